Background: an optimization exercise with open tools, aiming at small area. Do not read the settings as production practice.
The RTL was checked by simulation tests, not by an equivalence proof against the original design.
Order is by start time. A run may have started before the one above it ended, and the first run may already hold edits.
Some runs may be left out. An edit can pass the tests and still lose a function that they never use.
Power figures rest on the tool's default switching activity, not on a simulated workload.

==> design/flow/design.v <==
module register_file #(parameter DATA_WIDTH=32, LOG2_NUM_REGS=4, NUM_REGS=16)
	  		(
			clk, 
			reset_n,
			read_en, 
			write_en, 
			raddr_0,
			raddr_1, 
			waddr,
			wdata,
			rdata_0,
			rdata_1
			);
input clk;				 
input reset_n;				 
input [1:0] read_en;			 
input [LOG2_NUM_REGS-1:0] raddr_0;	 
input [LOG2_NUM_REGS-1:0] raddr_1;	 
input write_en;				 
input [LOG2_NUM_REGS-1:0] waddr;	 
input [DATA_WIDTH-1:0]    wdata;	 
output [DATA_WIDTH-1:0]    rdata_0;	 
output [DATA_WIDTH-1:0]    rdata_1;	 
reg   [DATA_WIDTH-1:0]    RF[0:NUM_REGS-1];  
wire read_port_0;
wire read_port_1;
wire read_port_2;
assign read_port_0 = read_en[0]; 
assign read_port_1 = read_en[1];    
assign rdata_0 = read_port_0 ? RF[raddr_0]: 32'h0;
assign rdata_1 = read_port_1 ? RF[raddr_1]: 32'h0;
always @(posedge clk)
begin
	if(~reset_n)
	begin
		RF[0] 	<= 32'h0;
		RF[1] 	<= 32'h0;
		RF[2] 	<= 32'h0;
		RF[3] 	<= 32'h0;
		RF[4] 	<= 32'h0;
		RF[5] 	<= 32'h0;
		RF[6] 	<= 32'h0;
		RF[7] 	<= 32'h0;
		RF[8] 	<= 32'h0;
		RF[9] 	<= 32'h0;
		RF[10]	<= 32'h0;
		RF[11] 	<= 32'h0;
		RF[12] 	<= 32'h0;
		RF[13] 	<= 32'h0;
		RF[14] 	<= 32'h0;
		RF[15] 	<= 32'h0;
	end
	else
	begin
	if(write_en)
		RF[waddr] <= wdata;
	end
end
endmodule
module register_bank  #(parameter NUM_LANES=8, DATA_WIDTH=32, NUM_REGS=16, LOG2_NUM_REGS=4)
			(
			clk, 
			rst_n,
			read_en_0,
			read_en_1, 
			raddr_0,
			raddr_1, 
			write_en, 
			wdata_0,	 
			wdata_1,	 
			wdata_2,	 
			wdata_3,	 
			wdata_4,	 
			wdata_5,	 
			wdata_6,	 
			wdata_7,	 
			rdata_0_0,	 
			rdata_1_0,	 
			rdata_0_1,	 
			rdata_1_1,	 
			rdata_0_2,	 
			rdata_1_2,	 
			rdata_0_3,	 
			rdata_1_3,	 
			rdata_0_4,	 
			rdata_1_4,	 
			rdata_0_5,	 
			rdata_1_5,	 
			rdata_0_6,	 
			rdata_1_6,	 
			rdata_0_7,	 
			rdata_1_7,	 
			waddr
			);
input clk;				 
input rst_n;				 
input [NUM_LANES-1:0] read_en_0; 	 
input [NUM_LANES-1:0] read_en_1;
input [NUM_LANES-1:0] write_en;
input [LOG2_NUM_REGS-1:0] raddr_0;
input [LOG2_NUM_REGS-1:0] raddr_1;
input [LOG2_NUM_REGS-1:0] waddr;
input [DATA_WIDTH-1:0]    wdata_0;	 
input [DATA_WIDTH-1:0]    wdata_1;	 
input [DATA_WIDTH-1:0]    wdata_2;	 
input [DATA_WIDTH-1:0]    wdata_3;	 
input [DATA_WIDTH-1:0]    wdata_4;	 
input [DATA_WIDTH-1:0]    wdata_5;	 
input [DATA_WIDTH-1:0]    wdata_6;	 
input [DATA_WIDTH-1:0]    wdata_7;	 
output [DATA_WIDTH-1:0]    rdata_0_0;	 
output [DATA_WIDTH-1:0]    rdata_1_0;	 
output [DATA_WIDTH-1:0]    rdata_0_1;	 
output [DATA_WIDTH-1:0]    rdata_1_1;	 
output [DATA_WIDTH-1:0]    rdata_0_2;	 
output [DATA_WIDTH-1:0]    rdata_1_2;	 
output [DATA_WIDTH-1:0]    rdata_0_3;	 
output [DATA_WIDTH-1:0]    rdata_1_3;	 
output [DATA_WIDTH-1:0]    rdata_0_4;	 
output [DATA_WIDTH-1:0]    rdata_1_4;	 
output [DATA_WIDTH-1:0]    rdata_0_5;	 
output [DATA_WIDTH-1:0]    rdata_1_5;	 
output [DATA_WIDTH-1:0]    rdata_0_6;	 
output [DATA_WIDTH-1:0]    rdata_1_6;	 
output [DATA_WIDTH-1:0]    rdata_0_7;	 
output [DATA_WIDTH-1:0]    rdata_1_7;	 
register_file 		#(.DATA_WIDTH(32), 
                          .NUM_REGS(16),
                          .LOG2_NUM_REGS(4))
		RF_LANE_0(
			.clk(clk),
			.reset_n(rst_n),
			.read_en({read_en_1[0], read_en_0[0]}),
			.write_en(write_en[0]),
			.raddr_0(raddr_0),
			.raddr_1(raddr_1),
			.waddr(waddr),
			.wdata(wdata_0),
			.rdata_0(rdata_0_0),
			.rdata_1(rdata_1_0)
			);
register_file 		#(.DATA_WIDTH(32), 
			  .NUM_REGS(16),
			  .LOG2_NUM_REGS(4))
		RF_LANE_1(
			.clk(clk),
			.reset_n(rst_n),
			.read_en({read_en_1[1], read_en_0[1]}),
			.write_en(write_en[1]),
			.raddr_0(raddr_0),
			.raddr_1(raddr_1),
			.waddr(waddr),
			.wdata(wdata_1),
			.rdata_0(rdata_0_1),
			.rdata_1(rdata_1_1)
			);
register_file 		#(.DATA_WIDTH(32), 
                          .NUM_REGS(16),
                          .LOG2_NUM_REGS(4))
		RF_LANE_2(
			.clk(clk),
			.reset_n(rst_n),
			.read_en({read_en_1[2], read_en_0[2]}),
			.write_en(write_en[2]),
			.raddr_0(raddr_0),
			.raddr_1(raddr_1),
			.waddr(waddr),
			.wdata(wdata_2),
			.rdata_0(rdata_0_2),
			.rdata_1(rdata_1_2)
			);
register_file 		#(.DATA_WIDTH(32), 
                          .NUM_REGS(16),
                          .LOG2_NUM_REGS(4))
		RF_LANE_3(
			.clk(clk),
			.reset_n(rst_n),
			.read_en({read_en_1[3], read_en_0[3]}),
			.write_en(write_en[3]),
			.raddr_0(raddr_0),
			.raddr_1(raddr_1),
			.waddr(waddr),
			.wdata(wdata_3),
			.rdata_0(rdata_0_3),
			.rdata_1(rdata_1_3)
			);
register_file 		#(.DATA_WIDTH(32), 
                          .NUM_REGS(16),
                          .LOG2_NUM_REGS(4))
		RF_LANE_4(
			.clk(clk),
			.reset_n(rst_n),
			.read_en({read_en_1[4], read_en_0[4]}),
			.write_en(write_en[4]),
			.raddr_0(raddr_0),
			.raddr_1(raddr_1),
			.waddr(waddr),
			.wdata(wdata_4),
			.rdata_0(rdata_0_4),
			.rdata_1(rdata_1_4)
			);
register_file 		#(.DATA_WIDTH(32), 
                          .NUM_REGS(16),
                          .LOG2_NUM_REGS(4))
		RF_LANE_5 (
			.clk(clk),
			.reset_n(rst_n),
			.read_en({read_en_1[5], read_en_0[5]}),
			.write_en(write_en[5]),
			.raddr_0(raddr_0),
			.raddr_1(raddr_1),
			.waddr(waddr),
			.wdata(wdata_5),
			.rdata_0(rdata_0_5),
			.rdata_1(rdata_1_5)
			);
register_file 		#(.DATA_WIDTH(32), 
                          .NUM_REGS(16),
                          .LOG2_NUM_REGS(4))
		RF_LANE_6(
			.clk(clk),
			.reset_n(rst_n),
			.read_en({read_en_1[6], read_en_0[6]}),
			.write_en(write_en[6]),
			.raddr_0(raddr_0),
			.raddr_1(raddr_1),
			.waddr(waddr),
			.wdata(wdata_6),
			.rdata_0(rdata_0_6),
			.rdata_1(rdata_1_6)
			);
register_file 		#(.DATA_WIDTH(32), 
                          .NUM_REGS(16),
                          .LOG2_NUM_REGS(4))
		RF_LANE_7(
			.clk(clk),
			.reset_n(rst_n),
			.read_en({read_en_1[7], read_en_0[7]}),
			.write_en(write_en[7]),
			.raddr_0(raddr_0),
			.raddr_1(raddr_1),
			.waddr(waddr),
			.wdata(wdata_7),
			.rdata_0(rdata_0_7),
			.rdata_1(rdata_1_7)
			);
endmodule			
==> design/flow/run.sh <==
#!/bin/bash
# synth_recipe.tcl (not shown) runs the flow's synth.tcl, then flattens the netlist and writes it again
# the make line also repeats each setting of config.mk as NAME=value (left out here)
make -C /OpenROAD-flow-scripts/flow DESIGN_CONFIG=/design/flow/config.mk WORK_HOME=/design/flow/orfs CLKGATE_MAP_FILE= SYNTH_SCRIPT=/design/flow/synth_recipe.tcl finish
==> design/flow/config.mk <==
export PLATFORM = sky130hd
export DESIGN_NAME = register_bank
export DESIGN_NICKNAME = register_bank
export VERILOG_FILES = /design/flow/design.v
export SDC_FILE = /design/flow/constraint.sdc
export NUM_CORES = 4
export LEC_CHECK = 0
export CAP_MARGIN = 20
export CORE_MARGIN = 2
export CORE_UTILIZATION = 40
export SLEW_MARGIN = 20
==> design/flow/constraint.sdc <==
create_clock -name core_clock -period 8.0 [get_ports {clk}]
set_input_delay 1.6000 -clock core_clock [delete_from_list [all_inputs] [get_ports {clk}]]
set_output_delay 1.6000 -clock core_clock [all_outputs]
set_load 0.01 [all_outputs]
==> results of run 1 <==
-- area by class of cell --
class	instances	area [um2]	share of cell area (%)
Tap cell	7261	9085	3.571
Antenna cell	98	245.2	0.09638
Sequential cell	4096	123000	48.34
Multi-Input combinational cell	11692	92490	36.35
Inverter	2	20.02	0.007868
Timing Repair Buffer	1467	14950	5.875
Clock buffer	547	11750	4.619
Clock inverter	284	2893	1.137
-- worst max-delay path, delay by kind of cell --
kind            cells  cell delay (ns)
compound gates      2             1.42
buf+inv             3             1.80
mux                 1             0.40
-- metal layers --
metal	up-vias	global-route usage, %	routed length, um
met1	79268	38.50	330900
met3	1979	6.803	88930
met2	8744	47.52	394600
li1	65656	-	-
met4	102	12.96	41160
met5	-	0	645
-- cells in the mapped netlist (all sizes together) --
cell / instances / area, um2
nor2: 132 / 495.5
a22oi: 1638 / 12300
and2: 4098 / 25640
edfxtp: 4096 / 123000
nand3: 6 / 30.03
mux2i: 3686 / 36900
nand2b: 16 / 100.1
nor2b: 4 / 25.02
buf: 536 / 2959
inv: 2 / 7.510
and2b: 4 / 30.03
o22ai: 307 / 1921
clkbuf: 1146 / 4320
o21ai: 538 / 2693
nand2: 852 / 3198
a221oi: 205 / 1795
nand4: 1 / 6.260
mux4: 205 / 4617
-- stage by stage --
stage / area [um2] / util [%] / total power (uW)
3_5_place_dp: 239400 / 43.67 / 32980
3_3_place_gp: 238900 / 43.58 / 32860
5_1_grt: 254300 / 46.37 / 55090
6_report: 254400 / 46.41 / 53730
4_1_cts: 254100 / 46.34 / 53730
2_1_floorplan: 220000 / - / 29610
-- layout by cell type, fill, tap and decap left out, types with 248 or more instances in the layout --
cell             netlist  layout
a22oi_1             1638    1638
buf_4                142     537
edfxtp_1            4096    4096
clkdlybuf4s50_1        0     783
and2_1              4098    4096
clkbuf_16              0     456
o22ai_1              307     304
mux2i_1             3686    3686
nand2_1              852     819
o21ai_0              377     248
-- power groups by stage --
stage / logic, uW / clock network (uW) / registers [uW]
after floorplan: 3800 / 0 / 25800
after global placement: 7030 / 0 / 25800
after detailed placement: 7070 / 0 / 25900
after CTS: 7100 / 21200 / 25500
after global routing: 7480 / 22000 / 25600
final: 7210 / 21000 / 25500
-- cells by family (layout without fill, tap and decap cells) --
group / after synthesis / count (layout) / synth area share [%]
flip-flops: 4096 / 4096 / 55.90
AO/OA/AOI/OAI: 2688 / 2688 / 8.502
buffers and inverters: 1684 / 2300 / 3.312
AND/OR/NAND/NOR: 5113 / 5113 / 13.42
other: 0 / 98 / 0
multiplexers: 3891 / 3891 / 18.87
-- registers in the layout, summed over array words and instances, names as in the netlist --
signal	flops
RF_LANE_0.RF	512
RF_LANE_1.RF	512
RF_LANE_2.RF	512
RF_LANE_3.RF	512
RF_LANE_4.RF	512
RF_LANE_5.RF	512
RF_LANE_6.RF	512
RF_LANE_7.RF	512
-- final timing paths --
check	startpoint	endpoint	slack, ns	cells past startpoint
max	raddr_0[2]	rdata_0_4[31]	0.94	6
min	rst_n	RF_LANE_7.RF[9][28]	1.34	2
==> summary.txt, run 1 <==
Status: no timing/DRC/antenna violations
Port Buffers: 805
NetSw: 14390 uW
Root buf cell: clkbuf_16
Worst setup EP type: output pin
Crit path cell chain: buf_8 > buf_4 > mux4_2 > o21ai_0 > o21ai_0 > clkdlybuf4s50_1
Vias in the first global route: 154279
Placed cells: 24514
1st-iter DRT viols: 19789
Reg clk slew, reported paths: 0.06 ns
PD cells: 211.2 mW/mm2
Crit-path max FO: 31
Slew Viols, Final: 0
Die width: 745.7 um
Most Frequent Cell on Critical Path: o21ai_0
Max_slew headroom: 19.21%
Cell area after synthesis: 0.2200 mm2
DR DRC count: 0
Fillers: 48494
Final setup violation count: 0
Synth Net Count: 17766
Crit path kind: primary input to output pin
Grt total ovfl: 0
Routed len/inst: 33.65 um
Int Power: 39350 uW
Dpl ws: 1.092 ns
Initial core utilization: 40.13%
Post-synthesis sequential area ratio: 55.90%
Avg Cell Area, Syn: 12.59 um2
Final-stage net count: 18005
Type of origin of the critical path: primary input
Synthesis-stage register bit count: 4096
Pre-Repair DR Iteration Count: 5
CP max stage cell: o21ai_0
DRT Wirelength: 856300 um
Io pins: 806
Worst hold path type: primary input to register
WP data required: 6.40 ns
ANT nets after route: 0
Syn Inst Count: 17472
Die area: 0.5560 mm2
Post-DP HPWL: 486600 um
H-tree depth: 5
CTS tree: built
Vias: 155749
Global placer's final weighted congestion: 0.8268
Layout cell share with drive strength beyond 1: 10.16%
RSZ-0062 raised after global routing: no
Crit path DAT: 5.46 ns
Net Sw Frac: 26.77%
Cts hold-fix bufs: 0
First-pass GRT wire length: 1185000 um
Final Non-Filler Cells: 25447
Fin Hold WS: 1.344 ns
Number of vias per cell: 6.121
Final worst slack: 0.9429 ns
Largest net degree at the start of global routing: 117
Clock tree buffer depth: 4
Clock share of power: 39.2%
Post-CTS Setup Inserts: 0
# Max-Cap Violations: 0
Number of distinct library cells after synthesis: 23
Hold Fails Final Rpt: 0
CORE AREA: 0.5483 mm2
Sequential share of power: 47.4%
Peak VDD IR: 0.2116 mV
Area delta synth->final: 15.64%
Number of buffers created by CTS: 452
Comb power frac: 13.4%
Yosys warns: 1
Die H: 745.7 um
Leakage: 0.09722 uW
Fmax: 141.7 MHz
FP Rows: 272
Antenna violations before repair: 164
Post-CTS sizing: 0
Post-route minimum period: 7.057 ns
Setup Total Neg Slack: 0 ns
CP peak stage delay: 0.87 ns
Final period util: 88.21%
# clock sinks: 4096
GRT Overall Usage: 29.65%
Worst-margin pin slew: 1.199 ns
==> run 2, diff against run 1 <==
--- a/design/flow/design.v
+++ b/design/flow/design.v
@@ -1,61 +1,46 @@
 module register_file #(parameter DATA_WIDTH=32, LOG2_NUM_REGS=4, NUM_REGS=16)
-	  		(
-			clk, 
-			reset_n,
-			read_en, 
-			write_en, 
-			raddr_0,
-			raddr_1, 
-			waddr,
-			wdata,
-			rdata_0,
-			rdata_1
-			);
-input clk;				 
-input reset_n;				 
-input [1:0] read_en;			 
-input [LOG2_NUM_REGS-1:0] raddr_0;	 
-input [LOG2_NUM_REGS-1:0] raddr_1;	 
-input write_en;				 
-input [LOG2_NUM_REGS-1:0] waddr;	 
-input [DATA_WIDTH-1:0]    wdata;	 
-output [DATA_WIDTH-1:0]    rdata_0;	 
-output [DATA_WIDTH-1:0]    rdata_1;	 
-reg   [DATA_WIDTH-1:0]    RF[0:NUM_REGS-1];  
-wire read_port_0;
-wire read_port_1;
-wire read_port_2;
-assign read_port_0 = read_en[0]; 
-assign read_port_1 = read_en[1];    
-assign rdata_0 = read_port_0 ? RF[raddr_0]: 32'h0;
-assign rdata_1 = read_port_1 ? RF[raddr_1]: 32'h0;
+	(
+	input                      clk,
+	input                      reset_n,
+	input  [1:0]               read_en,
+	input                      write_en,
+	input  [LOG2_NUM_REGS-1:0] raddr_0,
+	input  [LOG2_NUM_REGS-1:0] raddr_1,
+	input  [LOG2_NUM_REGS-1:0] waddr,
+	input  [DATA_WIDTH-1:0]    wdata,
+	output [DATA_WIDTH-1:0]    rdata_0,
+	output [DATA_WIDTH-1:0]    rdata_1
+	);
+wire [DATA_WIDTH-1:0] wd = wdata & {DATA_WIDTH{reset_n}};
+reg [DATA_WIDTH-1:0] RF [0:NUM_REGS-1];
+wire [NUM_REGS-1:0] sel_0, sel_1;
+genvar r;
+generate
+for (r = 0; r < NUM_REGS; r = r + 1) begin : g_dec
+	assign sel_0[r] = read_en[0] & (raddr_0 == r);
+	assign sel_1[r] = read_en[1] & (raddr_1 == r);
+end
+endgenerate
+integer w;
 always @(posedge clk)
-begin
-	if(~reset_n)
-	begin
-		RF[0] 	<= 32'h0;
-		RF[1] 	<= 32'h0;
-		RF[2] 	<= 32'h0;
-		RF[3] 	<= 32'h0;
-		RF[4] 	<= 32'h0;
-		RF[5] 	<= 32'h0;
-		RF[6] 	<= 32'h0;
-		RF[7] 	<= 32'h0;
-		RF[8] 	<= 32'h0;
-		RF[9] 	<= 32'h0;
-		RF[10]	<= 32'h0;
-		RF[11] 	<= 32'h0;
-		RF[12] 	<= 32'h0;
-		RF[13] 	<= 32'h0;
-		RF[14] 	<= 32'h0;
-		RF[15] 	<= 32'h0;
+	if (~reset_n) begin
+		for (w = 0; w < NUM_REGS; w = w + 1)
+			RF[w] <= wd;
 	end
-	else
-	begin
-	if(write_en)
-		RF[waddr] <= wdata;
+	else if (write_en)
+		RF[waddr] <= wd;
+reg [DATA_WIDTH-1:0] rd0, rd1;
+integer i;
+always @* begin
+	rd0 = {DATA_WIDTH{1'b0}};
+	rd1 = {DATA_WIDTH{1'b0}};
+	for (i = 0; i < NUM_REGS; i = i + 1) begin
+		rd0 = rd0 | (RF[i] & {DATA_WIDTH{sel_0[i]}});
+		rd1 = rd1 | (RF[i] & {DATA_WIDTH{sel_1[i]}});
 	end
 end
+assign rdata_0 = rd0;
+assign rdata_1 = rd1;
 endmodule
 module register_bank  #(parameter NUM_LANES=8, DATA_WIDTH=32, NUM_REGS=16, LOG2_NUM_REGS=4)
 			(
==> summary.txt, run 2 <==
Status: no timing/DRC/antenna violations
Ys flop type: edfxtp_1
Root buf cell: clkbuf_16
Commonest non-fill, non-tap cell in the layout: edfxtp_1
Int Power: 38460 uW (-2.2%)
Vias: 136508 (-12%)
Die area: 0.4446 mm2 (-20%)
Most frequent cell after synthesis: edfxtp_1
FP Rows: 243 (-11%)
Post-CTS Setup Inserts: 0 (unchanged)
Final period util: 93.49% (+5.3 points)
Type of origin of the critical path: primary input
Global placer's final weighted congestion: 0.9083 (+9.9%)
Initial core utilization: 40.14% (about the same)
Final setup violation count: 0 (unchanged)
WP data required: 6.40 ns (about the same)
PD cells: 250.5 mW/mm2 (+19%)
# Max-Cap Violations: 0 (unchanged)
Synthesis-stage register bit count: 4096 (unchanged)
Fillers: 38030 (-22%)
Net Sw Frac: 25.49% (-1.3 points)
Pre-Repair DR Iteration Count: 9 (+4)
Crit path from: raddr_1[2]
Die H: 666.8 um (-11%)
First-pass GRT wire length: 1043000 um (-12%)
Hold Fails Final Rpt: 0 (unchanged)
Leakage: 0.07042 uW (-28%)
Port Buffers: 805 (unchanged)
Syn Inst Count: 12572 (-28%)
Number of distinct library cells after synthesis: 57 (+150%)
1st-iter DRT viols: 23161 (+17%)
Number of buffers created by CTS: 430 (-4.9%)
GRT Overall Usage: 33.52% (+3.9 points)
DRT Wirelength: 776300 um (-9.3%)
Yosys warns: 1 (unchanged)
Final worst slack: 0.5205 ns (-0.4224 ns)
DR DRC count: 0 (unchanged)
Area delta synth->final: 17.26%
Synth Net Count: 12866 (-28%)
Final-stage net count: 13458 (-25%)
Synth area leader: edfxtp_1
Crit path DAT: 5.88 ns (+0.42 ns)
H-tree depth: 5 (unchanged)
Die width: 666.8 um (-11%)
Slew Viols, Final: 0 (unchanged)
Most frequent cells in the layout: edfxtp_1 (4096), a22oi_1 (2474), nand2_1 (1091)
Routed len/inst: 40.12 um (+19%)
Dominant cells by area after synthesis: edfxtp_1 (70%), a22oi_1 (11%), nand2_1 (2.6%)
Grt total ovfl: 0 (unchanged)
Post-route minimum period: 7.480 ns (+0.4224 ns)
Post-synth EDFFs: 4096 (unchanged)
ANT nets after route: 0 (unchanged)
Worst hold path type: primary input to register
Share of the synthesized area in the top cell type: 69.99% (+14 points)
Synth top cells by count: edfxtp_1 (4096), a22oi_1 (2474), nand2_1 (1222)
Worst-margin pin slew: 1.253 ns (+0.05353 ns)
Clock tree buffer depth: 4 (unchanged)
Crit path kind: primary input to output pin
CORE AREA: 0.4378 mm2 (-20%)
Ys async rst share: 0% (unchanged)
Cell area after synthesis: 0.1757 mm2 (-20%)
Crit-path max FO: 21 (-32%)
Post-CTS sizing: 0 (unchanged)
Post-synthesis sequential area ratio: 69.99% (+14 points)
Worst setup EP type: output pin
Antenna violations before repair: 74 (-55%)
Cts hold-fix bufs: 0 (unchanged)
Fmax: 133.7 MHz (-5.6%)
NetSw: 13160 uW (-8.5%)
Sequential share of power: 52.0% (+4.6 points)
Vias in the first global route: 130074 (-16%)
Max_slew headroom: 16.48% (-2.7 points)
# clock sinks: 4096 (unchanged)
Io pins: 806 (unchanged)
CTS tree: built
Worst Min Path Start: rst_n
Clock share of power: 38.9% (-0.3 points)
Setup Total Neg Slack: 0 ns (unchanged)
Reg clk slew, reported paths: 0.06 ns (about the same)
Largest net degree at the start of global routing: 96 (-18%)
Peak VDD IR: 0.2199 mV (+3.9%)
Number of vias per cell: 7.055 (+15%)
RSZ-0062 raised after global routing: no
Avg Cell Area, Syn: 13.98 um2 (+11%)
Post-DP HPWL: 435800 um (-10%)
Layout cell share with drive strength beyond 1: 11.97% (+1.8 points)
Comb power frac: 9.1% (-4.3 points)
Dpl ws: 0.7951 ns (-0.2969 ns)
==> run 2: cell types whose count changed after synthesis, sizes merged, moves of 300 or more <==
cell,change
mux2i,-3664
o21ai,-517
o22ai,-300
and2,-3802
nand3,+774
buf,-312
nand2,+370
a22oi,+836
a22o,+501
nand4,+475
==> run 2: worst paths after layout <==
kind | to | slack [ns] | cells past startpoint
worst max-delay path | rdata_1_2[7] | 0.52 | 9
worst min-delay path | RF_LANE_6.RF[6][30] | 1.26 | 2
==> run 2: routing by layer <==
layer  up-vias  global-route usage (%)  routed length (um)
met4        16                   22.40               59620
met5         -                 0.05426                 138
met2     12407                   49.36              334400
met1     68137                   43.52              277500
met3      2662                   8.880              104700
li1      53286                       -                   -
==> run 2: layout make-up <==
cell class,instances,area (um2),share of cell area [%]
flip-flops and latches,4096,123000,59.69
diodes,62,155.1,0.07530
inverters,2,7.507,0.003643
multi-input cells,7307,49540,24.04
repair buffers,1327,12260,5.951
clock buffers,511,11090,5.380
well taps,5757,7203,3.496
clock inverters,287,2800,1.359
==> run 2: stage by stage <==
step                power, uW  utilization [%]  hold WS (ns)  cell area (um2)  std cells
global route            52740            47.05         1.219           206000      19329
detailed placement      31770            43.83         2.219           191900      18484
CTS                     51490            47.00         1.158           205800      19282
finish                  51620            47.06         1.262           206100      19349
global placement        31740            43.81         2.218           191800      18481
floorplan               28710                -         2.046           175700      12572
==> run 2: worst max-delay path: stages <==
cell	delay, ns
buf_4	0.48
nor2b_4	0.81
buf_4	0.38
and3_2	0.78
buf_4	0.39
a22o_1	0.16
a221oi_1	0.05
nand4_1	0.43
clkdlybuf4s50_1	0.66
==> run 2: power by group through the flow <==
stage | clock network (uW) | registers (uW) | logic [uW]
floorplan | 0 | 26900 | 1840
global placement | 0 | 27200 | 4550
detailed placement | 0 | 27200 | 4560
CTS | 20100 | 26800 | 4580
global route | 20900 | 27000 | 4780
finish | 20100 | 26800 | 4710
==> run 2: cell families after synthesis <==
family                 synth area share [%]
flip-flops                            69.99
AO/OA/AOI/OAI                         16.89
AND/OR/NAND/NOR                       10.06
buffers and inverters                 2.615
multiplexers                         0.4329
==> run 3, diff against run 2 <==
--- a/design/flow/design.v
+++ b/design/flow/design.v
@@ -13,14 +13,6 @@
 	);
 wire [DATA_WIDTH-1:0] wd = wdata & {DATA_WIDTH{reset_n}};
 reg [DATA_WIDTH-1:0] RF [0:NUM_REGS-1];
-wire [NUM_REGS-1:0] sel_0, sel_1;
-genvar r;
-generate
-for (r = 0; r < NUM_REGS; r = r + 1) begin : g_dec
-	assign sel_0[r] = read_en[0] & (raddr_0 == r);
-	assign sel_1[r] = read_en[1] & (raddr_1 == r);
-end
-endgenerate
 integer w;
 always @(posedge clk)
 	if (~reset_n) begin
@@ -29,18 +21,48 @@
 	end
 	else if (write_en)
 		RF[waddr] <= wd;
-reg [DATA_WIDTH-1:0] rd0, rd1;
-integer i;
-always @* begin
-	rd0 = {DATA_WIDTH{1'b0}};
-	rd1 = {DATA_WIDTH{1'b0}};
-	for (i = 0; i < NUM_REGS; i = i + 1) begin
-		rd0 = rd0 | (RF[i] & {DATA_WIDTH{sel_0[i]}});
-		rd1 = rd1 | (RF[i] & {DATA_WIDTH{sel_1[i]}});
-	end
+wire [15:0] sel_0, sel_1;
+wire [DATA_WIDTH-1:0] q [0:15];
+genvar r, b;
+generate
+for (r = 0; r < 16; r = r + 1) begin : g_reg
+	assign sel_0[r] = read_en[0] & (raddr_0 == r);
+	assign sel_1[r] = read_en[1] & (raddr_1 == r);
+	assign q[r] = RF[r];
 end
-assign rdata_0 = rd0;
-assign rdata_1 = rd1;
+for (b = 0; b < DATA_WIDTH; b = b + 1) begin : g_bit
+	wire [15:0] col = {q[15][b], q[14][b], q[13][b], q[12][b],
+	                   q[11][b], q[10][b], q[9][b],  q[8][b],
+	                   q[7][b],  q[6][b],  q[5][b],  q[4][b],
+	                   q[3][b],  q[2][b],  q[1][b],  q[0][b]};
+	rb_mux16 u_rd0 (.s(sel_0), .d(col), .y(rdata_0[b]));
+	rb_mux16 u_rd1 (.s(sel_1), .d(col), .y(rdata_1[b]));
+end
+endgenerate
+endmodule
+module rb_mux16 (input [15:0] s, input [15:0] d, output y);
+wire [5:0] n;
+wire       a;
+rb_aoi222 u0 (.a1(s[0]),  .a2(d[0]),  .b1(s[1]),  .b2(d[1]),  .c1(s[2]),  .c2(d[2]),  .y(n[0]));
+rb_aoi222 u1 (.a1(s[3]),  .a2(d[3]),  .b1(s[4]),  .b2(d[4]),  .c1(s[5]),  .c2(d[5]),  .y(n[1]));
+rb_aoi222 u2 (.a1(s[6]),  .a2(d[6]),  .b1(s[7]),  .b2(d[7]),  .c1(s[8]),  .c2(d[8]),  .y(n[2]));
+rb_aoi222 u3 (.a1(s[9]),  .a2(d[9]),  .b1(s[10]), .b2(d[10]), .c1(s[11]), .c2(d[11]), .y(n[3]));
+rb_aoi222 u4 (.a1(s[12]), .a2(d[12]), .b1(s[13]), .b2(d[13]), .c1(s[14]), .c2(d[14]), .y(n[4]));
+rb_nand2  u5 (.a(s[15]), .b(d[15]), .y(n[5]));
+rb_and3   u6 (.a(n[0]), .b(n[1]), .c(n[2]), .y(a));
+rb_nand4  u7 (.a(a), .b(n[3]), .c(n[4]), .d(n[5]), .y(y));
+endmodule
+module rb_aoi222 (input a1, a2, b1, b2, c1, c2, output y);
+assign y = ~((a1 & a2) | (b1 & b2) | (c1 & c2));
+endmodule
+module rb_nand2 (input a, b, output y);
+assign y = ~(a & b);
+endmodule
+module rb_and3 (input a, b, c, output y);
+assign y = a & b & c;
+endmodule
+module rb_nand4 (input a, b, c, d, output y);
+assign y = ~(a & b & c & d);
 endmodule
 module register_bank  #(parameter NUM_LANES=8, DATA_WIDTH=32, NUM_REGS=16, LOG2_NUM_REGS=4)
 			(
==> design/flow/flow/run.sh (new file) <==
#!/bin/bash
# Standard ORFS layout with two changes: ports are buffered with the
# smallest buffer, and the clock tree uses small clock buffers in clusters
# of about 8 registers, without dummy loads (the design has no
# register-to-register paths, so the tree needs no balancing).
set -e
cp standard.sh standard_sh.log
export BUFFER_PORTS_ARGS="-buffer_cell sky130_fd_sc_hd__buf_1"
export CTS_ARGS="-sink_clustering_enable -repair_clock_nets -dont_use_dummy_load -buf_list sky130_fd_sc_hd__clkbuf_4 -root_buf sky130_fd_sc_hd__clkbuf_8 -sink_clustering_size 8 -sink_clustering_max_diameter 50"
bash standard.sh > standard.log 2>&1
==> design/flow/standard.sh (new file) <==
#!/bin/bash
# synth_recipe.tcl (not shown) runs the flow's synth.tcl, then flattens the netlist and writes it again
# the make line also repeats each setting of config.mk as NAME=value (left out here)
make -C /OpenROAD-flow-scripts/flow DESIGN_CONFIG=/design/flow/config.mk WORK_HOME=/design/flow/orfs CLKGATE_MAP_FILE= SYNTH_SCRIPT=/design/flow/synth_recipe.tcl "${@:-finish}"
==> design/flow/config.mk (replaced) <==
export PLATFORM = sky130hd
export DESIGN_NAME = register_bank
export DESIGN_NICKNAME = register_bank
export VERILOG_FILES = /design/flow/design.v
export SDC_FILE = /design/flow/constraint.sdc
export NUM_CORES = 4
export LEC_CHECK = 0
export CAP_MARGIN = 5
export CORE_MARGIN = 2
export CORE_UTILIZATION = 45
export SLEW_MARGIN = 5
export SYNTH_HIERARCHICAL = 1
removed: design/flow/run.sh
==> summary.txt, run 3 <==
Final worst slack: 1.084 ns (+0.5635 ns)
Fmax: 144.6 MHz (+8.1%)
Crit path kind: primary input to output pin
Vias: 120089 (-12%)
Max_slew headroom: 11.71% (-4.8 points)
Synth top cells by count: edfxtp_1 (4096), a222oi_1 (2560), nand2_1 (536)
Dpl ws: 1.148 ns (+0.3534 ns)
Number of buffers created by CTS: 597 (+39%)
Cell area after synthesis: 0.1616 mm2 (-8.0%)
Worst Min Path Start: wdata_3[6]
FP Rows: 220 (-9.5%)
Share of the synthesized area in the top cell type: 76.10% (+6.1 points)
Top Usage Layer GRT: met2
Met2 usage: 49.53% (+0.17 points)
# Max-Cap Violations: 0 (unchanged)
Clock share of power: 25.4% (-14 points)
Met1 Track Usage GR: 40.35% (-3.2 points)
Worst hold path type: primary input to register
Synth Net Count: 9342 (-27%)
Post-DP HPWL: 351100 um (-19%)
Post-CTS Setup Inserts: 0 (unchanged)
Crit-path max FO: 32 (+52%)
1st-iter DRT viols: 28178 (+22%)
Pre-Repair DR Iteration Count: 14 (+5)
H-tree depth: 6 (+1)
Type of origin of the critical path: primary input
Area delta synth->final: 12.25%
Final period util: 86.45% (-7.0 points)
Ys async rst share: 0% (unchanged)
Leakage: 0.05474 uW (-22%)
Port Buffers: 805 (unchanged)
Crit path DAT: 5.32 ns (-0.56 ns)
Worst hold endpoint: RF_LANE_3.RF[9][6]
Final-stage net count: 11139 (-17%)
Slew Viols, Final: 0 (unchanged)
Int Power: 30060 uW (-22%)
First-pass GRT wire length: 845600 um (-19%)
Synthesis-stage register bit count: 4096 (unchanged)
Number of distinct library cells after synthesis: 19 (-67%)
Net Sw Frac: 26.04% (+0.55 points)
Initial core utilization: 45.10% (+5.0 points)
Crit path cell chain: buf_2 > nand3b_1 > nor2_2 > buf_4 > a222oi_1 > and3_1 > nand4_1 > buf_1
Vias in the first global route: 117516 (-9.7%)
CORE AREA: 0.3584 mm2 (-18%)
ANT nets after route: 0 (unchanged)
Layout cell share with drive strength beyond 1: 13.31% (+1.3 points)
Commonest non-fill, non-tap cell in the layout: edfxtp_1
Sequential share of power: 65.6% (+14 points)
# clock sinks: 4096 (unchanged)
Post-route minimum period: 6.916 ns (-0.5635 ns)
Routed len/inst: 39.19 um (-2.3%)
PD cells: 224.0 mW/mm2 (-11%)
Synth area leader: edfxtp_1
Global placer's final weighted congestion: 0.8569 (-5.7%)
Cts hold-fix bufs: 0 (unchanged)
Hold Crit Depth: 2 (unchanged)
Peak VDD IR: 0.1449 mV (-34%)
Die width: 603.3 um (-9.5%)
CTS tree: built
Final Non-Filler Cells: 15674 (-19%)
Dominant cells by area after synthesis: edfxtp_1 (76%), a222oi_1 (16%), and3_1 (2.0%)
Root buf cell: clkbuf_8
Status: no timing/DRC/antenna violations
Comb power frac: 9.0% (about the same)
Post-CTS sizing: 0 (unchanged)
Yosys warns: 7 (+6)
Ys flop type: edfxtp_1
GRT Overall Usage: 32.26% (-1.3 points)
WP data required: 6.40 ns (about the same)
Number of vias per cell: 7.662 (+8.6%)
Largest net degree at the start of global routing: 112 (+17%)
CP max stage cell: nor2_2
Clock tree buffer depth: 4 (unchanged)
Io pins: 806 (unchanged)
Hold Fails Final Rpt: 0 (unchanged)
Most frequent cell after synthesis: edfxtp_1
NetSw: 10580 uW (-20%)
Post-synth EDFFs: 4096 (unchanged)
Final setup violation count: 0 (unchanged)
Most frequent cells in the layout: edfxtp_1 (4096), a222oi_1 (2560), buf_1 (792)
GR Util met3: 8.322% (-0.56 points)
Reg clk slew, reported paths: 0.09 ns (+0.03 ns)
Avg Cell Area, Syn: 17.86 um2 (+28%)
Grt total ovfl: 0 (unchanged)
RSZ-0062 raised after global routing: no
Setup Total Neg Slack: 0 ns (unchanged)
DRT Wirelength: 614300 um (-21%)
Post-synthesis sequential area ratio: 76.10% (+6.1 points)
Antenna violations before repair: 80 (+8.1%)
Die area: 0.3640 mm2 (-18%)
Syn Inst Count: 9048 (-28%)
Worst setup EP type: output pin
Final standard cell utilization of the core: 50.62% (+3.6 points)
CP peak stage delay: 1.06 ns (+0.25 ns)
Placed cells: 15019 (-19%)
Worst-margin pin slew: 1.323 ns (+0.07015 ns)
Die H: 603.3 um (-9.5%)
DR DRC count: 0 (unchanged)
-- run 3: cell count changes after synthesis, moves of 501 or more --
cell / previous run / this run
nand3_1: 780 / 24
clkbuf_1: 943 / 32
a222oi_1: 12 / 2560
a22o_1: 501 / 0
nand2_1: 1222 / 536
a22oi_1: 2474 / 0
-- run 3: layout make-up --
| class | count | area [um2] |
|---|---|---|
| well taps | 4773 | 5972 |
| flip-flops and latches | 4096 | 123000 |
| clock buffers | 597 | 4488 |
| fillers | 29567 | 177000 |
| multi-input cells | 4912 | 41440 |
| diodes | 58 | 145.1 |
| repair buffers | 1238 | 6389 |
-- run 3: kinds of logic (layout without fill, tap and decap cells) --
| group | count (synthesis) | after routing | synth area share (%) |
|---|---|---|---|
| buffers and inverters | 40 | 1835 | 0.09909 |
| AO/OA/AOI/OAI | 2688 | 2688 | 16.25 |
| flip-flops | 4096 | 4096 | 76.10 |
| AND/OR/NAND/NOR | 2224 | 2224 | 7.549 |
| other | 0 | 58 | 0 |
-- run 3: modules after synthesis, one instance, submodules excluded, a selection --
module     cells  flops+latches
rb_and3        1              0
rb_aoi222      1              0
rb_nand2       1              0
rb_nand4       1              0
-- run 3: critical path, delay by kind of cell --
kind	cells	cell delay (ns)
simple gates	4	2.13
compound gates	1	0.08
buf+inv	3	1.44
-- run 3: layer usage --
metal | vias up | wire length, um
li1 | 47360 | -
met3 | 2175 | 88440
met1 | 59515 | 204300
met4 | 22 | 45170
met2 | 11017 | 276000
met5 | - | 379
-- run 3: through the flow --
stage	hold slack [ns]	power (uW)	area [um2]
finish	0.6724	40640	181400
global route	0.6565	41830	181400
CTS	0.5787	40610	181300
detailed placement	2.186	30700	176800
global placement	2.169	30490	176800
floorplan	2.028	28530	161600
-- run 3: worst max path at each step --
| stage | endpoint | from | slack (ns) | cells after the start |
|---|---|---|---|---|
| detailed placement | rdata_0_0[29] | raddr_0[2] | 1.15 | 8 |
| finish | rdata_1_0[6] | raddr_1[2] | 1.08 | 8 |
| global route | rdata_0_0[17] | raddr_0[2] | 1.07 | 8 |
| CTS | rdata_0_0[29] | raddr_0[2] | 1.15 | 8 |
| global placement | rdata_0_0[29] | raddr_0[2] | 1.18 | 8 |
| floorplan | rdata_0_0[0] | raddr_0[2] | 2.34 | 5 |
-- run 3: power by group through the flow --
| stage | Clock (uW) | Sequential (uW) | Combinational (uW) |
|---|---|---|---|
| 2_1_floorplan | 0 | 26900 | 1630 |
| 3_3_place_gp | 0 | 26900 | 3540 |
| 3_5_place_dp | 0 | 27100 | 3590 |
| 4_1_cts | 10400 | 26600 | 3600 |
| 5_1_grt | 11200 | 26900 | 3760 |
| 6_report | 10300 | 26700 | 3670 |
==> run 4, diff against run 3 <==
==> design/flow/run.sh (new file) <==
#!/bin/bash
# synth_recipe.tcl (not shown) runs the flow's synth.tcl, then flattens the netlist and writes it again
# the make line also repeats each setting of config.mk as NAME=value (left out here)
make -C /OpenROAD-flow-scripts/flow DESIGN_CONFIG=/design/flow/config.mk WORK_HOME=/design/flow/orfs CLKGATE_MAP_FILE= SYNTH_SCRIPT=/design/flow/synth_recipe.tcl finish
--- a/design/flow/config.mk
+++ b/design/flow/config.mk
@@ -8,5 +8,8 @@
 export CAP_MARGIN = 5
 export CORE_MARGIN = 2
 export CORE_UTILIZATION = 45
+export CTS_BUF_LIST = sky130_fd_sc_hd__clkbuf_4 sky130_fd_sc_hd__clkbuf_8
+export CTS_CLUSTER_DIAMETER = 50
+export CTS_CLUSTER_SIZE = 8
 export SLEW_MARGIN = 5
 export SYNTH_HIERARCHICAL = 1
removed: design/flow/flow/run.sh
removed: design/flow/standard.sh
==> summary.txt, run 4 <==
Status: no timing/DRC/antenna violations
Final Non-Filler Cells: 15781 (+0.68%)
Most frequent cells in the layout: edfxtp_1 (4096), a222oi_1 (2560), clkdlybuf4s50_1 (792)
Cts hold-fix bufs: 0 (unchanged)
GRT Overall Usage: 32.27% (about the same)
Synth top cells by count: edfxtp_1 (4096), a222oi_1 (2560), nand2_1 (536)
Worst hold path type: primary input to register
Worst setup EP type: output pin
Post-DP HPWL: 346700 um (-1.3%)
Fmax: 139.4 MHz (-3.6%)
Dpl ws: 0.9660 ns (-0.1825 ns)
Hold Crit Depth: 2 (unchanged)
Commonest non-fill, non-tap cell in the layout: edfxtp_1
Routed len/inst: 38.92 um (-0.68%)
Worst-margin pin slew: 1.369 ns (+0.04577 ns)
Number of distinct library cells after synthesis: 19 (unchanged)
Die H: 603.3 um (unchanged)
Dominant cells by area after synthesis: edfxtp_1 (76%), a222oi_1 (16%), and3_1 (2.0%)
Placed cells: 15023 (+0.027%)
XOR/XNOR share of the synthesized area: 0% (unchanged)
Final setup violation count: 0 (unchanged)
Cell area after synthesis: 0.1616 mm2 (unchanged)
Multiplexer area fraction after synthesis: 0% (unchanged)
Die width: 603.3 um (unchanged)
First-pass GRT wire length: 847100 um (+0.18%)
Post-CTS Setup Inserts: 0 (unchanged)
1st-iter DRT viols: 27217 (-3.4%)
Largest net degree at the start of global routing: 97 (-13%)
# Max-Cap Violations: 0 (unchanged)
Number of vias per cell: 7.586 (-0.99%)
Vias in the first global route: 117818 (+0.26%)
Yosys warns: 7 (unchanged)
ANT nets after route: 0 (unchanged)
RSZ-0062 raised after global routing: no
Leakage: 0.05886 uW (+7.5%)
Global placer's final weighted congestion: 0.8682 (+1.3%)
Root buf cell: clkbuf_8
Area delta synth->final: 18.20%
Syn Inst Count: 9048 (unchanged)
Synthesis-stage register bit count: 4096 (unchanged)
Clock tree buffer depth: 4 (unchanged)
Share of the synthesized area in the top cell type: 76.10% (unchanged)
Post-route minimum period: 7.175 ns (+0.2594 ns)
Synth area leader: edfxtp_1
DR DRC count: 0 (unchanged)
CTS tree: built
Slew Viols, Final: 0 (unchanged)
Port Buffers: 805 (unchanged)
Ys async rst share: 0% (unchanged)
Type of origin of the critical path: primary input
Ys flop type: edfxtp_1
Max_slew headroom: 8.257% (-3.5 points)
CORE AREA: 0.3584 mm2 (unchanged)
Peak VDD IR: 0.1809 mV (+25%)
Post-synthesis sequential area ratio: 76.10% (unchanged)
Die area: 0.3640 mm2 (unchanged)
Io pins: 806 (unchanged)
Crit path DAT: 5.58 ns (+0.26 ns)
Layout cell share with drive strength beyond 1: 14.11% (+0.80 points)
Setup Total Neg Slack: 0 ns (unchanged)
Synth Area in Simple Gates: 7.549% (unchanged)
Sequential Area: 0.1230 mm2 (unchanged)
Synth Area in Compound Gates: 16.25% (unchanged)
Final-stage net count: 11144 (+0.045%)
PD cells: 240.5 mW/mm2 (+7.4%)
Reg clk slew, reported paths: 0.06 ns (-0.03 ns)
FP Rows: 220 (unchanged)
Synth Net Count: 9342 (unchanged)
Largest family of logic cells by synthesized area: compound AO/OA/AOI/OAI gates
Final standard cell utilization of the core: 53.30% (+2.7 points)
Hold Fails Final Rpt: 0 (unchanged)
DRT Wirelength: 614300 um (about the same)
Vias: 119715 (-0.31%)
Crit-path max FO: 23 (-28%)
Most frequent cell after synthesis: edfxtp_1
Post-Synth Adder-Cell Area: 0% (unchanged)
Post-synth EDFFs: 4096 (unchanged)
Number of buffers created by CTS: 598 (+0.17%)
Final period util: 89.69% (+3.2 points)
Initial core utilization: 45.10% (unchanged)
WP data required: 6.40 ns (about the same)
# clock sinks: 4096 (unchanged)
Grt total ovfl: 0 (unchanged)
Antenna violations before repair: 72 (-10%)
Avg Cell Area, Syn: 17.86 um2 (unchanged)
Post-CTS sizing: 0 (unchanged)
Fillers: 28605 (-3.3%)
Multi-input gate area: 0.04114 mm2 (-0.72%)
Final worst slack: 0.8246 ns (-0.2594 ns)
Pre-Repair DR Iteration Count: 14 (unchanged)
H-tree depth: 6 (unchanged)
Crit path kind: primary input to output pin
-- run 4: power by group --
group / total, uW / internal (uW) / switching, uW
Clock: 15100 / 7210 / 7850
Sequential: 26700 / 25800 / 935
Combinational: 4170 / 1410 / 2760
-- run 4: path summary, 6_finish.rpt --
path	from	to	slack, ns
min	wdata_3[20]	RF_LANE_3.RF[11][20]	1.30
max	raddr_0[2]	rdata_0_0[26]	0.82
-- run 4: cell families (layout without fill, tap and decap cells) --
kind of cell	Yosys count	after routing
simple gates	2224	2224
flops	4096	4096
other cells	0	48
buf+inv	40	1952
compound gates	2688	2688
-- run 4: critical path, stage by stage --
cell and delay [ns]:
buf_2 0.60, buf_4 0.44, nand3b_1 0.28, nor3_2 1.09
buf_12 0.29, a222oi_1 0.10, and3_1 0.22, nand4_1 0.13
clkdlybuf4s50_1 0.78
-- run 4: area by class of cell --
class | count | share of cell area (%)
clock inverter | 81 | 0.4414
tap | 4773 | 3.126
clock buffer | 629 | 4.469
sequential | 4096 | 64.38
antenna | 48 | 0.06287
multi-input combinational | 4912 | 21.53
timing repair buffer | 1242 | 5.984
-- run 4: modules after synthesis (local to each module, per instance), a selection --
module / cells / area [um2] / flip-flops and latches / times used
rb_nand2: 1 / 3.754 / 0 / 512
rb_nand4: 1 / 6.256 / 0 / 512
rb_aoi222: 1 / 10.01 / 0 / 2560
rb_and3: 1 / 6.256 / 0 / 512
-- run 4: routing by layer --
metal  GRT usage [%]  vias to the layer above  wire [um]
met5               0                        -        134
met4           21.35                       22      44410
met3           8.482                     2063      84820
met2           50.14                    10637     279700
met1           39.94                    59781     205100
li1                -                    47212          -
-- run 4: metrics by stage --
stage	power (uW)	hold slack [ns]	cell area (um2)
6_report	45950	1.303	191000
5_1_grt	47160	1.284	191000
4_1_cts	45950	1.208	190900
3_5_place_dp	31210	2.540	181500
3_3_place_gp	30990	2.504	181500
2_1_floorplan	28530	2.028	161600
==> run 5, diff against run 4 <==
==> design/flow/flow/run.sh (new file) <==
#!/bin/bash
# Standard ORFS layout with three changes:
#  - ports are buffered with the smallest buffer;
#  - after placement, flow/downsize.tcl makes over-sized gates and buffers
#    smaller where slew, capacitance and setup slack keep a margin;
#  - the clock tree uses small clock buffers in clusters of about 8
#    registers, without dummy loads (the design has no register-to-register
#    paths, so the tree needs no balancing).
set -e
cp standard.sh standard_sh.log
export BUFFER_PORTS_ARGS="-buffer_cell sky130_fd_sc_hd__buf_1"
export CTS_ARGS="-sink_clustering_enable -repair_clock_nets -dont_use_dummy_load -buf_list sky130_fd_sc_hd__clkbuf_4 -root_buf sky130_fd_sc_hd__clkbuf_8 -sink_clustering_size 8 -sink_clustering_max_diameter 50"
bash standard.sh place > standard_place.log 2>&1
openroad -no_init -exit flow/place_downsize.tcl > downsize.log 2>&1
bash standard.sh > standard.log 2>&1
==> design/flow/flow/downsize.tcl (new file) <==
# Area recovery after placement (run on 3_place.odb, before clock tree
# synthesis). Two kinds of cell are made smaller, keeping function and pins:
#  1. a gate or buffer that drives a single input pin is set to the
#     smallest drive strength of its family;
set db [ord::get_db]
set block [ord::get_db_block]
estimate_parasitics -placement

proc family_sizes {db m} {
  if {![regexp {^(sky130_fd_sc_hd__[a-z0-9]+)_([0-9]+)$} $m -> fam sz]} { return {} }
  if {[regexp {clkbuf|clkinv|dfxtp|dfrtp|edfxtp|tap|fill|decap|diode|conb|dly|lpflow} $fam]} { return {} }
  set out {}
  for {set s 0} {$s < $sz} {incr s} {
    set nm [$db findMaster ${fam}_$s]
    if {$nm != "NULL" && $nm != ""} { lappend out $nm }
  }
  return $out
}

proc out_net {inst} {
  foreach it [$inst getITerms] {
    if {[$it isOutputSignal]} { return [$it getNet] }
  }
  return "NULL"
}

proc is_clock_inst {inst} {
  foreach it [$inst getITerms] {
    set net [$it getNet]
    if {$net != "NULL" && [$net getSigType] == "CLOCK"} { return 1 }
  }
  return 0
}

proc sink_count {net} {
  set n [llength [$net getBTerms]]
  foreach l [$net getITerms] { if {[$l isInputSignal]} { incr n } }
  return $n
}

proc area_um2 {block} {
  set a 0.0
  foreach inst [$block getInsts] {
    set mm [$inst getMaster]
    if {[$mm getType] eq "CORE"} { set a [expr {$a + double([$mm getWidth])*[$mm getHeight]}] }
  }
  set dbu [$block getDbUnitsPerMicron]
  return [expr {$a/$dbu/$dbu}]
}

set a0 [area_um2 $block]
set wns0 [sta::worst_slack_cmd max]
puts "downsize: area $a0 wns $wns0 slew viol [sta::max_slew_violation_count] cap viol [sta::max_capacitance_violation_count]"

# 1. single-sink drivers
set single {}
foreach inst [$block getInsts] {
  set sizes [family_sizes $db [[$inst getMaster] getName]]
  if {[llength $sizes] == 0} continue
  if {[is_clock_inst $inst]} continue
  set net [out_net $inst]
  if {$net == "NULL"} continue
  if {[sink_count $net] != 1} continue
  set om [$inst getMaster]
  if {[$inst swapMaster [lindex $sizes 0]]} { lappend single [list $inst $om] }
}
estimate_parasitics -placement
puts "downsize: single-sink drivers made smaller: [llength $single]; area [area_um2 $block] wns [sta::worst_slack_cmd max]"

set bufs {}
for {set pass 0} {$pass < 1} {incr pass} {
# 2. multi-sink cells, one size down, with margin
set cur {}
foreach inst [$block getInsts] {
  set m [[$inst getMaster] getName]
  set sizes [family_sizes $db $m]
  if {[llength $sizes] == 0} continue
  if {[is_clock_inst $inst]} continue
  set net [out_net $inst]
  if {$net == "NULL" || [sink_count $net] < 2} continue
  set om [$inst getMaster]
  if {[$inst swapMaster [lindex $sizes end]]} { lappend cur [list $inst $om $net] }
}
estimate_parasitics -placement
set nrev 0
foreach b $cur {
  lassign $b inst om net
  set ok 1
  foreach it [$net getITerms] {
    set pin [sta::find_pin [[$it getInst] getName]/[[$it getMTerm] getName]]
    foreach e {rise fall} { if {[get_property $pin slew_max_$e] > 1.1} { set ok 0 } }
  }
  if {!$ok} { $inst swapMaster $om; incr nrev }
}
estimate_parasitics -placement
set bufs [concat $bufs $cur]
puts "downsize: multi-sink cells tried [llength $cur], undone $nrev; area [area_um2 $block] wns [sta::worst_slack_cmd max]"

}
# capacitance margin: undo any buffer whose driver pin is within 25% of max cap
set nrev2 0
sta::redirect_string_begin
report_check_types -max_capacitance -max_count 100000
set rep [sta::redirect_string_end]
set tight [dict create]
foreach line [split $rep "\n"] {
  if {[regexp {^(\S+)/[A-Z]+\s+([0-9.]+)\s+([0-9.]+)\s+(-?[0-9.]+)} $line -> iname lim cap sl]} {
    if {$cap > 0.75 * $lim} { dict set tight $iname 1 }
  }
}
foreach b [lreverse $bufs] {
  lassign $b inst om net
  if {[$inst getMaster] ne $om && [dict exists $tight [$inst getName]]} { $inst swapMaster $om; incr nrev2 }
}
estimate_parasitics -placement
puts "downsize: undone for capacitance margin $nrev2"

if {[sta::worst_slack_cmd max] < 0.3e-9} {
  puts "downsize: slack too small, undoing buffer changes"
  foreach b [lreverse $bufs] { lassign $b inst om net; $inst swapMaster $om }
  estimate_parasitics -placement
}
if {[sta::worst_slack_cmd max] < 0.3e-9} {
  puts "downsize: slack too small, undoing single-sink changes"
  foreach b $single { lassign $b inst om; $inst swapMaster $om }
  estimate_parasitics -placement
}
puts "downsize: final area [area_um2 $block] wns [sta::worst_slack_cmd max] slew viol [sta::max_slew_violation_count] cap viol [sta::max_capacitance_violation_count]"
report_check_types -max_slew -max_capacitance -max_count 3
==> design/flow/flow/place_downsize.tcl (new file) <==
# Runs flow/downsize.tcl on the placed design and writes it back, so that
# the rest of the standard flow (clock tree, routing) continues from it.
set res orfs/results/sky130hd/register_bank/base
read_liberty $::env(FLOW_HOME)/platforms/sky130hd/lib/sky130_fd_sc_hd__tt_025C_1v80.lib
read_db $res/3_place.odb
read_sdc $res/3_place.sdc
source $::env(FLOW_HOME)/platforms/sky130hd/setRC.tcl
source flow/downsize.tcl
write_db $res/3_place.odb
==> design/flow/standard.sh (new file) <==
#!/bin/bash
# synth_recipe.tcl (not shown) runs the flow's synth.tcl, then flattens the netlist and writes it again
# the make line also repeats each setting of config.mk as NAME=value (left out here)
make -C /OpenROAD-flow-scripts/flow DESIGN_CONFIG=/design/flow/config.mk WORK_HOME=/design/flow/orfs CLKGATE_MAP_FILE= SYNTH_SCRIPT=/design/flow/synth_recipe.tcl "${@:-finish}"
--- a/design/flow/config.mk
+++ b/design/flow/config.mk
@@ -8,8 +8,5 @@
 export CAP_MARGIN = 5
 export CORE_MARGIN = 2
 export CORE_UTILIZATION = 45
-export CTS_BUF_LIST = sky130_fd_sc_hd__clkbuf_4 sky130_fd_sc_hd__clkbuf_8
-export CTS_CLUSTER_DIAMETER = 50
-export CTS_CLUSTER_SIZE = 8
 export SLEW_MARGIN = 5
 export SYNTH_HIERARCHICAL = 1
removed: design/flow/run.sh
==> summary.txt, run 5 <==
Post-route minimum period: 7.229 ns (+0.05339 ns)
Clock tree buffer depth: 4 (unchanged)
Peak VDD IR: 0.1462 mV (-19%)
Routed len/inst: 39.23 um (+0.77%)
Largest net degree at the start of global routing: 112 (+15%)
Post-synth EDFFs: 4096 (unchanged)
Ys async rst share: 0% (unchanged)
Crit path kind: primary input to output pin
CTS tree: built
Synth top cells by count: edfxtp_1 (4096), a222oi_1 (2560), nand2_1 (536)
Die H: 603.3 um (unchanged)
ANT nets after route: 0 (unchanged)
Global placer's final weighted congestion: 0.8569 (-1.3%)
Leakage: 0.05418 uW (-7.9%)
Fin Hold WS: 0.7708 ns (-0.5326 ns)
Most frequent cells in the layout: edfxtp_1 (4096), a222oi_1 (2560), buf_1 (794)
Commonest non-fill, non-tap cell in the layout: edfxtp_1
FP Rows: 220 (unchanged)
CORE AREA: 0.3584 mm2 (unchanged)
Number of distinct library cells after synthesis: 19 (unchanged)
Number of buffers created by CTS: 597 (-0.17%)
Share of the synthesized area in the top cell type: 76.10% (unchanged)
Final standard cell utilization of the core: 49.87% (-3.4 points)
Worst-margin pin slew: 1.332 ns (-0.03624 ns)
RSZ-0062 raised after global routing: no
Antenna violations before repair: 77 (+6.9%)
Max_slew headroom: 10.96% (+2.7 points)
Crit path DAT: 5.63 ns (+0.05 ns)
Worst setup EP type: output pin
CP Capture Point: rdata_1_5[30]
Post-CTS sizing: 0 (unchanged)
Post-synthesis sequential area ratio: 76.10% (unchanged)
Die width: 603.3 um (unchanged)
Vias in the first global route: 117430 (-0.33%)
Status: no timing/DRC/antenna violations
Setup Total Neg Slack: 0 ns (unchanged)
Die area: 0.3640 mm2 (unchanged)
GRT Overall Usage: 32.27% (about the same)
Post-DP HPWL: 351100 um (+1.3%)
DR DRC count: 0 (unchanged)
Yosys warns: 7 (unchanged)
Crit-path max FO: 32 (+39%)
Root buf cell: clkbuf_8
Most frequent cell after synthesis: edfxtp_1
First-pass GRT wire length: 845900 um (-0.13%)
Grt total ovfl: 0 (unchanged)
Pre-Repair DR Iteration Count: 13 (-1)
Crit path from: raddr_1[3]
# Max-Cap Violations: 0 (unchanged)
Synth Net Count: 9342 (unchanged)
Hold Fails Final Rpt: 0 (unchanged)
Area delta synth->final: 10.58%
Cts hold-fix bufs: 0 (unchanged)
Initial core utilization: 45.10% (unchanged)
Reg clk slew, reported paths: 0.10 ns (+0.04 ns)
Final-stage net count: 11139 (-0.045%)
Post-CTS Setup Inserts: 0 (unchanged)
Synthesis-stage register bit count: 4096 (unchanged)
Vias: 120152 (+0.37%)
H-tree depth: 6 (unchanged)
Dominant cells by area after synthesis: edfxtp_1 (76%), a222oi_1 (16%), and3_1 (2.0%)
Syn Inst Count: 9048 (unchanged)
Io pins: 806 (unchanged)
Worst hold path type: primary input to register
Tot Pwr: 40520 uW (-12%)
WP data required: 6.40 ns (about the same)
Ys flop type: edfxtp_1
Fmax: 138.3 MHz (-0.74%)
Final period util: 90.36% (+0.67 points)
Final setup violation count: 0 (unchanged)
Number of vias per cell: 7.663 (+1.0%)
Port Buffers: 805 (unchanged)
Slew Viols, Final: 0 (unchanged)
Avg Cell Area, Syn: 17.86 um2 (unchanged)
Cell area after synthesis: 0.1616 mm2 (unchanged)
Synth area leader: edfxtp_1
Layout cell share with drive strength beyond 1: 11.49% (-2.6 points)
PD cells: 226.7 mW/mm2 (-5.8%)
Type of origin of the critical path: primary input
1st-iter DRT viols: 28644 (+5.2%)
DRT Wirelength: 615100 um (+0.13%)
# clock sinks: 4096 (unchanged)
## run 5: cell types whose count changed in the layout (fill, tap and decap cells not counted), moves of 52 or more
cell	change
o21ai_4	-112
o21ai_0	+93
buf_1	+794
nor3_1	+52
clkbuf_8	-609
and2_1	-255
nor2_2	-63
clkbuf_4	+582
and2_0	+255
buf_4	-342
clkdlybuf4s50_1	-792
buf_2	+332
## run 5: how the worst min path moves through the flow
stage | startpoint | end | slack [ns] | cells past startpoint
after floorplan | wdata_0[28] | RF_LANE_0.RF[0][28] | 2.03 | 1
after global placement | wdata_1[19] | RF_LANE_1.RF[13][19] | 2.17 | 2
after detailed placement | wdata_1[27] | RF_LANE_1.RF[12][27] | 2.19 | 2
after CTS | write_en[4] | RF_LANE_4.RF[3][0] | 0.62 | 3
after global routing | write_en[4] | RF_LANE_4.RF[3][0] | 0.72 | 3
final | write_en[4] | RF_LANE_4.RF[3][0] | 0.77 | 3
## run 5: power by group
group	leakage [uW]	switching, uW	internal [uW]
clock	0.00275	6870	3430
sequential	0.0397	927	25700
combinational	0.0117	2720	829
total	0.0542	10500	30000
## run 5: layout make-up
type | instances | area, um2
repair buffers | 1238 | 5505
clock buffers | 597 | 4488
flip-flops and latches | 4096 | 123000
diodes | 64 | 160.2
fillers | 30048 | 179700
well taps | 4773 | 5972
multi-input cells | 4912 | 39600
## run 5: through the flow
step                      instances  worst slack (ns)  cell area, um2
after floorplan                9048             2.339          161600
after global placement        15019             1.181          176800
after detailed placement      15019             1.148          176800
after CTS                     15616            0.8824          178600
after global routing          15661            0.7485          178700
final                         15680            0.7712          178700
## run 5: critical path: stages
cell      delay, ns
buf_2          0.80
nand3_1        0.49
nor2_2         1.06
buf_2          0.81
a222oi_1       0.22
nand4_1        0.36
buf_1          0.22
## run 5: cell families (layout without fill, tap and decap cells)
logic type	after synthesis	in the layout	synth area share [%]
flops	4096	4096	76.10
buf+inv	40	1835	0.09909
simple gates	2224	2224	7.549
compound gates	2688	2688	16.25
other cells	0	64	0
## run 5: routing by layer
metal / part of all wire [%] / global-route usage (%)
met2: 45 / 49.55
met4: 7.2 / 21.75
met3: 14 / 8.187
met5: 0.063 / 0.5285
met1: 33 / 40.45
## run 5: per-module statistics from Yosys, one instance, submodules excluded, a selection
module     area [um2]  cells inside  copies in the design  flops+latches
rb_nand2        3.754             1                   512              0
rb_aoi222       10.01             1                  2560              0
rb_nand4        6.256             1                   512              0
rb_and3         6.256             1                   512              0
==> run 6, diff against run 5 <==
==> design/flow/flow/run.sh (replaced) <==
#!/bin/bash
# Standard ORFS layout with three changes:
#  - ports are buffered with the smallest buffer;
#  - after placement, flow/downsize.tcl makes over-sized gates and buffers
#    smaller where slew, capacitance and setup slack keep a margin;
#  - the clock tree uses small clock buffers in clusters of about 9
#    registers, without dummy loads (the design has no register-to-register
#    paths, so the tree needs no balancing).
set -e
cp standard.sh standard_sh.log
export BUFFER_PORTS_ARGS="-buffer_cell sky130_fd_sc_hd__buf_1"
export CTS_ARGS="-sink_clustering_enable -repair_clock_nets -dont_use_dummy_load -buf_list sky130_fd_sc_hd__clkbuf_4 -root_buf sky130_fd_sc_hd__clkbuf_8 -sink_clustering_size 9 -sink_clustering_max_diameter 50"
bash standard.sh place > standard_place.log 2>&1
openroad -no_init -exit flow/place_downsize.tcl > downsize.log 2>&1
bash standard.sh > standard.log 2>&1
==> summary.txt, run 6 <==
Synth area leader: edfxtp_1
Setup Total Neg Slack: 0 ns (unchanged)
Dpl ws: 1.148 ns (unchanged)
Worst-margin pin slew: 1.336 ns (+0.003230 ns)
Status: no timing/DRC/antenna violations
Reg clk slew, reported paths: 0.09 ns (about the same)
Final Non-Filler Cells: 15625 (-0.35%)
Dominant cells by area after synthesis: edfxtp_1 (76%), a222oi_1 (16%), and3_1 (2.0%)
Io pins: 806 (unchanged)
Final setup violation count: 0 (unchanged)
Slew Viols, Final: 0 (unchanged)
Die width: 603.3 um (unchanged)
Synth Net Count: 9342 (unchanged)
Sequential share of power: 66.5% (+0.7 points)
Post-DP HPWL: 351100 um (unchanged)
RSZ-0062 raised after global routing: no
Final standard cell utilization of the core: 49.76% (-0.11 points)
Port Buffers: 805 (unchanged)
Placed cells: 15019 (unchanged)
Number of vias per cell: 7.676 (+0.17%)
Max_slew headroom: 10.74% (-0.22 points)
CORE AREA: 0.3584 mm2 (unchanged)
Leakage: 0.05394 uW (-0.45%)
Syn Inst Count: 9048 (unchanged)
Tot Pwr: 40100 uW (-1.0%)
Post-synthesis sequential area ratio: 76.10% (unchanged)
Crit path buf inv count: 3 (unchanged)
Comb power frac: 8.8% (about the same)
Number of distinct library cells after synthesis: 19 (unchanged)
ANT nets after route: 0 (unchanged)
Initial core utilization: 45.10% (unchanged)
Post-route minimum period: 7.228 ns (-0.0003170 ns)
Crit path kind: primary input to output pin
DR DRC count: 0 (unchanged)
WP data required: 6.40 ns (about the same)
Post-CTS Setup Inserts: 0 (unchanged)
Int Power: 29710 uW (-0.99%)
Area delta synth->final: 10.33%
Share of the synthesized area in the top cell type: 76.10% (unchanged)
Synthesis-stage register bit count: 4096 (unchanged)
DRT Wirelength: 613700 um (-0.22%)
Root buf cell: clkbuf_8
NetSw: 10390 uW (-1.1%)
Final-stage net count: 11086 (-0.48%)
Antenna violations before repair: 79 (+2.6%)
Worst hold path type: primary input to register
Die area: 0.3640 mm2 (unchanged)
Routed len/inst: 39.28 um (+0.13%)
CTS tree: built
Clock share of power: 24.7% (-0.7 points)
Ys async rst share: 0% (unchanged)
Number of buffers created by CTS: 544 (-8.9%)
Most frequent cell after synthesis: edfxtp_1
Crit path DAT: 5.63 ns (about the same)
Synth top cells by count: edfxtp_1 (4096), a222oi_1 (2560), nand2_1 (536)
Grt total ovfl: 0 (unchanged)
Fmax: 138.3 MHz (about the same)
Pre-Repair DR Iteration Count: 14 (+1)
Most frequent cells in the layout: edfxtp_1 (4096), a222oi_1 (2560), buf_1 (794)
# Max-Cap Violations: 0 (unchanged)
Layout cell share with drive strength beyond 1: 11.06% (-0.43 points)
# clock sinks: 4096 (unchanged)
Type of origin of the critical path: primary input
Hold Fails Final Rpt: 0 (unchanged)
Vias in the first global route: 116870 (-0.48%)
Die H: 603.3 um (unchanged)
Avg Cell Area, Syn: 17.86 um2 (unchanged)
Cell area after synthesis: 0.1616 mm2 (unchanged)
H-tree depth: 6 (unchanged)
Final period util: 90.36% (about the same)
Clock tree buffer depth: 4 (unchanged)
1st-iter DRT viols: 28141 (-1.8%)
Most Frequent Cell on Critical Path: buf_2
Commonest non-fill, non-tap cell in the layout: edfxtp_1
Worst setup EP type: output pin
CP delay by family, top: buffers and inverters
Ys flop type: edfxtp_1
Cts hold-fix bufs: 0 (unchanged)
Post-synth EDFFs: 4096 (unchanged)
Net Sw Frac: 25.91% (-0.027 points)
Vias: 119933 (-0.18%)
CP peak stage delay: 1.04 ns (-0.02 ns)
Global placer's final weighted congestion: 0.8569 (unchanged)
Post-CTS sizing: 0 (unchanged)
Yosys warns: 7 (unchanged)
GRT Overall Usage: 32.21% (-0.055 points)
First-pass GRT wire length: 844100 um (-0.21%)
Crit path cell chain: buf_2 > nand3_1 > nor2_2 > buf_2 > a222oi_1 > nand4_1 > buf_1
FP Rows: 220 (unchanged)
Final worst slack: 0.7715 ns (+0.0003170 ns)
CP max stage cell: nor2_2
PD cells: 224.9 mW/mm2 (-0.80%)
Largest net degree at the start of global routing: 112 (unchanged)
Crit-path max FO: 32 (unchanged)
Peak VDD IR: 0.1473 mV (+0.75%)
[run 6: cell count changes in the layout (fill, tap and decap cells not counted)]
cell      before  now
clkbuf_4     601  548
diode_2       64   62
[run 6: cell families (layout without fill, tap and decap cells)]
group | after synthesis | count (layout) | synth area share, %
compound gates | 2688 | 2688 | 16.25
buf+inv | 40 | 1782 | 0.09909
flops | 4096 | 4096 | 76.10
other cells | 0 | 62 | 0
simple gates | 2224 | 2224 | 7.549
[run 6: metal layers]
| layer | share of wire [%] | GRT usage, % |
|---|---|---|
| met3 | 14 | 8.257 |
| met2 | 45 | 49.57 |
| met5 | 0.053 | 0.3568 |
| met4 | 7.3 | 21.33 |
| met1 | 34 | 40.40 |
[run 6: cell type report]
cell class	count	area, um2
clock buffers	544	4090
flip-flops and latches	4096	123000
well taps	4773	5972
diodes	62	155.1
repair buffers	1238	5505
multi-input cells	4912	39600
fillers	30037	180100
[run 6: Yosys stat by module, one instance, submodules excluded, a selection]
module     flops+latches  cells inside  copies in the design  area [um2]
rb_and3                0             1                   512       6.256
rb_nand4               0             1                   512       6.256
rb_nand2               0             1                   512       3.754
rb_aoi222              0             1                  2560       10.01
[run 6: power by group through the flow]
stage                     sequential (uW)  combinational [uW]  clock (uW)
after floorplan                     26900                1630           0
after global placement              26900                3540           0
after detailed placement            27100                3590           0
after CTS                           26600                3470        9970
after global routing                26900                3640       10800
final                               26700                3540        9890
[run 6: path summary, 6_finish.rpt]
kind / startpoint / end / cells past startpoint
hold / removal: wdata_1[27] / RF_LANE_1.RF[15][27] / 2
setup / recovery: raddr_1[2] / rdata_1_5[31] / 7
[run 6: metrics by stage]
stage	cell area (um2)	hold WS [ns]
6_report	178300	0.8388
5_1_grt	178300	0.7741
4_1_cts	178200	0.6977
3_5_place_dp	176800	2.186
3_3_place_gp	176800	2.169
2_1_floorplan	161600	2.028
==> run 7, diff against run 6 <==
==> design/flow/flow/run.sh (replaced) <==
#!/bin/bash
# Standard ORFS layout with three changes:
#  - ports are buffered with the smallest buffer;
#  - after placement, flow/downsize.tcl makes over-sized gates and buffers
#    smaller where slew, capacitance and setup slack keep a margin;
#  - the clock tree uses small clock buffers in clusters of about 10
#    registers, without dummy loads (the design has no register-to-register
#    paths, so the tree needs no balancing).
set -e
cp standard.sh standard_sh.log
export BUFFER_PORTS_ARGS="-buffer_cell sky130_fd_sc_hd__buf_1"
export CTS_ARGS="-sink_clustering_enable -repair_clock_nets -dont_use_dummy_load -buf_list sky130_fd_sc_hd__clkbuf_4 -root_buf sky130_fd_sc_hd__clkbuf_8 -sink_clustering_size 10 -sink_clustering_max_diameter 50"
bash standard.sh place > standard_place.log 2>&1
openroad -no_init -exit flow/place_downsize.tcl > downsize.log 2>&1
bash standard.sh > standard.log 2>&1
==> summary.txt, run 7 <==
Status: no timing/DRC/antenna violations
RSZ-0062 raised after global routing: no
Worst-margin pin slew: 1.326 ns (-0.009644 ns)
Commonest non-fill, non-tap cell in the layout: edfxtp_1
Fmax: 138.2 MHz (about the same)
# clock sinks: 4096 (unchanged)
Hold Crit Depth: 3 (+1)
Area delta synth->final: 10.13%
Root buf cell: clkbuf_8
Most frequent cells in the layout: edfxtp_1 (4096), a222oi_1 (2560), buf_1 (794)
DRT Wirelength: 612400 um (-0.22%)
Crit path kind: primary input to output pin
Max_slew headroom: 11.39% (+0.64 points)
Crit-path max FO: 32 (unchanged)
Post-synth EDFFs: 4096 (unchanged)
1st-iter DRT viols: 28136 (-0.018%)
ANT nets after route: 0 (unchanged)
Peak VDD IR: 0.1345 mV (-8.7%)
Vias in the first global route: 116247 (-0.53%)
Worst setup EP type: output pin
Post-CTS Setup Inserts: 0 (unchanged)
Die width: 603.3 um (unchanged)
Initial core utilization: 45.10% (unchanged)
GRT Overall Usage: 32.13% (-0.083 points)
Avg Cell Area, Syn: 17.86 um2 (unchanged)
Crit path DAT: 5.63 ns (about the same)
Dominant cells by area after synthesis: edfxtp_1 (76%), a222oi_1 (16%), and3_1 (2.0%)
Synth Net Count: 9342 (unchanged)
Grt total ovfl: 0 (unchanged)
Post-CTS sizing: 0 (unchanged)
Slew Viols, Final: 0 (unchanged)
Synth top cells by count: edfxtp_1 (4096), a222oi_1 (2560), nand2_1 (536)
Synth area leader: edfxtp_1
Largest net degree at the start of global routing: 112 (unchanged)
Type of origin of the critical path: primary input
Fillers: 30032 (-0.017%)
Final-stage net count: 11015 (-0.64%)
Placed cells: 15019 (unchanged)
Syn Inst Count: 9048 (unchanged)
Reg clk slew, reported paths: 0.11 ns (+0.02 ns)
Ys flop type: edfxtp_1
Most frequent cell after synthesis: edfxtp_1
Number of distinct library cells after synthesis: 19 (unchanged)
Post-synthesis sequential area ratio: 76.10% (unchanged)
WP data required: 6.40 ns (about the same)
PD cells: 223.3 mW/mm2 (-0.72%)
# Max-Cap Violations: 0 (unchanged)
Synthesis-stage register bit count: 4096 (unchanged)
Number of buffers created by CTS: 473 (-13%)
Die H: 603.3 um (unchanged)
Cts hold-fix bufs: 0 (unchanged)
Leakage: 0.05369 uW (-0.45%)
Ys async rst share: 0% (unchanged)
Hold Fails Final Rpt: 0 (unchanged)
Antenna violations before repair: 74 (-6.3%)
Worst hold path type: primary input to register
Share of the synthesized area in the top cell type: 76.10% (unchanged)
Routed len/inst: 39.36 um (+0.21%)
Global placer's final weighted congestion: 0.8569 (unchanged)
Io pins: 806 (unchanged)
H-tree depth: 5 (-1)
Post-DP HPWL: 351100 um (unchanged)
Post-route minimum period: 7.234 ns (+0.005722 ns)
Final period util: 90.43% (about the same)
Layout cell share with drive strength beyond 1: 10.47% (-0.59 points)
CORE AREA: 0.3584 mm2 (unchanged)
FP Rows: 220 (unchanged)
Final setup violation count: 0 (unchanged)
Final Non-Filler Cells: 15558 (-0.43%)
Cell area after synthesis: 0.1616 mm2 (unchanged)
Setup Total Neg Slack: 0 ns (unchanged)
Yosys warns: 7 (unchanged)
Pre-Repair DR Iteration Count: 17 (+3)
Vias: 119404 (-0.44%)
Clock tree buffer depth: 4 (unchanged)
Number of vias per cell: 7.675 (about the same)
First-pass GRT wire length: 841800 um (-0.28%)
CTS tree: built
Port Buffers: 805 (unchanged)
DR DRC count: 0 (unchanged)
Die area: 0.3640 mm2 (unchanged)
==> run 7: changes by cell type in the layout (fill, tap and decap cells not counted) <==
| cell | previous run | this run |
|---|---|---|
| clkbuf_4 | 548 | 445 |
| diode_2 | 62 | 66 |
| clkbuf_8 | 1 | 33 |
==> run 7: cell type report <==
class                      instances  area (um2)  share of cell area, %
sequential                      4096      123000                  69.10
clock buffer                     473        3757                  2.111
timing repair buffer            1238        5505                  3.093
tap                             4773        5972                  3.355
multi-input combinational       4912       39600                  22.25
antenna                           66       165.2                0.09278
==> run 7: critical path, stage by stage <==
cell and delay (ns):
buf_2 0.85, nand3_1 0.51, nor2_2 1.01, buf_2 0.82
a222oi_1 0.20, nand4_1 0.14, buf_1 0.44
==> run 7: cells by family (layout without fill, tap and decap cells) <==
| logic type | after synthesis | count (layout) | share of synthesized area [%] |
|---|---|---|---|
| simple gates | 2224 | 2224 | 7.549 |
| other cells | 0 | 66 | 0 |
| flops | 4096 | 4096 | 76.10 |
| buf+inv | 40 | 1711 | 0.09909 |
| compound gates | 2688 | 2688 | 16.25 |
==> run 7: path summary, 6_finish.rpt <==
path | slack [ns] | end | startpoint
worst max-delay path | 0.77 | rdata_1_5[2] | raddr_1[3]
worst min-delay path | 0.93 | RF_LANE_4.RF[3][0] | write_en[4]
==> run 7: modules after synthesis (local to each module, per instance), excerpt <==
| module | cells inside | area, um2 | flops+latches | times used |
|---|---|---|---|---|
| rb_and3 | 1 | 6.256 | 0 | 512 |
| rb_nand2 | 1 | 3.754 | 0 | 512 |
| rb_nand4 | 1 | 6.256 | 0 | 512 |
| rb_aoi222 | 1 | 10.01 | 0 | 2560 |
==> run 7: layer usage <==
layer,vias to the layer above,GRT usage (%),share of wire (%)
met1,59515,40.43,34
met5,-,0.4228,0.015
li1,47034,-,-
met3,2038,7.999,14
met4,16,21.35,7.2
met2,10801,49.44,45
==> run 7: power breakdown <==
part           switching (uW)  total (uW)  internal (uW)
Combinational            2720        3550            829
Sequential                927       26700          25700
Clock                    6620        9520           2910
==> run 7: metrics by stage <==
stage	setup WS (ns)	hold slack (ns)	total power [uW]	area, um2	utilization (%)
2_1_floorplan	2.339	2.028	28530	161600	-
4_1_cts	0.8943	0.8266	39700	177800	49.62
6_report	0.7658	0.9342	39740	178000	49.67
3_3_place_gp	1.181	2.169	30490	176800	49.33
5_1_grt	0.7763	0.9086	40870	177900	49.65
3_5_place_dp	1.148	2.186	30700	176800	49.33

[static timing again, ports no longer ideal]
How much do the figures lean on ideal ports? The routed layouts below were timed once more, with nothing changed but the port constraints.
Step 1, drivers: a clkbuf_16 drives clk and a buf_2 each remaining input, both assumed.
Step 2 also shifts input and output timing later by t, the mid clock arrival at the registers, as if the neighbouring blocks saw the same clock.
a / b / c = ideal / step 1 / step 2; a / b = the first two.
run	t, ns	setup slack, ns	hold slack, ns	worst setup path after step 2	latest minus earliest clock arrival (ns)
run 1	1.169	0.943 / 0.893 / 0.893	1.344 / 1.341 / 2.510	input to output	0.108 / 0.108
run 2	1.131	0.520 / 0.439 / 0.439	1.262 / 1.176 / 2.307	input to output	0.088 / 0.087
run 3	1.528	1.084 / 0.965 / 0.965	0.672 / 0.592 / 2.121	input to output	0.213 / 0.213
run 4	1.328	0.825 / 0.712 / 0.712	1.303 / 1.207 / 2.534	input to output	0.088 / 0.089
run 5	1.518	0.771 / 0.622 / 0.622	0.771 / 0.723 / 2.203	input to output	0.188 / 0.188
run 6	1.488	0.772 / 0.623 / 0.623	0.839 / 0.756 / 2.174	input to output	0.225 / 0.225
run 7	1.356	0.766 / 0.635 / 0.635	0.934 / 0.892 / 2.248	input to output	0.137 / 0.136
After both steps setup and hold are still met in every run listed.
